Background: an optimization exercise with open tools, aiming at small area. Do not read the settings as production practice.
Function was checked by simulation only, so behaviour that the tests miss may differ from the original.
The runs stand in the order in which they began. Some may have run side by side, so a run need not build on the results above it, and the first need not be the original design.
The series may have gaps, and a smaller design here may also do less where the tests do not look.
The clock port is modelled as an ideal driver; clocking choices that lean on that would not hold on a real chip.
Power and IR drop assume default switching activity.

`flow/run.sh`:
```
#!/bin/bash
# synth_recipe.tcl (not shown) runs the flow's synth.tcl, then flattens the netlist and writes it again
# the make line also repeats each setting of config.mk as NAME=value (left out here)
make -C /OpenROAD-flow-scripts/flow DESIGN_CONFIG=/design/flow/config.mk WORK_HOME=/design/flow/orfs CLKGATE_MAP_FILE= SYNTH_SCRIPT=/design/flow/synth_recipe.tcl finish
```
`flow/config.mk`:
```
export PLATFORM = sky130hd
export DESIGN_NAME = UM6845R
export DESIGN_NICKNAME = UM6845R
export VERILOG_FILES = /design/flow/design.v
export SDC_FILE = /design/flow/constraint.sdc
export NUM_CORES = 4
export LEC_CHECK = 0
export CAP_MARGIN = 20
export CORE_MARGIN = 2
export CORE_UTILIZATION = 40
export PLACE_DENSITY = 0.6
export SLEW_MARGIN = 20
```
`flow/constraint.sdc`:
```
create_clock -name core_clock -period 8.0 [get_ports {CLOCK}]
set_input_delay 1.6000 -clock core_clock [delete_from_list [all_inputs] [get_ports {CLOCK}]]
set_output_delay 1.6000 -clock core_clock [all_outputs]
set_load 0.01 [all_outputs]
```
`flow/design.v`:
```
module UM6845R
(
  	input            CLOCK,
	input            CLKEN,
	input            nRESET,
	input            TYPE,
	input            ENABLE,
	input            nCS,
	input            R_nW,
	input            RS,
	input      [7:0] DI,
	output reg [7:0] DO,
	output reg       VSYNC,
	output reg       HSYNC,
	output           DE,
	output           hBlank,
	output           vBlank,
	output           FIELD,
	output           CURSOR,
	output    [13:0] MA,
	output     [4:0] RA
);
/*verilator lint_off WIDTH*/
assign FIELD = ~field & interlace[0];
assign MA = row_addr + hcc;
assign RA = line | (field & interlace[0]);
assign DE = de[R8_skew & ~{2{TYPE}}];
assign hBlank = ~hde;
assign vBlank = ~vde;
reg [7:0] R0_h_total;
reg [7:0] R1_h_displayed;
reg [7:0] R2_h_sync_pos;
reg [3:0] R3_v_sync_width;
reg [3:0] R3_h_sync_width;
reg [6:0] R4_v_total;
reg [4:0] R5_v_total_adj;
reg [6:0] R6_v_displayed;
reg [6:0] R7_v_sync_pos;
reg [1:0] R8_skew;
reg [1:0] R8_interlace;
reg [4:0] R9_v_max_line;
reg [1:0] R10_cursor_mode;
reg [4:0] R10_cursor_start;
reg [4:0] R11_cursor_end;
reg [5:0] R12_start_addr_h;
reg [7:0] R13_start_addr_l;
reg [5:0] R14_cursor_h;
reg [7:0] R15_cursor_l;
reg [4:0] addr;
always @(*) begin
	DO = 8'hFF;
	if (ENABLE & ~nCS) begin
		if (RS) begin
			case (addr)
				10: DO = {R10_cursor_mode, R10_cursor_start};
				11: DO = R11_cursor_end;
				12: DO = TYPE ? 8'h00 : R12_start_addr_h;
				13: DO = TYPE ? 8'h00 : R13_start_addr_l;
				14: DO = R14_cursor_h;
				15: DO = R15_cursor_l;
				31: DO = TYPE ? 8'hFF : 8'h00;
			 default: DO = 0;
			endcase
		end
		else if(TYPE) begin
			DO = vde ? 8'h00 : 8'h20;  
		end
	end
end
always @(posedge CLOCK) begin
	if (~nRESET) begin
		addr <= 0;
		R0_h_total <= 0;
		R1_h_displayed <= 0;
		R2_h_sync_pos <= 0;
		{R3_v_sync_width,R3_h_sync_width} <= 0;
		R4_v_total <= 0;
		R5_v_total_adj <= 0;
		R6_v_displayed <= 0;
		R7_v_sync_pos <= 0;
		{R8_skew, R8_interlace} <= 0;
		R9_v_max_line <= 0;
		{R10_cursor_mode,R10_cursor_start} <= 0;
		R11_cursor_end <= 0;
		R12_start_addr_h <= 0;
		R13_start_addr_l <= 0;
		R14_cursor_h <= 0;
		R15_cursor_l <= 0;
	end
	else if (ENABLE & ~nCS & ~R_nW) begin
		if (~RS) addr <= DI[4:0];
		else begin
			case (addr)
				00: R0_h_total <= DI;
				01: R1_h_displayed <= DI;
				02: R2_h_sync_pos <= DI;
				03: {R3_v_sync_width,R3_h_sync_width} <= DI;
				04: R4_v_total <= DI[6:0];
				05: R5_v_total_adj <= DI[4:0];
				06: R6_v_displayed <= DI[6:0];
				07: R7_v_sync_pos <= DI[6:0];
				08: {R8_skew, R8_interlace} <= {DI[5:4],DI[1:0]};
				09: R9_v_max_line <= DI[4:0];
				10: {R10_cursor_mode,R10_cursor_start} <= DI[6:0];
				11: R11_cursor_end <= DI[4:0];
				12: R12_start_addr_h <= DI[5:0];
				13: R13_start_addr_l <= DI[7:0];
				14: R14_cursor_h <= DI[5:0];
				15: R15_cursor_l <= DI[7:0];
			endcase
		end
	end
end
wire [4:0] interlace = &R8_interlace[1:0];
reg        in_adj;
reg  [7:0] hcc;
wire       hcc_last  = (hcc == R0_h_total) && (TYPE || R0_h_total);  
wire [7:0] hcc_next  = hcc_last ? 8'h00 : hcc + 1'd1;
reg  [4:0] line;
wire [4:0] line_max  = (in_adj ? R5_v_total_adj-1'd1 : R9_v_max_line) & ~interlace;
wire       line_last = (line == line_max) || !line_max;
wire [4:0] line_next = (line_last ? 5'd0 : line + 1'd1 + interlace) & ~interlace;
wire       line_new  = hcc_last;
reg  [6:0] row;
wire       row_last  = (row == R4_v_total) || !R4_v_total;
wire [6:0] row_next  = (row_last & ~frame_adj) ? 7'd0 : row + 1'd1;
wire       row_new   = line_new & line_last;
wire       frame_adj = row_last && ~in_adj && R5_v_total_adj;
wire       frame_new = row_new & (row_last | in_adj) & ~frame_adj;
reg  field;
always @(posedge CLOCK) begin
	if(~nRESET) begin
		hcc    <= 0;
		line   <= 0;
		row    <= 0;
		in_adj <= 0;
		field  <= 0;
	end
	else if(CLKEN) begin
		hcc <= hcc_next;
		if(line_new) line <= line_next;
		if(row_new) begin
			if(frame_adj) in_adj <= 1;
			else if(frame_new) begin
				in_adj <= 0;
				row <= 0;
				field <= ~field & R8_interlace[0];
			end
			else row <= row_next;
		end
	end
end
wire CRTC1_reload =  TYPE & ~line_last & !row & !hcc_next;  
wire CRTC0_reload = ~TYPE & line_new & !R4_v_total & !R9_v_max_line;
reg  [13:0] row_addr;
always @(posedge CLOCK) begin
	if(~nRESET) row_addr <= 0;
	else if(CLKEN) begin
		if(hcc_next == R1_h_displayed && line_last) row_addr <= row_addr + R1_h_displayed;
		if(frame_new | CRTC0_reload | CRTC1_reload) row_addr <= {R12_start_addr_h, R13_start_addr_l};
	end
end
reg hde;
reg [3:0] hsc;
always @(posedge CLOCK) begin
	if(~nRESET) begin
		hsc    <= 0;
		hde    <= 0;
		HSYNC  <= 0;
	end
	else if (CLKEN) begin
		if(line_new)                   hde <= 1;
		if(hcc_next == R1_h_displayed) hde <= 0;
		if(hsc) hsc <= hsc - 1'd1;
		else if (hcc_next == R2_h_sync_pos) begin
			if(R3_h_sync_width) begin
				HSYNC <= 1;
				hsc <= R3_h_sync_width - 1'd1;
			end
		end
		else HSYNC <= 0;
	end
end
reg vde;
reg old_hs;
reg [3:0] vsc;
always @(posedge CLOCK) begin
	if(~nRESET) begin
		vsc    <= 0;
		vde    <= 0;
		VSYNC  <= 0;
		old_hs <= 0;
	end
	else if (CLKEN) begin
		if(row_new) begin
			if(frame_new)                  vde <= 1;
			if(row_next == R6_v_displayed) vde <= 0;
		end
		old_hs <= HSYNC;
		if(old_hs && ~HSYNC && !vsc) VSYNC <= 0;
		if(field ? (hcc_next == {1'b0, R0_h_total[7:1]}) : line_new) begin
			if(vsc) vsc <= vsc - 1'd1;
			else if (field ? (row == R7_v_sync_pos && !line) : (row_next == R7_v_sync_pos && line_last)) begin
				VSYNC <= 1;
				vsc <= (TYPE ? 4'd0 : R3_v_sync_width) - 1'd1;
			end
			else VSYNC <= 0;
		end
	end
end
wire [3:0] de = {1'b0, dde[1:0], hde & vde & |R6_v_displayed};
reg  [1:0] dde;
always @(posedge CLOCK) if (~nRESET) dde <= 0; else if (CLKEN) dde <= {dde[0],de[0]};
reg cursor_line;
assign CURSOR = hde & vde & MA == {R14_cursor_h, R15_cursor_l} & cursor_line;
always @(posedge CLOCK) begin
	if(~nRESET) begin
		cursor_line <= 0;
	end
	else if (CLKEN) begin
		if (line == R10_cursor_start)
			cursor_line <= 1;
		else if (line == R11_cursor_end)
			cursor_line <= 0;
		end
	end
endmodule
```
==> results_dict.tcl, run 1 <==
set metrics [dict create \
    final_area_um2 11860 \
    grt_antenna_before_repair 0 \
    slew_headroom 0.2333 \
    r2r-start "hcc[4]$_SDFFE_PN0P_" \
    slew_viol_final 0 \
    crit_path_end "CURSOR" \
    grt_max_degree 115 \
    area_delta_synth_final_pct 10.54 \
    comb_power_share 0.157 \
    dr.pass1.iters 8 \
    cp_data_required_time_ps 6400 \
    worstPathArrival_ps 4280 \
    design.core.area_um2 26210 \
    worstMarginPinSlew_ps 1146 \
    grtUsageTotal 0.2178 \
    hold_viol 0 \
    grt_pass1_wl_um 49130 \
    intPower_mw 1.361 \
    portBuffers 49 \
    die_w_um 167.8 \
    syn_area_um2 10730 \
    cap_violations 0 \
    swShare 0.2949 \
    clkPwrFrac 0.401 \
    syn_area_per_cell_um2 8.235 \
    rrSetupSlack_ps 3990 \
    ys_ff_latch 164 \
    hp-start "R8_skew[0]$_SDFFE_PN0P_" \
    power.switching_mw 0.5694 \
    clock.fmax_mhz 170.0 \
    setup_tns_ps 0 \
    r2r_end "row_addr[0]$_SDFFE_PN0P_" \
    synth_edf_count 0 \
    status "complete, no violations" \
    syn-num-nets 1345 \
    grt_setup_unrepaired "no" \
    peakVddDrop_mv 0.1479 \
    clk_pin_slew_ps 70 \
    dieArea_um2 28150 \
    ys_types 92 \
    numCtsBuffers 17 \
    grt_overflow 0 \
    period_minus_slack_ps 5881 \
    final_common_cell "dfxtp_1" \
    cts_resized 0 \
    drc 0 \
    cts_tree "done" \
    via_per_inst 5.788 \
    placed_area_um2 11310 \
    grt_pass1_vias 8852 \
    syn_inst 1303 \
    dr_total_vias 9486 \
    first_iter_violations 747 \
    critical_path.startpoint_type "flop" \
    r2r_cells 9 \
    ys_async_sr_fraction 0 \
    nets 1333 \
    post_cts_buffers 0 \
    synth_area_leader_cell "dfxtp_1" \
    clock-sinks 164 \
    power_frac_seq 0.442 \
    critPathMaxFanout 19 \
    endpoint_kind "output pin" \
    ant_nets 0 \
    skew_ps 11.86 \
    drive_gt1_frac 0.05982 \
    synth-main-ff-cell "dfxtp_1" \
    startpoint "hcc[0]$_SDFFE_PN0P_" \
    cts_root_buf "clkbuf_16" \
    pin_count 50 \
    min_period_over_period 0.7352 \
    fin_util 0.4526 \
    ys_warn_count 1 \
    layout.cells.non_filler 1639 \
    drt_wl_total_um 31160 \
    leakagePower_nw 4.508 \
    clk_path_buf_depth 2 \
    crit_type "reg2out" \
    htree_num_levels 4 \
    layout_common_cells "dfxtp_1 (164), nand2_1 (142), nor2b_1 (97)" \
    setup_viol 0 \
    die_h_um 167.8 \
    powerDensity_nw_per_um2 162.8 \
    rows 59 \
    initial_core_util 0.4095 \
    yosysSeqAreaShare 0.3060 \
    min_path_type "reg2reg" \
    place.gp.congestion 0.8808 \
    dp_hpwl_um 21910 \
    clk_latency_ps 430 \
    synthTopCellsByArea "dfxtp_1 (31%), mux2i_1 (7.5%), nor2b_1 (5.7%), nand2_1 (5.0%), nand3_1 (4.0%)" \
    num_antenna_cells 0 \
    place_inst 1607 \
    synth_top_area_frac 0.3060 \
    wl_per_cell_um 19.01 \
    cts_hold_buf 0 \
    finalPower_mw 1.931 \
]
==> worst min path at each step <==
| stage | endpoint | slack [ps] | depth (start not counted) |
|---|---|---|---|
| floorplan | R8_skew[0]$_SDFFE_PN0P_ | 450 | 2 |
| finish | R8_skew[0]$_SDFFE_PN0P_ | 480 | 2 |
| CTS | R8_skew[0]$_SDFFE_PN0P_ | 480 | 2 |
| global route | R8_interlace[1]$_SDFFE_PN0P_ | 520 | 2 |
| global placement | R8_skew[0]$_SDFFE_PN0P_ | 470 | 2 |
| detailed placement | R8_skew[0]$_SDFFE_PN0P_ | 480 | 2 |
==> cells in the mapped netlist, types with 5 or more instances <==
cell type  instances
dfxtp_1          164
nand2_1          142
nor2b_1           97
nand3_1           85
mux2i_1           80
nor2_1            67
clkbuf_1          61
a21boi_0          55
xor2_1            45
xnor2_1           42
a21oi_1           41
o21ai_0           41
inv_1             28
nor3_1            25
ha_1              24
nand2b_1          15
buf_2             14
nor4_1            14
nand4_1           13
nor3b_1           13
a22oi_1           12
a31oi_1           12
and3_1            12
and2_1            11
o32ai_1           10
a211oi_1           9
a32oi_1            8
buf_4              8
mux2_2             8
nand3b_1           8
a211o_1            7
a222oi_1           5
a2bb2oi_1          5
and4_1             5
or2_2              5
or3_1              5
==> through the flow <==
step	setup slack, ps	hold slack, ps
4_1_cts	2089	484.9
5_1_grt	1760	520.3
3_3_place_gp	2334	470.2
6_report	2119	483.8
3_5_place_dp	2201	475.6
2_1_floorplan	3531	453.7
==> flip-flops by register name, indices dropped and copies added, names as in the netlist, 7 cells and up, named ones only <==
register	cells
R0_h_total	8
R13_start_addr_l	8
R15_cursor_l	8
R1_h_displayed	8
R2_h_sync_pos	8
R4_v_total	7
R6_v_displayed	7
R7_v_sync_pos	7
hcc	8
row	7
row_addr	14
==> per-layer routing <==
| layer | up-vias | routed length (um) | GRT usage |
|---|---|---|---|
| met4 | 0 | 632 | 0.06692 |
| met5 | - | 0 | 0 |
| met1 | 4518 | 14890 | 0.3067 |
| met2 | 289 | 13990 | 0.3419 |
| li1 | 4632 | - | - |
| met3 | 47 | 1642 | 0.03573 |
==> area by class of cell <==
type                       count  area (um^2)
fill                        2574        14350
multi-input combinational   1020         6942
sequential                   164         3283
timing repair buffer          59        563.0
clock buffer                  20        446.7
tap                          335        419.2
inverter                      29        108.9
clock inverter                12        98.84
==> cells by family (layout without fill, tap and decap cells) <==
family	after synthesis	after routing	synth area share
DFF	164	164	0.3060
adders and majority gates	26	26	0.03172
AOI/OAI and AO/OA	272	272	0.1852
muxes	89	89	0.08442
and+or+nand+nor	542	542	0.2662
xor gates and xnor gates	91	91	0.07824
buffers and inverters	119	120	0.04827
==> power by group through the flow <==
stage | Clock (mW) | Combinational, mW | Sequential (mW)
after global routing | 0.821 | 0.327 | 0.856
after global placement | 0 | 0.300 | 0.872
after CTS | 0.783 | 0.301 | 0.853
after detailed placement | 0 | 0.300 | 0.872
final | 0.774 | 0.303 | 0.854
after floorplan | 0 | 0.229 | 0.857
==> worst max-delay path, stage by stage (launching register included) <==
cell and delay, ps:
dfxtp_1 760, ha_1 280, inv_1 50, fa_1 400, nor2b_1 120, o21ai_0 100, a21boi_0 230, o21ai_0 140
nor2b_1 210, or4_1 480, o31ai_1 80, nand4_1 140, nor4_1 290, clkdlybuf4s50_1 580
==> run 2: changes to the inputs <==
==> flow/design.v (replaced) <==
module UM6845R
(
  	input            CLOCK,
	input            CLKEN,
	input            nRESET,
	input            TYPE,
	input            ENABLE,
	input            nCS,
	input            R_nW,
	input            RS,
	input      [7:0] DI,
	output reg [7:0] DO,
	output reg       VSYNC,
	output reg       HSYNC,
	output           DE,
	output           hBlank,
	output           vBlank,
	output           FIELD,
	output           CURSOR,
	output    [13:0] MA,
	output     [4:0] RA
);
reg [7:0] R0_h_total;
reg [7:0] R1_h_displayed;
reg [7:0] R2_h_sync_pos;
reg [3:0] R3_v_sync_width;
reg [3:0] R3_h_sync_width;
reg [6:0] R4_v_total;
reg [4:0] R5_v_total_adj;
reg [6:0] R6_v_displayed;
reg [6:0] R7_v_sync_pos;
reg [1:0] R8_skew;
reg [1:0] R8_interlace;
reg [4:0] R9_v_max_line;
reg [1:0] R10_cursor_mode;
reg [4:0] R10_cursor_start;
reg [4:0] R11_cursor_end;
reg [5:0] R12_start_addr_h;
reg [7:0] R13_start_addr_l;
reg [5:0] R14_cursor_h;
reg [7:0] R15_cursor_l;
reg [4:0] addr;
reg  [7:0] hcc;
reg  [4:0] line;
reg  [6:0] row;
reg        in_adj;
reg        field;
reg [13:0] row_addr;
reg        hde;
reg  [3:0] hsc;
reg        vde;
reg        old_hs;
reg  [3:0] vsc;
reg  [1:0] dde;
reg        cursor_line;
wire il = R8_interlace[1] & R8_interlace[0];
assign FIELD  = ~field & il;
assign MA     = row_addr + hcc;
assign RA     = {line[4:1], line[0] | (field & il)};
assign hBlank = ~hde;
assign vBlank = ~vde;
wire de0 = hde & vde & |R6_v_displayed;
assign DE = TYPE ? de0 :
            R8_skew[1] ? (~R8_skew[0] & dde[1]) :
            (R8_skew[0] ? dde[0] : de0);
wire sel = ENABLE & ~nCS;
always @(*) begin
	DO = 8'hFF;
	if (sel) begin
		if (RS) begin
			case (addr)
				10: DO = {1'b0, R10_cursor_mode, R10_cursor_start};
				11: DO = {3'b0, R11_cursor_end};
				12: DO = TYPE ? 8'h00 : {2'b0, R12_start_addr_h};
				13: DO = TYPE ? 8'h00 : R13_start_addr_l;
				14: DO = {2'b0, R14_cursor_h};
				15: DO = R15_cursor_l;
				31: DO = {8{TYPE}};
			 default: DO = 0;
			endcase
		end
		else if (TYPE) DO = {2'b0, ~vde, 5'b0};
	end
end
wire       wr  = sel & ~R_nW;
wire       rst = ~nRESET;
wire [7:0] dr  = DI & {8{nRESET}};
wire       wd  = wr & RS;
wire [15:0] we;
genvar gi;
generate for (gi = 0; gi < 16; gi = gi + 1) begin : g_we
	assign we[gi] = rst | (wd & (addr == gi));
end endgenerate
wire       wa  = rst | (wr & ~RS);
always @(posedge CLOCK) begin
	if (wa)     addr <= dr[4:0];
	if (we[0])  R0_h_total <= dr;
	if (we[1])  R1_h_displayed <= dr;
	if (we[2])  R2_h_sync_pos <= dr;
	if (we[3])  {R3_v_sync_width,R3_h_sync_width} <= dr;
	if (we[4])  R4_v_total <= dr[6:0];
	if (we[5])  R5_v_total_adj <= dr[4:0];
	if (we[6])  R6_v_displayed <= dr[6:0];
	if (we[7])  R7_v_sync_pos <= dr[6:0];
	if (we[8])  {R8_skew, R8_interlace} <= {dr[5:4],dr[1:0]};
	if (we[9])  R9_v_max_line <= dr[4:0];
	if (we[10]) {R10_cursor_mode,R10_cursor_start} <= dr[6:0];
	if (we[11]) R11_cursor_end <= dr[4:0];
	if (we[12]) R12_start_addr_h <= dr[5:0];
	if (we[13]) R13_start_addr_l <= dr;
	if (we[14]) R14_cursor_h <= dr[5:0];
	if (we[15]) R15_cursor_l <= dr;
end
wire       hcc_last = (hcc == R0_h_total) & (TYPE | (|R0_h_total));
wire [7:0] hcc_inc  = hcc + 1'd1;
wire [7:0] hcc_next = hcc_last ? 8'h00 : hcc_inc;
wire [4:0] line_max  = {in_adj ? R5_v_total_adj[4:1] - {3'b0, ~|R5_v_total_adj[0]} : R9_v_max_line[4:1],
                        ~il & (in_adj ? ~R5_v_total_adj[0] : R9_v_max_line[0])};
wire       line_last = (line == line_max) | ~|line_max;
wire [4:0] line_inc  = line + {il, ~il};
wire [4:0] line_next = line_last ? 5'd0 : {line_inc[4:1], line_inc[0] & ~il};
wire       row_last  = (row == R4_v_total) | ~|R4_v_total;
wire [6:0] row_inc   = row + 1'd1;
wire       frame_adj = row_last & ~in_adj & (|R5_v_total_adj);
wire       row_wrap  = row_last & ~frame_adj;
wire [6:0] row_next  = row_wrap ? 7'd0 : row_inc;
wire       row_new   = hcc_last & line_last;
wire       frame_new = row_new & (row_last | in_adj) & ~frame_adj;
always @(posedge CLOCK) begin
	if (~nRESET) begin
		hcc    <= 0;
		line   <= 0;
		row    <= 0;
		in_adj <= 0;
		field  <= 0;
	end
	else if (CLKEN) begin
		hcc <= hcc_next;
		if (hcc_last) line <= line_next;
		if (row_new) begin
			if (frame_adj) in_adj <= 1;
			else if (frame_new) begin
				in_adj <= 0;
				row <= 0;
				field <= ~field & R8_interlace[0];
			end
			else row <= row_inc;
		end
	end
end
wire hd_match   = (hcc_next == R1_h_displayed);
wire reload     = frame_new |
                  (~TYPE & hcc_last & ~|R4_v_total & ~|R9_v_max_line) |
                  (TYPE & ~line_last & ~|row & ~|hcc_next);
always @(posedge CLOCK) begin
	if (~nRESET) row_addr <= 0;
	else if (CLKEN) begin
		if (reload) row_addr <= {R12_start_addr_h, R13_start_addr_l};
		else if (hd_match & line_last & (|R1_h_displayed)) row_addr <= MA + 1'd1;
	end
end
always @(posedge CLOCK) begin
	if (~nRESET) begin
		hsc   <= 0;
		hde   <= 0;
		HSYNC <= 0;
	end
	else if (CLKEN) begin
		if (hd_match) hde <= 0;
		else if (hcc_last) hde <= 1;
		if (|hsc) hsc <= hsc - 1'd1;
		else if (hcc_next == R2_h_sync_pos) begin
			if (|R3_h_sync_width) begin
				HSYNC <= 1;
				hsc <= R3_h_sync_width - 1'd1;
			end
		end
		else HSYNC <= 0;
	end
end
always @(posedge CLOCK) begin
	if (~nRESET) begin
		vsc    <= 0;
		vde    <= 0;
		VSYNC  <= 0;
		old_hs <= 0;
	end
	else if (CLKEN) begin
		if (row_new) begin
			if (row_next == R6_v_displayed) vde <= 0;
			else if (frame_new) vde <= 1;
		end
		old_hs <= HSYNC;
		if (field ? (hcc_next == {1'b0, R0_h_total[7:1]}) : hcc_last) begin
			if (|vsc) vsc <= vsc - 1'd1;
			else if (field ? (row == R7_v_sync_pos && ~|line) : (row_next == R7_v_sync_pos && line_last)) begin
				VSYNC <= 1;
				vsc <= TYPE ? 4'hF : R3_v_sync_width - 1'd1;
			end
			else VSYNC <= 0;
		end
		else if (old_hs & ~HSYNC & ~|vsc) VSYNC <= 0;
	end
end
always @(posedge CLOCK) begin
	if (~nRESET) dde <= 0;
	else if (CLKEN) dde <= {dde[0], de0};
end
assign CURSOR = hde & vde & cursor_line & (MA == {R14_cursor_h, R15_cursor_l});
always @(posedge CLOCK) begin
	if (~nRESET) cursor_line <= 0;
	else if (CLKEN) begin
		if (line == R10_cursor_start) cursor_line <= 1;
		else if (line == R11_cursor_end) cursor_line <= 0;
	end
end
endmodule
==> flow/flow/run.sh (new file) <==
#!/bin/bash
# Layout flow: the standard ORFS flow (standard.sh) with an area-oriented
# ABC mapping script in synthesis and a lighter clock tree. Each tool's
# output goes to ORFS's own logs under orfs/logs; make's output to flow.log.
set -euo pipefail
HERE=$(pwd)
CTS="-sink_clustering_enable -repair_clock_nets -dont_use_dummy_load -buf_list {sky130_fd_sc_hd__clkbuf_2 sky130_fd_sc_hd__clkbuf_4 sky130_fd_sc_hd__clkbuf_8}"
bash standard.sh \
  SYNTH_SCRIPT=$HERE/flow/my_synth.tcl \
  "CTS_ARGS=$CTS" \
  "BUFFER_PORTS_ARGS=-buffer_cell sky130_fd_sc_hd__buf_1" \
  finish > flow.log 2>&1
==> flow/flow/abc.script (new file) <==
strash
dch -f
amap
topo
==> flow/flow/my_synth.tcl (new file) <==
set my_abc_script [file join [file dirname [file normalize [info script]]] abc.script]
proc synth {args} { yosys synth -nofsm -noshare {*}$args }
proc abc {args} {
  set i [lsearch -exact $args -script]
  if {$i >= 0} {
    set args [lreplace $args $i [expr {$i+1}] -script $::my_abc_script]
  }
  yosys abc {*}$args
}
source $::env(SCRIPTS_DIR)/synth.tcl
# left out here: clear keep_hierarchy, flatten, clean up, hide names made inside functions, write 1_2_yosys.v
==> flow/standard.sh (new file) <==
#!/bin/bash
# synth_recipe.tcl (not shown) runs the flow's synth.tcl, then flattens the netlist and writes it again
# the make line also repeats each setting of config.mk as NAME=value (left out here)
make -C /OpenROAD-flow-scripts/flow DESIGN_CONFIG=/design/flow/config.mk WORK_HOME=/design/flow/orfs CLKGATE_MAP_FILE= SYNTH_SCRIPT=/design/flow/synth_recipe.tcl "${@:-finish}"
--- a/flow/config.mk
+++ b/flow/config.mk
@@ -5,8 +5,9 @@
 export SDC_FILE = /design/flow/constraint.sdc
 export NUM_CORES = 4
 export LEC_CHECK = 0
+export ABC_AREA = 1
 export CAP_MARGIN = 20
 export CORE_MARGIN = 2
-export CORE_UTILIZATION = 40
-export PLACE_DENSITY = 0.6
+export CORE_UTILIZATION = 65
+export PLACE_DENSITY = 0.75
 export SLEW_MARGIN = 20
removed: flow/run.sh
==> run 2 against run 1 <==
Net effect: still clean; sequential share of layout area rose by 21 points; clock-buffer cell count fell by 3; first-iteration DRC count rose by 48%; setup slack got worse by 320 ps; non-clock buffer count rose by 1; register-to-register slack got worse by 1200 ps; power fell by 13%; critical path depth rose by 3; die area fell by 51%; maximum frequency fell by 5.2%; synthesized cell count fell by 32%; critical path type is now in2reg; critical endpoint is now row_addr[3]$_SDFFE_PN0P_.
==> results_dict.tcl, run 2 <==
set metrics [dict create \
    status "complete, no violations" \
    fin_util 0.7216 \
    pin_count 50 \
    largest_reg_flops 14 \
    crit_top_cell "clkinv_1" \
    critPathMaxFanout 15 \
    syn_inst 887 \
    critPathMaxStageDelay_ps 670 \
    drive_gt1_frac 0.03333 \
    slew_headroom 0.2946 \
    grtUsageTotal 0.3408 \
    synthTopCellsByArea "edfxtp_1 (40%), dfxtp_1 (12%), clkinv_1 (6.6%), nor2_1 (4.2%), o22ai_1 (4.1%)" \
    setup_tns_ps 0 \
    critPathSlowestCell "a211oi_1" \
    peakVddDrop_mv 0.1690 \
    comb_power_share 0.145 \
    synth_edf_count 112 \
    setup_viol 0 \
    power.switching_mw 0.4638 \
    drc 0 \
    cts_root_buf "clkbuf_8" \
    syn_area_um2 8411 \
    first_iter_violations 1108 \
    cap_violations 0 \
    layout_common_cells "clkinv_1 (147), edfxtp_1 (112), nor2_1 (94)" \
    grt_pass1_wl_um 36560 \
    clock.fmax_mhz 161.2 \
    num_antenna_cells 0 \
    fill_cells 953 \
    post_cts_buffers 0 \
    dieArea_um2 13870 \
    syn-num-nets 924 \
    swShare 0.2748 \
    hold_depth 2 \
    r2r_cells 14 \
    period_minus_slack_ps 6202 \
    portBuffers 49 \
    slew_viol_final 0 \
    wl_per_cell_um 20.82 \
    area_delta_synth_final_pct 8.271 \
    crit_cells 16 \
    nets 999 \
    clock-sinks 164 \
    ys_ff_latch 164 \
    grt_max_degree 37 \
    skew_ps 28.95 \
    rows 41 \
    crit_buf_inv 6 \
    ys_async_sr_fraction 0 \
    crit_type "in2reg" \
    yosysSeqAreaShare 0.5237 \
    via_per_inst 6.761 \
    cp_data_required_time_ps 8330 \
    critical_path.top_delay_family "compound AO/OA/AOI/OAI gates" \
    design.core.area_um2 12620 \
    drt_wl_total_um 23570 \
    powerDensity_nw_per_um2 185.3 \
    ant_nets 0 \
    dp_hpwl_um 17190 \
    finalPower_mw 1.688 \
    min_period_over_period 0.7752 \
    final_common_cell "clkinv_1" \
    power_frac_seq 0.592 \
    worstPathArrival_ps 6530 \
    yosysMostFrequentCell "clkinv_1" \
    numCtsBuffers 17 \
    ys_warn_count 1 \
    synthTopCellsByCount "clkinv_1 (147), edfxtp_1 (112), nor2_1 (94), nand2_1 (62), a21oi_1 (57)" \
    min_path_type "reg2reg" \
    critical_path.startpoint_type "primary input" \
    grt_antenna_before_repair 0 \
    place.gp.congestion 1.006 \
    endpoint_kind "flop" \
    grt_overflow 0 \
    cts_tree "done" \
    cts_hold_buf 0 \
    cts_resized 0 \
    clkPwrFrac 0.263 \
    ys_types 47 \
    synth-main-ff-cell "edfxtp_1" \
    initial_core_util 0.6665 \
    hold_viol 0 \
    htree_num_levels 4 \
    synth_top_area_frac 0.3999 \
    synth_area_leader_cell "edfxtp_1" \
    leakagePower_nw 2.961 \
    grt_setup_unrepaired "no" \
    dr_total_vias 7653 \
    dr.pass1.iters 6 \
    intPower_mw 1.224 \
    path_cells "buf_1 > buf_4 > nor4_1 > a21oi_1 > o211ai_1 > clkinv_1 > a211oi_1 > clkinv_1 > nand2_1 > o2111ai_1 > a2111oi_0 > o311ai_0 > o21ai_0 > buf_4 > clkinv_1 > o221a_1" \
    grt_pass1_vias 7141 \
    die_w_um 117.8 \
    clk_latency_ps 460 \
    clk_pin_slew_ps 80 \
    worstMarginPinSlew_ps 1056 \
    clk_path_buf_depth 2 \
    largest-register "row_addr" \
    die_h_um 117.8 \
    syn_area_per_cell_um2 9.482 \
]
## run 2: changes by cell type after synthesis, sizes merged, moves of 60 or more
cell / previous run / this run
clkinv: 1 / 147
dfxtp: 164 / 52
edfxtp: 0 / 112
nor2b: 97 / 11
mux2i: 80 / 0
nand2: 142 / 62
clkbuf: 62 / 0
a21boi: 60 / 0
## run 2: worst min-delay path, delay by kind of cell (launching register included)
kind            cells  cell delay, ps
flops               1             310
buf+inv             1              70
compound gates      1              60
## run 2: layout make-up
cell class | instances | area, um^2 | area share
inverter | 147 | 551.8 | 0.06059
tap | 172 | 215.2 | 0.02363
sequential | 164 | 4404 | 0.4836
timing repair buffer | 60 | 266.5 | 0.02927
clock buffer | 17 | 234.0 | 0.02569
multi-input combinational | 572 | 3435 | 0.3772
## run 2: worst paths after layout
path	startpoint	end	slack, ps
worst max-delay path	TYPE	row_addr[3]$_SDFFE_PN0P_	1800
worst min-delay path	vsc[2]$_SDFFE_PN0P_	vsc[2]$_SDFFE_PN0P_	480
worst max register to register	R0_h_total[7]$_DFFE_PP_	row_addr[3]$_SDFFE_PN0P_	2750
worst min register to register	vsc[2]$_SDFFE_PN0P_	vsc[2]$_SDFFE_PN0P_	480
## run 2: per-layer routing
layer | global-route usage | vias to the layer above | routed length, um
li1 | - | 3481 | -
met1 | 0.4384 | 3556 | 9007
met2 | 0.5607 | 533 | 11200
met3 | 0.07025 | 83 | 2596
met4 | 0.1506 | 0 | 765
met5 | 0 | - | 0
## run 2: power groups by stage
stage	Clock, mW	Combinational (mW)	Sequential, mW
finish	0.444	0.245	0.998
global route	0.469	0.268	1.00
CTS	0.441	0.239	0.997
detailed placement	0	0.237	1.02
global placement	0	0.225	1.01
floorplan	0	0.164	1.00
## run 2: kinds of logic (layout without fill, tap and decap cells)
kind of cell / count (synthesis) / after routing / share of synthesized area
AO/OA/AOI/OAI: 295 / 295 / 0.2358
XOR/XNOR: 2 / 2 / 0.002083
adder cells (fa/ha/maj): 21 / 21 / 0.03303
buffers and inverters: 151 / 224 / 0.06918
flip-flops: 164 / 164 / 0.5237
AND/OR/NAND/NOR: 254 / 254 / 0.1363
## run 2: per-stage QoR
stage / instance area [um^2] / hold WS (ps) / setup WS, ps / cells
floorplan: 8411 / 441.8 / 2360 / 887
global placement: 8872 / 462.3 / 1734 / 1115
detailed placement: 8872 / 466.2 / 1523 / 1115
CTS: 9106 / 479.5 / 1959 / 1132
global route: 9106 / 507.9 / 1301 / 1132
finish: 9106 / 481.5 / 1798 / 1132
==> run 3: changes to the inputs <==
--- a/flow/flow/run.sh
+++ b/flow/flow/run.sh
@@ -4,7 +4,7 @@
 # output goes to ORFS's own logs under orfs/logs; make's output to flow.log.
 set -euo pipefail
 HERE=$(pwd)
-CTS="-sink_clustering_enable -repair_clock_nets -dont_use_dummy_load -buf_list {sky130_fd_sc_hd__clkbuf_2 sky130_fd_sc_hd__clkbuf_4 sky130_fd_sc_hd__clkbuf_8}"
+CTS="-sink_clustering_enable -repair_clock_nets -dont_use_dummy_load -sink_clustering_size 40 -sink_clustering_max_diameter 120 -buf_list {sky130_fd_sc_hd__clkbuf_2 sky130_fd_sc_hd__clkbuf_4 sky130_fd_sc_hd__clkbuf_8}"
 bash standard.sh \
   SYNTH_SCRIPT=$HERE/flow/my_synth.tcl \
   "CTS_ARGS=$CTS" \
--- a/flow/config.mk
+++ b/flow/config.mk
@@ -6,8 +6,8 @@
 export NUM_CORES = 4
 export LEC_CHECK = 0
 export ABC_AREA = 1
-export CAP_MARGIN = 20
+export CAP_MARGIN = 0
 export CORE_MARGIN = 2
-export CORE_UTILIZATION = 65
-export PLACE_DENSITY = 0.75
-export SLEW_MARGIN = 20
+export CORE_UTILIZATION = 80
+export PLACE_DENSITY = 0.88
+export SLEW_MARGIN = 0
==> run 3 against run 2 <==
Net effect: clock skew up 1.6 ps; routed wire length up 9.5%; critical path type unchanged; worst hold slack improved by 32 ps; first-iteration DRC count up 73%; sequential share of layout area up 0.36 points; flip-flop and latch count unchanged; design area decreased by 0.74%; register-to-register slack improved by 80 ps; maximum frequency fell by 0.80%; still clean on timing, DRC and antenna; largest power group unchanged; sequential power about the same; combinational power up 6%; critical endpoint is now hsc[3]$_SDFFE_PN0P_; area after synthesis did not move.
==> results_dict.tcl, run 3 <==
set metrics [dict create \
    status "complete, no violations" \
    final_common_cell "clkinv_1" \
    slew_viol_final 0 \
    die_w_um 106.5 \
    cts_root_buf "clkbuf_8" \
    die_h_um 106.5 \
    synthTopCellsByArea "edfxtp_1 (40%), dfxtp_1 (12%), clkinv_1 (6.6%), nor2_1 (4.2%), o22ai_1 (4.1%)" \
    cp_data_required_time_ps 8390 \
    ys_async_sr_fraction 0 \
    syn_area_per_cell_um2 9.482 \
    placed_area_um2 8800 \
    skew_ps 30.52 \
    initial_core_util 0.8184 \
    clkPwrFrac 0.264 \
    endpoint_kind "flop" \
    synth_top_family_by_area "compound AO/OA/AOI/OAI gates" \
    cts_hold_buf 0 \
    r2r-start "R5_v_total_adj[0]$_DFFE_PP_" \
    setup_tns_ps 0 \
    design.core.area_um2 10280 \
    setup_viol 0 \
    r2r_end "row_addr[8]$_SDFFE_PN0P_" \
    grt_max_degree 37 \
    place.gp.congestion 1.083 \
    peakVddDrop_mv 0.2576 \
    cap_violations 0 \
    syn_inst 887 \
    drt_wl_total_um 25820 \
    grt_antenna_before_repair 1 \
    period_minus_slack_ps 6252 \
    area_delta_synth_final_pct 7.468 \
    min_path_type "reg2reg" \
    ys_warn_count 1 \
    drive_gt1_frac 0.03033 \
    leakagePower_nw 2.942 \
    power.switching_mw 0.4902 \
    path_cells "buf_1 > nor4_1 > a21oi_1 > o211ai_1 > clkinv_1 > a211oi_1 > a21oi_1 > a2111oi_0 > o2111ai_1 > a2111oi_0 > clkinv_1 > nor2_1 > o21ai_0 > clkinv_1 > a31oi_1 > nor3_1" \
    clock.fmax_mhz 160.0 \
    ys_types 47 \
    place_inst 1075 \
    r2r_cells 19 \
    hp-start "row_addr[13]$_SDFFE_PN0P_" \
    dr.pass1.iters 10 \
    cts_tree "done" \
    drc 0 \
    cts_resized 0 \
    post_cts_buffers 0 \
    first_iter_violations 1916 \
    final_area_um2 9039 \
    powerDensity_nw_per_um2 189.7 \
    grtUsageTotal 0.4711 \
    ant_nets 0 \
    clk_path_buf_depth 2 \
    synthSimpleGateAreaFrac 0.1363 \
    synth-compound-area-share 0.2358 \
    yosysMostFrequentCell "clkinv_1" \
    grt_setup_unrepaired "no" \
    swShare 0.2859 \
    layout_common_cells "clkinv_1 (147), edfxtp_1 (112), nor2_1 (94)" \
    layout.cells.non_filler 1094 \
    synthMuxAreaShare 0 \
    worstPathArrival_ps 6640 \
    multiInputGateArea_um2 3437 \
    rows 37 \
    clk_latency_ps 470 \
    critPathMaxStageDelay_ps 970 \
    nets 995 \
    hold_viol 0 \
    slew_headroom 0.07223 \
    clock-sinks 164 \
    synth-adder-area-share 0.03303 \
    yosysSeqAreaShare 0.5237 \
    portBuffers 49 \
    ys_ff_latch 164 \
    pin_count 50 \
    synth-xor-area-share 0.002083 \
    min_period_over_period 0.7815 \
    comb_power_share 0.152 \
    wl_per_cell_um 23.60 \
    largest-register "row_addr" \
    crit_top_cell "clkinv_1" \
    fill_cells 521 \
    syn_area_um2 8411 \
    numCtsBuffers 17 \
    seqCellArea_um2 4404 \
    largest_reg_flops 14 \
    grt_overflow 0 \
    synthTopCellsByCount "clkinv_1 (147), edfxtp_1 (112), nor2_1 (94), nand2_1 (62), a21oi_1 (57)" \
    grt_pass1_wl_um 40280 \
    synth_top_area_frac 0.3999 \
    critPathSlowestCell "a2111oi_0" \
    syn-num-nets 924 \
    critPathMaxFanout 9 \
    worstMarginPinSlew_ps 1389 \
    synth_edf_count 112 \
    dr_total_vias 8334 \
    dp_hpwl_um 18260 \
    synth-main-ff-cell "edfxtp_1" \
    synth_area_leader_cell "edfxtp_1" \
    power_frac_seq 0.585 \
    htree_num_levels 4 \
    rrSetupSlack_ps 2830 \
    via_per_inst 7.618 \
    dieArea_um2 11350 \
    hold_depth 2 \
    crit_type "in2reg" \
    hold_end "row_addr[13]$_SDFFE_PN0P_" \
    intPower_mw 1.224 \
    grt_pass1_vias 7852 \
    clk_pin_slew_ps 90 \
    critical_path.startpoint_type "primary input" \
]
-- run 3: cell counts after synthesis --
Identical to the previous run, type by type.
-- run 3: area by class of cell --
class | instances | area share
multi-input cells | 572 | 0.3803
clock buffers | 17 | 0.02589
well taps | 136 | 0.01883
flip-flops and latches | 164 | 0.4873
repair buffers | 56 | 0.02616
diodes | 2 | 0.0005537
inverters | 147 | 0.06105
-- run 3: per-stage QoR --
step	utilization	hold slack, ps	total power [mW]	setup WS [ps]
3_3_place_gp	0.8562	456.5	1.232	1979
6_report	0.8795	513.7	1.714	1748
4_1_cts	0.8790	506.2	1.684	2122
3_5_place_dp	0.8562	491.3	1.260	1681
5_1_grt	0.8792	527.4	1.751	1502
2_1_floorplan	-	441.8	1.166	2360
-- run 3: kinds of logic after synthesis --
group                    Yosys count
flip-flops                       164
adder cells (fa/ha/maj)           21
buffers and inverters            151
XOR/XNOR                           2
AO/OA/AOI/OAI                    295
AND/OR/NAND/NOR                  254
-- run 3: worst max-delay path, delay by kind of cell --
kind / cells / cell delay (ps)
AOI/OAI and AO/OA: 9 / 3130
buffers and inverters: 4 / 1180
and+or+nand+nor: 3 / 740
-- run 3: layer usage --
| layer | part of all wire | track usage |
|---|---|---|
| met1 | 0.33 | 0.6077 |
| met2 | 0.44 | 0.7262 |
| met3 | 0.16 | 0.1471 |
| met4 | 0.066 | 0.2347 |
| met5 | 0 | 0 |
-- run 3: power groups by stage --
stage | clock network (mW) | registers, mW | logic [mW]
after floorplan | 0 | 1.00 | 0.164
after global placement | 0 | 1.01 | 0.220
after detailed placement | 0 | 1.02 | 0.243
after CTS | 0.439 | 0.999 | 0.246
after global routing | 0.469 | 1.01 | 0.277
final | 0.452 | 1.00 | 0.260
-- run 3: worst max-delay path by stage --
stage / start / endpoint / slack [ps] / depth (start not counted)
final: TYPE / hsc[3]$_SDFFE_PN0P_ / 1750 / 16
after global routing: TYPE / hsc[3]$_SDFFE_PN0P_ / 1500 / 16
after CTS: TYPE / hsc[3]$_SDFFE_PN0P_ / 2120 / 16
after detailed placement: TYPE / hsc[3]$_SDFFE_PN0P_ / 1680 / 16
after global placement: TYPE / hsc[3]$_SDFFE_PN0P_ / 1980 / 16
after floorplan: TYPE / row_addr[3]$_SDFFE_PN0P_ / 2360 / 13
==> run 4: changes to the inputs <==
--- a/flow/config.mk
+++ b/flow/config.mk
@@ -8,6 +8,6 @@
 export ABC_AREA = 1
 export CAP_MARGIN = 0
 export CORE_MARGIN = 2
-export CORE_UTILIZATION = 80
-export PLACE_DENSITY = 0.88
+export CORE_UTILIZATION = 65
+export PLACE_DENSITY = 0.75
 export SLEW_MARGIN = 0
==> run 4 against run 3 <==
Net effect: still clean on timing, DRC and antenna; routed wire length fell by 8.7%; sequential power about the same; combinational power fell by 6%; design area increased by 0.75%; synthesized cell count unchanged; clock-buffer cell count stayed put; highest routed layer unchanged.
==> results_dict.tcl, run 4 <==
set metrics [dict create \
    status "complete, no violations" \
    dr_total_vias 7653 \
    finalPower_mw 1.688 \
    clk_latency_ps 460 \
    dp_hpwl_um 17190 \
    dr.pass1.iters 6 \
    leakagePower_nw 2.961 \
    powerDensity_nw_per_um2 185.3 \
    synth_area_leader_cell "edfxtp_1" \
    rrSetupSlack_ps 2750 \
    wl_per_cell_um 20.82 \
    synth-main-ff-cell "edfxtp_1" \
    peakVddDrop_mv 0.1690 \
    hold_depth 2 \
    cts_tree "done" \
    setup_viol 0 \
    grt_pass1_wl_um 36560 \
    initial_core_util 0.6665 \
    clock.fmax_mhz 161.2 \
    endpoint_kind "flop" \
    worstPathArrival_ps 6530 \
    largest-register "row_addr" \
    min_path_type "reg2reg" \
    post_cts_buffers 0 \
    ant_nets 0 \
    hp-start "vsc[2]$_SDFFE_PN0P_" \
    grt_antenna_before_repair 0 \
    largest_reg_flops 14 \
    slew_headroom 0.2946 \
    syn_area_per_cell_um2 9.482 \
    syn_area_um2 8411 \
    grt_setup_unrepaired "no" \
    cp_data_required_time_ps 8330 \
    area_delta_synth_final_pct 8.271 \
    slew_viol_final 0 \
    synth_edf_count 112 \
    r2r_cells 14 \
    pin_count 50 \
    via_per_inst 6.761 \
    portBuffers 49 \
    final_common_cell "clkinv_1" \
    syn_inst 887 \
    critPathMaxFanout 15 \
    synth_top_area_frac 0.3999 \
    crit_type "in2reg" \
    clock-sinks 164 \
    setup_tns_ps 0 \
    clk_pin_slew_ps 80 \
    ys_types 47 \
    place.gp.congestion 1.006 \
    yosysSeqAreaShare 0.5237 \
    synthTopCellsByArea "edfxtp_1 (40%), dfxtp_1 (12%), clkinv_1 (6.6%), nor2_1 (4.2%), o22ai_1 (4.1%)" \
    drive_gt1_frac 0.03333 \
    hold_viol 0 \
    syn-num-nets 924 \
    drc 0 \
    placed_area_um2 8872 \
    grt_max_degree 37 \
    worstMarginPinSlew_ps 1056 \
    grt_pass1_vias 7141 \
    cts_root_buf "clkbuf_8" \
    cap_violations 0 \
    r2r_end "row_addr[3]$_SDFFE_PN0P_" \
    rows 41 \
    nets 999 \
    clk_path_buf_depth 2 \
    dieArea_um2 13870 \
    htree_num_levels 4 \
    die_h_um 117.8 \
    num_antenna_cells 0 \
    cts_hold_buf 0 \
    grtUsageTotal 0.3408 \
    min_period_over_period 0.7752 \
    final_area_um2 9106 \
    critical_path.startpoint_type "primary input" \
    die_w_um 117.8 \
    ys_ff_latch 164 \
    hold_end "vsc[2]$_SDFFE_PN0P_" \
    period_minus_slack_ps 6202 \
    layout_common_cells "clkinv_1 (147), edfxtp_1 (112), nor2_1 (94)" \
    ys_async_sr_fraction 0 \
    drt_wl_total_um 23570 \
    skew_ps 28.95 \
    numCtsBuffers 17 \
    design.core.area_um2 12620 \
    synthTopCellsByCount "clkinv_1 (147), edfxtp_1 (112), nor2_1 (94), nand2_1 (62), a21oi_1 (57)" \
    cts_resized 0 \
    r2r-start "R0_h_total[7]$_DFFE_PP_" \
    yosysMostFrequentCell "clkinv_1" \
    ys_warn_count 1 \
    first_iter_violations 1108 \
    grt_overflow 0 \
]
## run 4: cell types whose count changed in the layout (fill, tap and decap cells not counted)
| cell | change |
|---|---|
| buf_4 | +4 |
| diode_2 | -2 |
| nor2b_1 | +1 |
| nor2b_2 | -1 |
## run 4: final cells by class
cell class,instances,area (um^2)
Sequential cell,164,4404
Inverter,147,551.8
Fill cell,953,3513
Tap cell,172,215.2
Clock buffer,17,234.0
Timing Repair Buffer,60,266.5
Multi-Input combinational cell,572,3435
## run 4: cell families after synthesis
logic type      synth area share
xor+xnor                0.002083
flops                     0.5237
simple gates              0.1363
buf+inv                  0.06918
fa+ha+maj                0.03303
compound gates            0.2358
## run 4: power breakdown
group / leakage [nW] / internal (mW) / switching [mW]
combinational: 1.27 / 0.0780 / 0.167
sequential: 1.57 / 0.959 / 0.0397
clock: 0.122 / 0.187 / 0.257
total: 2.96 / 1.22 / 0.464
## run 4: how the worst max path moves through the flow
stage,from,depth (start not counted),endpoint,slack [ps]
finish,TYPE,16,row_addr[3]$_SDFFE_PN0P_,1800
global route,TYPE,17,row_addr[8]$_SDFFE_PN0P_,1300
global placement,TYPE,16,row_addr[5]$_SDFFE_PN0P_,1730
CTS,TYPE,16,row_addr[3]$_SDFFE_PN0P_,1960
floorplan,TYPE,13,row_addr[3]$_SDFFE_PN0P_,2360
detailed placement,TYPE,16,row_addr[3]$_SDFFE_PN0P_,1520
## run 4: metrics by stage
stage	std cells	hold slack [ps]	utilization	worst slack (ps)
after global placement	1115	462.3	0.7031	1734
after global routing	1132	507.9	0.7216	1301
after floorplan	887	441.8	-	2360
after detailed placement	1115	466.2	0.7031	1523
after CTS	1132	479.5	0.7216	1959
final	1132	481.5	0.7216	1798
## run 4: layer usage
metal  GRT usage  wire length [um]  part of all wire  up-vias
met3     0.07025              2596              0.11       83
met1      0.4384              9007              0.38     3556
li1            -                 -                 -     3481
met4      0.1506               765             0.032        0
met5           0                 0                 0        -
met2      0.5607             11200              0.48      533
## run 4: worst max-delay path, stage by stage
cell       delay, ps
buf_1             70
buf_4            180
nor4_1           290
a21oi_1          100
o211ai_1         610
clkinv_1         420
a211oi_1         670
clkinv_1         280
nand2_1          130
o2111ai_1        130
a2111oi_0        590
o311ai_0         280
o21ai_0          170
buf_4            250
clkinv_1         360
o221a_1          390
==> run 5: changes to the inputs <==
--- a/flow/flow/run.sh
+++ b/flow/flow/run.sh
@@ -8,5 +8,6 @@
 bash standard.sh \
   SYNTH_SCRIPT=$HERE/flow/my_synth.tcl \
   "CTS_ARGS=$CTS" \
+  ADDER_MAP_FILE= \
   "BUFFER_PORTS_ARGS=-buffer_cell sky130_fd_sc_hd__buf_1" \
   finish > flow.log 2>&1
--- a/flow/config.mk
+++ b/flow/config.mk
@@ -8,6 +8,6 @@
 export ABC_AREA = 1
 export CAP_MARGIN = 0
 export CORE_MARGIN = 2
-export CORE_UTILIZATION = 65
-export PLACE_DENSITY = 0.75
+export CORE_UTILIZATION = 70
+export PLACE_DENSITY = 0.8
 export SLEW_MARGIN = 0
==> run 5 against run 4 <==
Net effect: maximum frequency increased by 0.28%; largest power group unchanged; sequential power decreased by 0.9%; sequential share of layout area increased by 2.0 points; register-to-register slack got worse by 410 ps; final cell count decreased by 3.6%; global-route usage increased by 5.4 points; clock-buffer cell count unchanged; routed wire length increased by 3.4%; first-iteration DRC count increased by 6.9%; clock skew decreased by 11 ps; non-clock buffer count unchanged.
==> results_dict.tcl, run 5 <==
set metrics [dict create \
    grt_pass1_wl_um 37490 \
    die_h_um 111.4 \
    powerDensity_nw_per_um2 187.8 \
    critPathMaxFanout 8 \
    syn_area_per_cell_um2 9.227 \
    grt_overflow 0 \
    rows 39 \
    grt_antenna_before_repair 0 \
    clock.fmax_mhz 161.7 \
    slew_headroom 0.2351 \
    dieArea_um2 12410 \
    min_period_over_period 0.7730 \
    use_met3 0.07567 \
    nets 966 \
    yosysMostFrequentCell "clkinv_1" \
    leakagePower_nw 2.882 \
    portBuffers 49 \
    cts_hold_buf 0 \
    worst_slack_ps 1816 \
    syn_area_um2 8074 \
    synth-main-ff-cell "edfxtp_1" \
    synth_edf_count 112 \
    use_met2 0.6589 \
    final_area_um2 8743 \
    setup_tns_ps 0 \
    grt_pass1_vias 7260 \
    synth_top_area_frac 0.4166 \
    setup_viol 0 \
    largest-register "row_addr" \
    largest_reg_flops 14 \
    first_iter_violations 1185 \
    num_antenna_cells 0 \
    clock-sinks 164 \
    status "complete, no violations" \
    critPathSlowestCell "dfxtp_1" \
    ys_types 44 \
    critical_path.top_delay_family "compound AO/OA/AOI/OAI gates" \
    ant_nets 0 \
    path_cells "nand2_1 > o21ai_0 > nand2_1 > nand3_1 > o21ai_0 > o221ai_1 > clkinv_1 > o22ai_1 > clkinv_1 > o22ai_1 > o221ai_1 > or4_1 > a2111oi_0 > o211ai_1 > a2111oi_0 > buf_1" \
    via_per_inst 7.072 \
    peakVddDrop_mv 0.1669 \
    syn-num-nets 891 \
    cts_resized 0 \
    post_cts_buffers 0 \
    place.gp.congestion 0.9997 \
    crit_type "reg2out" \
    layout_common_cells "clkinv_1 (123), nor2_1 (115), edfxtp_1 (112)" \
    drt_wl_total_um 24360 \
    ys_warn_count 1 \
    grt_max_degree 34 \
    fin_util 0.7723 \
    synth_area_leader_cell "edfxtp_1" \
    dr.pass1.iters 8 \
    ys_ff_latch 164 \
    synthTopCellsByCount "clkinv_1 (123), nor2_1 (115), edfxtp_1 (112), nand2_1 (88), o21ai_0 (84)" \
    top_usage_layer "met2" \
    area_delta_synth_final_pct 8.291 \
    syn_inst 875 \
    hp-start "old_hs$_SDFFE_PN0P_" \
    rrSetupSlack_ps 2340 \
    skew_ps 18.41 \
    clk_latency_ps 450 \
    drc 0 \
    grt_setup_unrepaired "no" \
    die_w_um 111.4 \
    cts_tree "done" \
    grtUsageTotal 0.3947 \
    design.core.area_um2 11320 \
    numCtsBuffers 17 \
    hold_depth 2 \
    hold_viol 0 \
    worstMarginPinSlew_ps 1135 \
    place_ws_ps 1798 \
    htree_num_levels 4 \
    critical_path.startpoint_type "flop" \
    crit_buf_inv 3 \
    synthTopCellsByArea "edfxtp_1 (42%), dfxtp_1 (13%), clkinv_1 (5.7%), nor2_1 (5.3%), o21ai_0 (5.2%)" \
    drive_gt1_frac 0.03586 \
    cts_root_buf "clkbuf_8" \
    startpoint "hcc[0]$_SDFFE_PN0P_" \
    period_minus_slack_ps 6184 \
    fill_cells 757 \
    endpoint_kind "output pin" \
    hold_end "old_hs$_SDFFE_PN0P_" \
    r2r-start "hcc[6]$_SDFFE_PN0P_" \
    worstPathArrival_ps 4580 \
    clk_path_buf_depth 2 \
    wl_per_cell_um 22.33 \
    clk_pin_slew_ps 70 \
    ys_async_sr_fraction 0 \
    r2r_cells 15 \
    use_met1 0.4938 \
    initial_core_util 0.7132 \
    placed_area_um2 8509 \
    min_path_type "reg2reg" \
    cp_data_required_time_ps 6400 \
    pin_count 50 \
    yosysSeqAreaShare 0.5455 \
    dr_total_vias 7716 \
    critPathMaxStageDelay_ps 490 \
    slew_viol_final 0 \
    dp_hpwl_um 17610 \
    r2r_end "row_addr[6]$_SDFFE_PN0P_" \
    cap_violations 0 \
    final_common_cell "clkinv_1" \
]
-- run 5: power by group --
| group | internal (mW) | switching (mW) |
|---|---|---|
| Sequential | 0.954 | 0.0348 |
| Clock | 0.187 | 0.257 |
| Combinational | 0.0628 | 0.145 |
-- run 5: through the flow --
stage	hold WS, ps	power (mW)	instances
6_report	457.6	1.642	1091
5_1_grt	481.9	1.688	1091
4_1_cts	454.4	1.628	1091
3_5_place_dp	445.2	1.206	1074
3_3_place_gp	435.6	1.193	1074
2_1_floorplan	423.2	1.128	875
-- run 5: layout make-up --
type	count	area [um^2]	area share
Timing Repair Buffer	60	266.5	0.03048
Multi-Input combinational cell	584	3198	0.3658
Tap cell	143	178.9	0.02046
Sequential cell	164	4404	0.5037
Inverter	123	461.7	0.05280
Clock buffer	17	234.0	0.02676
-- run 5: worst reg2reg max path, stage by stage (launching register included) --
cell and delay (ps):
dfxtp_1 460, clkinv_1 200, a2111oi_0 570, o211ai_1 430, o211ai_1 430, clkinv_1 200, or3_1 350, nor3_1 140
nand3_1 100, o221ai_1 850, clkinv_1 690, o32ai_2 230, buf_4 260, clkinv_1 280, a22oi_1 300, nor2_1 60
-- run 5: how the worst max path moves through the flow --
stage | end | slack, ps | cells after the start
after global routing | CURSOR | 1450 | 16
after detailed placement | row_addr[0]$_SDFFE_PN0P_ | 1800 | 17
after floorplan | row_addr[0]$_SDFFE_PN0P_ | 1820 | 12
final | CURSOR | 1820 | 16
after global placement | row_addr[3]$_SDFFE_PN0P_ | 1990 | 17
after CTS | CURSOR | 1920 | 16
-- run 5: kinds of logic (layout without fill, tap and decap cells) --
logic type / count (synthesis) / count (layout) / share of synthesized area
flops: 164 / 164 / 0.5455
simple gates: 288 / 288 / 0.1573
buf+inv: 127 / 200 / 0.06090
compound gates: 295 / 295 / 0.2352
xor+xnor: 1 / 1 / 0.001085
-- run 5: per-layer routing --
metal | part of all wire | vias up
met2 | 0.48 | 661
met1 | 0.34 | 3505
met3 | 0.12 | 140
li1 | - | 3410
met4 | 0.053 | 0
met5 | 0 | -
==> run 6: changes to the inputs <==
==> flow/flow/abc.script (replaced) <==
strash
&get -n
&deepsyn -T 30
&put
dch -f
amap
topo
==> run 6 against run 5 <==
Net effect: still clean; area after synthesis is 3.8% lower; register-to-register slack better by 350 ps; sequential share of layout area is 2.2 points higher; flip-flop and latch count stayed put; design area is 4.1% lower; synthesized cell count is 8.0% lower; critical path depth is 8 higher; global-route usage is 0.31 points lower; clock power hardly changed; largest cell class unchanged.
==> results_dict.tcl, run 6 <==
set metrics [dict create \
    syn-num-nets 821 \
    critPathMaxFanout 8 \
    setup_tns_ps 0 \
    cts_hold_buf 0 \
    num_antenna_cells 0 \
    grt_overflow 0 \
    slew_headroom 0.1284 \
    syn_inst 805 \
    place.gp.congestion 0.9774 \
    dieArea_um2 11960 \
    cp_data_required_time_ps 6400 \
    ys_warn_count 1 \
    startpoint "hcc[1]$_SDFFE_PN0P_" \
    worstMarginPinSlew_ps 1294 \
    hold_end "old_hs$_SDFFE_PN0P_" \
    clk_pin_slew_ps 70 \
    peakVddDrop_mv 0.1688 \
    crit_buf_inv 2 \
    synth_edf_count 112 \
    critical_path.startpoint_type "flop" \
    post_cts_buffers 0 \
    hp-start "old_hs$_SDFFE_PN0P_" \
    cts_root_buf "clkbuf_8" \
    clock-sinks 164 \
    cap_violations 0 \
    dr.pass1.iters 10 \
    yosysMostFrequentCell "clkinv_1" \
    initial_core_util 0.7166 \
    place_ws_ps 1683 \
    seqCellArea_um2 4404 \
    r2r-start "hcc[2]$_SDFFE_PN0P_" \
    synth_area_leader_cell "edfxtp_1" \
    clk_path_buf_depth 2 \
    synth-main-ff-cell "edfxtp_1" \
    endpoint_kind "output pin" \
    leakagePower_nw 2.768 \
    grt_max_degree 28 \
    skew_ps 24.52 \
    worstPathArrival_ps 4960 \
    grtUsageTotal 0.3917 \
    ys_types 47 \
    grt_pass1_vias 6645 \
    slew_viol_final 0 \
    pin_count 50 \
    grt_setup_unrepaired "no" \
    path_cells "clkinv_1 > o22ai_1 > nor2_1 > a21oi_1 > nand2_1 > o21ai_0 > a22oi_1 > nand2_1 > o21ai_0 > o21ai_0 > o21ai_0 > a21oi_1 > a21boi_0 > o21ai_0 > a21oi_1 > o21ai_0 > a21oi_1 > o21ai_0 > a211o_1 > a211o_1 > a221oi_1 > nor2b_1 > o211a_1 > buf_1" \
    worst_slack_ps 1439 \
    hold_depth 2 \
    design.core.area_um2 10840 \
    wl_per_cell_um 22.23 \
    crit_type "reg2out" \
    rows 38 \
    nets 890 \
    layout_common_cells "clkinv_1 (125), edfxtp_1 (112), nor2_1 (108)" \
    dr_total_vias 7109 \
    crit_top_cell "o21ai_0" \
    synth_top_area_frac 0.4329 \
    status "complete, no violations" \
    area_delta_synth_final_pct 7.892 \
    drc 0 \
    grt_antenna_before_repair 0 \
    synthTopCellsByCount "clkinv_1 (125), edfxtp_1 (112), nor2_1 (108), nand2_1 (67), o21ai_0 (62)" \
    drt_wl_total_um 22500 \
    ys_async_sr_fraction 0 \
    clock.fmax_mhz 152.4 \
    min_path_type "reg2reg" \
    portBuffers 49 \
    cts_resized 0 \
    rrSetupSlack_ps 2690 \
    die_h_um 109.3 \
    first_iter_violations 1136 \
    r2r_end "vsc[3]$_SDFFE_PN0P_" \
    critPathMaxStageDelay_ps 490 \
    ant_nets 0 \
    drive_gt1_frac 0.03096 \
    fill_cells 730 \
    cts_tree "done" \
    period_minus_slack_ps 6561 \
    synthTopCellsByArea "edfxtp_1 (43%), dfxtp_1 (13%), clkinv_1 (6.0%), nor2_1 (5.2%), o21ai_0 (4.0%)" \
    ys_ff_latch 164 \
    largest-register "row_addr" \
    syn_area_per_cell_um2 9.651 \
    min_period_over_period 0.8201 \
    die_w_um 109.3 \
    setup_viol 0 \
    critical_path.top_delay_family "compound AO/OA/AOI/OAI gates" \
    powerDensity_nw_per_um2 187.1 \
    r2r_cells 20 \
    hold_viol 0 \
    yosysSeqAreaShare 0.5669 \
    multiInputGateArea_um2 2878 \
    dp_hpwl_um 16290 \
    final_common_cell "clkinv_1" \
    whs_ps 478.4 \
    htree_num_levels 4 \
    critPathSlowestCell "o21ai_0" \
    syn_area_um2 7769 \
    largest_reg_flops 14 \
    via_per_inst 7.025 \
    numCtsBuffers 17 \
    grt_pass1_wl_um 34530 \
    clk_latency_ps 470 \
]
## run 6: logic make-up (layout without fill, tap and decap cells)
group | after synthesis | after routing | share of synthesized area
xor+xnor | 2 | 2 | 0.002255
flops | 164 | 164 | 0.5669
simple gates | 249 | 249 | 0.1419
buf+inv | 129 | 196 | 0.06426
compound gates | 261 | 261 | 0.2247
## run 6: area by class of cell
type	instances	share of cell area
clock buffers	17	0.02791
inverters	125	0.05598
multi-input cells	512	0.3433
flip-flops and latches	164	0.5255
well taps	140	0.02090
repair buffers	54	0.02642
## run 6: where the power goes
| group | internal, mW | switching [mW] |
|---|---|---|
| logic | 0.0404 | 0.105 |
| registers | 0.950 | 0.0257 |
| clock network | 0.187 | 0.260 |
| total | 1.18 | 0.391 |
## run 6: metrics by stage
| stage | instances | power [mW] | area (um^2) | util |
|---|---|---|---|---|
| floorplan | 805 | 1.073 | 7769 | - |
| global placement | 995 | 1.122 | 8148 | 0.7516 |
| detailed placement | 995 | 1.132 | 8148 | 0.7516 |
| CTS | 1012 | 1.557 | 8382 | 0.7732 |
| global route | 1012 | 1.605 | 8382 | 0.7732 |
| finish | 1012 | 1.569 | 8382 | 0.7732 |
## run 6: worst max path at each step
stage,end,slack [ps],cells after the start
floorplan,CURSOR,2590,23
global placement,vsc[3]$_SDFFE_PN0P_,2020,23
detailed placement,vsc[3]$_SDFFE_PN0P_,1680,23
CTS,CURSOR,1560,24
global route,CURSOR,950,26
finish,CURSOR,1440,24
## run 6: worst register-to-register path: stages (launching register included)
cell,delay (ps)
dfxtp_1,430
clkinv_1,250
o22ai_1,270
nor4_1,90
o21ai_0,70
a2111oi_0,90
o21ai_0,270
clkinv_1,310
a211oi_1,540
clkinv_1,370
a221oi_1,380
o2111ai_1,170
a2111oi_0,570
a21oi_1,200
nor2_1,170
o311ai_0,290
nor2_1,240
clkinv_1,110
nor2_1,180
o21ai_0,100
a21oi_1,140
## run 6: metal layers
metal	share of wire	vias up	GRT usage
met5	0	-	0
met4	0.050	0	0.1971
met3	0.11	120	0.09247
met2	0.47	551	0.6270
met1	0.37	3306	0.5018
li1	-	3132	-
==> run 7: changes to the inputs <==
--- a/flow/design.v
+++ b/flow/design.v
@@ -63,53 +63,71 @@
 assign DE = TYPE ? de0 :
             R8_skew[1] ? (~R8_skew[0] & dde[1]) :
             (R8_skew[0] ? dde[0] : de0);
-wire sel = ENABLE & ~nCS;
+wire       sel  = ENABLE & ~nCS;
+wire       rd   = sel & RS;
+wire       a1x  = rd & (addr[4:2] == 3'b011);       
+wire       t10  = rd & (addr == 5'd10);
+wire       t11  = rd & (addr == 5'd11);
+wire       t12  = a1x & ~TYPE & (addr[1:0] == 2'd0);
+wire       t13  = a1x & ~TYPE & (addr[1:0] == 2'd1);
+wire       t14  = a1x & (addr[1:0] == 2'd2);
+wire       t15  = a1x & (addr[1:0] == 2'd3);
+wire       hall = ~sel | (~RS & ~TYPE) | (rd & TYPE & (&addr));
+wire       st5  = sel & ~RS & TYPE & ~vde;
+wire [7:0] r10  = {1'b0, R10_cursor_mode, R10_cursor_start};
+wire [7:0] r11  = {3'b0, R11_cursor_end};
+wire [7:0] r12  = {2'b0, R12_start_addr_h};
+wire [7:0] r14  = {2'b0, R14_cursor_h};
 always @(*) begin
-	DO = 8'hFF;
-	if (sel) begin
-		if (RS) begin
+	DO = {8{hall}} | ({8{t10}} & r10) | ({8{t11}} & r11) | ({8{t12}} & r12) |
+	     ({8{t13}} & R13_start_addr_l) | ({8{t14}} & r14) | ({8{t15}} & R15_cursor_l) |
+	     {2'b0, st5, 5'b0};
+end
+wire wr = sel & ~R_nW;
+always @(posedge CLOCK) begin
+	if (~nRESET) begin
+		addr <= 0;
+		R0_h_total <= 0;
+		R1_h_displayed <= 0;
+		R2_h_sync_pos <= 0;
+		{R3_v_sync_width,R3_h_sync_width} <= 0;
+		R4_v_total <= 0;
+		R5_v_total_adj <= 0;
+		R6_v_displayed <= 0;
+		R7_v_sync_pos <= 0;
+		{R8_skew, R8_interlace} <= 0;
+		R9_v_max_line <= 0;
+		{R10_cursor_mode,R10_cursor_start} <= 0;
+		R11_cursor_end <= 0;
+		R12_start_addr_h <= 0;
+		R13_start_addr_l <= 0;
+		R14_cursor_h <= 0;
+		R15_cursor_l <= 0;
+	end
+	else if (wr) begin
+		if (~RS) addr <= DI[4:0];
+		else begin
 			case (addr)
-				10: DO = {1'b0, R10_cursor_mode, R10_cursor_start};
-				11: DO = {3'b0, R11_cursor_end};
-				12: DO = TYPE ? 8'h00 : {2'b0, R12_start_addr_h};
-				13: DO = TYPE ? 8'h00 : R13_start_addr_l;
-				14: DO = {2'b0, R14_cursor_h};
-				15: DO = R15_cursor_l;
-				31: DO = {8{TYPE}};
-			 default: DO = 0;
+				00: R0_h_total <= DI;
+				01: R1_h_displayed <= DI;
+				02: R2_h_sync_pos <= DI;
+				03: {R3_v_sync_width,R3_h_sync_width} <= DI;
+				04: R4_v_total <= DI[6:0];
+				05: R5_v_total_adj <= DI[4:0];
+				06: R6_v_displayed <= DI[6:0];
+				07: R7_v_sync_pos <= DI[6:0];
+				08: {R8_skew, R8_interlace} <= {DI[5:4],DI[1:0]};
+				09: R9_v_max_line <= DI[4:0];
+				10: {R10_cursor_mode,R10_cursor_start} <= DI[6:0];
+				11: R11_cursor_end <= DI[4:0];
+				12: R12_start_addr_h <= DI[5:0];
+				13: R13_start_addr_l <= DI[7:0];
+				14: R14_cursor_h <= DI[5:0];
+				15: R15_cursor_l <= DI[7:0];
+				default: ;
 			endcase
 		end
-		else if (TYPE) DO = {2'b0, ~vde, 5'b0};
-	end
-end
-wire       wr  = sel & ~R_nW;
-wire       rst = ~nRESET;
-wire [7:0] dr  = DI & {8{nRESET}};
-wire       wd  = wr & RS;
-wire [15:0] we;
-genvar gi;
-generate for (gi = 0; gi < 16; gi = gi + 1) begin : g_we
-	assign we[gi] = rst | (wd & (addr == gi));
-end endgenerate
-wire       wa  = rst | (wr & ~RS);
-always @(posedge CLOCK) begin
-	if (wa)     addr <= dr[4:0];
-	if (we[0])  R0_h_total <= dr;
-	if (we[1])  R1_h_displayed <= dr;
-	if (we[2])  R2_h_sync_pos <= dr;
-	if (we[3])  {R3_v_sync_width,R3_h_sync_width} <= dr;
-	if (we[4])  R4_v_total <= dr[6:0];
-	if (we[5])  R5_v_total_adj <= dr[4:0];
-	if (we[6])  R6_v_displayed <= dr[6:0];
-	if (we[7])  R7_v_sync_pos <= dr[6:0];
-	if (we[8])  {R8_skew, R8_interlace} <= {dr[5:4],dr[1:0]};
-	if (we[9])  R9_v_max_line <= dr[4:0];
-	if (we[10]) {R10_cursor_mode,R10_cursor_start} <= dr[6:0];
-	if (we[11]) R11_cursor_end <= dr[4:0];
-	if (we[12]) R12_start_addr_h <= dr[5:0];
-	if (we[13]) R13_start_addr_l <= dr;
-	if (we[14]) R14_cursor_h <= dr[5:0];
-	if (we[15]) R15_cursor_l <= dr;
+	end
 end
 wire       hcc_last = (hcc == R0_h_total) & (TYPE | (|R0_h_total));
 wire [7:0] hcc_inc  = hcc + 1'd1;
--- a/flow/flow/run.sh
+++ b/flow/flow/run.sh
@@ -1,6 +1,7 @@
 #!/bin/bash
 # Layout flow: the standard ORFS flow (standard.sh) with an area-oriented
-# ABC mapping script in synthesis and a lighter clock tree. Each tool's
+# ABC mapping script in synthesis (flow/my_synth.tcl, flow/abc.script), no
+# adder cell mapping, and a clock tree without dummy loads. Each tool's
 # output goes to ORFS's own logs under orfs/logs; make's output to flow.log.
 set -euo pipefail
 HERE=$(pwd)
==> flow/flow/abc.script (replaced) <==
strash
&get -n
&deepsyn -T 30
&put
dch -f
amap -A 16 -F 4 -C 1000
topo
==> run 7 against run 6 <==
Net effect: still clean on timing, DRC and antenna; sequential share of layout area decreased by 12 points; worst hold slack got worse by 8.1 ps; maximum frequency increased by 3.7%; power increased by 4.3%; critical path depth decreased by 1; final cell count increased by 16%; first-iteration DRC count decreased by 1.3%; clock skew decreased by 5.1 ps.
==> results_dict.tcl, run 7 <==
set metrics [dict create \
    clock-sinks 164 \
    synthTopCellsByCount "clkinv_1 (205), o22ai_1 (175), dfxtp_1 (164), nor2_1 (92), nand2_1 (56)" \
    use_met3 0.1169 \
    dr.pass1.iters 6 \
    grt_pass1_vias 7238 \
    setup_tns_ps 0 \
    place_ws_ps 2020 \
    die_w_um 108.2 \
    skew_ps 19.41 \
    dieArea_um2 11710 \
    rows 38 \
    wl_per_cell_um 20.51 \
    cts_tree "done" \
    peakVddDrop_mv 0.1689 \
    setup_viol 0 \
    min_period_over_period 0.7908 \
    grt_pass1_wl_um 37230 \
    largest_reg_flops 14 \
    endpoint_kind "output pin" \
    min_path_type "reg2reg" \
    syn_area_um2 7605 \
    syn_inst 970 \
    top_usage_layer "met2" \
    period_minus_slack_ps 6326 \
    cts_root_buf "clkbuf_8" \
    crit_type "reg2out" \
    path_cells "nand2_1 > o21ai_0 > clkinv_1 > a2111oi_0 > o221ai_1 > a221oi_1 > o221ai_1 > a221oi_1 > o21ai_0 > a21oi_1 > o21ai_0 > a21oi_1 > o21ai_0 > a21oi_1 > o21ai_0 > a21oi_1 > o21ai_0 > a221o_1 > a211o_1 > a221oi_1 > o221a_1 > o221a_1 > buf_1" \
    drive_gt1_frac 0.02027 \
    placed_area_um2 7964 \
    design.core.area_um2 10700 \
    hold_viol 0 \
    fill_cells 829 \
    place.gp.congestion 0.9715 \
    yosysMostFrequentCell "clkinv_1" \
    status "complete, no violations" \
    via_per_inst 6.952 \
    post_cts_buffers 0 \
    largest-register "row_addr" \
    grt_setup_unrepaired "no" \
    synth_area_leader_cell "dfxtp_1" \
    area_delta_synth_final_pct 7.799 \
    clock.fmax_mhz 158.1 \
    finalPower_mw 1.636 \
    final_common_cell "clkinv_1" \
    ys_ff_latch 164 \
    cp_data_required_time_ps 6400 \
    crit_top_cell "o21ai_0" \
    num_antenna_cells 0 \
    syn-num-nets 986 \
    slew_headroom 0.2282 \
    die_h_um 108.2 \
    cts_hold_buf 0 \
    dp_hpwl_um 17400 \
    ys_types 46 \
    fin_util 0.7663 \
    worstMarginPinSlew_ps 1155 \
    grt_overflow 0 \
    numCtsBuffers 17 \
    first_iter_violations 1121 \
    synth_edf_count 0 \
    portBuffers 49 \
    critPathSlowestCell "a2111oi_0" \
    grt_antenna_before_repair 0 \
    nets 1054 \
    ant_nets 0 \
    critPathMaxStageDelay_ps 440 \
    leakagePower_nw 2.615 \
    initial_core_util 0.7109 \
    critPathMaxFanout 5 \
    pin_count 50 \
    clk_latency_ps 470 \
    synth_top_area_frac 0.4317 \
    synthTopCellsByArea "dfxtp_1 (43%), o22ai_1 (14%), clkinv_1 (10%), nor2_1 (4.5%), o221ai_1 (3.2%)" \
    ys_warn_count 1 \
    htree_num_levels 4 \
    dr_total_vias 8176 \
    synth-main-ff-cell "dfxtp_1" \
    grtUsageTotal 0.4191 \
    use_met2 0.6204 \
    grt_max_degree 36 \
    worst_slack_ps 1674 \
    ys_async_sr_fraction 0 \
    layout_common_cells "clkinv_1 (205), o22ai_1 (175), dfxtp_1 (164)" \
    yosysSeqAreaShare 0.4317 \
    cap_violations 0 \
    worstPathArrival_ps 4730 \
    drt_wl_total_um 24120 \
    clk_pin_slew_ps 80 \
    clk_path_buf_depth 2 \
    slew_viol_final 0 \
    syn_area_per_cell_um2 7.840 \
    powerDensity_nw_per_um2 199.5 \
    cts_resized 0 \
    final_area_um2 8198 \
    use_met1 0.5655 \
    critical_path.startpoint_type "flop" \
    drc 0 \
]
## run 7: worst paths after layout
check | start | end | slack (ps) | cells after the start
min | R8_interlace[1]$_SDFFE_PN0P_ | R8_interlace[1]$_SDFFE_PN0P_ | 470 | 2
min reg2reg | R8_interlace[1]$_SDFFE_PN0P_ | R8_interlace[1]$_SDFFE_PN0P_ | 470 | 2
max | hcc[0]$_SDFFE_PN0P_ | CURSOR | 1670 | 23
max reg2reg | R0_h_total[3]$_SDFFE_PN0P_ | row_addr[8]$_SDFFE_PN0P_ | 3260 | 16
## run 7: critical path: cells and delay by family (launching register included)
kind                   cells  cell delay (ps)
and+or+nand+nor            1              100
DFF                        1              400
buffers and inverters      2              370
AOI/OAI and AO/OA         20             3420
## run 7: logic make-up (layout without fill, tap and decap cells)
group / after synthesis / in the layout / synth area share
AO/OA/AOI/OAI: 375 / 375 / 0.3315
buffers and inverters: 209 / 275 / 0.1051
flip-flops: 164 / 164 / 0.4317
AND/OR/NAND/NOR: 222 / 222 / 0.1316
## run 7: layer usage
| layer | wire, um | vias up |
|---|---|---|
| met1 | 9357 | 3700 |
| met2 | 10410 | 597 |
| met5 | 0 | - |
| li1 | - | 3763 |
| met3 | 3249 | 116 |
| met4 | 1100 | 0 |
## run 7: layout make-up
cell class | count | area (um^2) | area share
Clock buffer | 17 | 234.0 | 0.02854
Inverter | 205 | 769.5 | 0.09386
Multi-Input combinational cell | 597 | 3522 | 0.4296
Sequential cell | 164 | 3283 | 0.4005
Tap cell | 140 | 175.2 | 0.02137
Timing Repair Buffer | 53 | 214.0 | 0.02610
## run 7: stage by stage
| stage | hold slack (ps) | std cells |
|---|---|---|
| final | 470.2 | 1176 |
| after global routing | 496.9 | 1176 |
| after CTS | 467.3 | 1176 |
| after detailed placement | 456.2 | 1159 |
| after global placement | 447.2 | 1159 |
| after floorplan | 434.5 | 970 |
## run 7: report_power, final
part           internal (mW)  switching (mW)  total, mW
Combinational         0.0967           0.217      0.314
Sequential             0.841          0.0301      0.871
Clock                  0.187           0.263      0.451
Total                   1.12           0.511       1.64
==> run 8: changes to the inputs <==
==> flow/flow/run.sh (replaced) <==
#!/bin/bash
# Layout flow: the standard ORFS flow (standard.sh) with an area-oriented
# ABC mapping script in synthesis (flow/my_synth.tcl, flow/abc.script), no
# adder cell mapping, and a clock tree without dummy loads
# whose clkbuf_4 leaves are upsized only where slew needs it (flow/pre_cts.tcl). Each tool's
# output goes to ORFS's own logs under orfs/logs; make's output to flow.log.
set -euo pipefail
HERE=$(pwd)
CTS="-sink_clustering_enable -repair_clock_nets -dont_use_dummy_load -sink_clustering_size 40 -sink_clustering_max_diameter 120 -root_buf sky130_fd_sc_hd__clkbuf_8 -buf_list {sky130_fd_sc_hd__clkbuf_4}"
bash standard.sh \
  SYNTH_SCRIPT=$HERE/flow/my_synth.tcl \
  "CTS_ARGS=$CTS" \
  PRE_CTS_TCL=$HERE/flow/pre_cts.tcl \
  ADDER_MAP_FILE= \
  "BUFFER_PORTS_ARGS=-buffer_cell sky130_fd_sc_hd__buf_1" \
  finish > flow.log 2>&1
==> flow/flow/pre_cts.tcl (new file) <==
# Clock tree: TritonCTS with small leaf buffers, then each leaf buffer whose
# estimated clock-pin slew is above a margin is upsized to clkbuf_8.
rename clock_tree_synthesis __tritoncts_clock_tree_synthesis
proc clock_tree_synthesis {args} {
  __tritoncts_clock_tree_synthesis {*}$args
  estimate_parasitics -placement
  set_propagated_clock [all_clocks]
  set block [ord::get_db_block]
  set n 0
  foreach inst [$block getInsts] {
    set m [[$inst getMaster] getName]
    if {![string match "clkbuf_*" [$inst getName]]} { continue }
    set net [[$inst findITerm X] getNet]
    set worst 0
    foreach it [$net getITerms] {
      if {[[$it getMTerm] getName] ne "CLK"} { continue }
      set p [get_pins [$it getName /]]
      foreach e {rise fall} { set s [get_property $p slew_max_$e]; if {$s > $worst} { set worst $s } }
    }
    if {$worst > 0.105 && $m ne "sky130_fd_sc_hd__clkbuf_8"} {
      replace_cell [get_cells [$inst getName]] sky130_fd_sc_hd__clkbuf_8
      incr n
    }
    puts "clock buffer [$inst getName] $m worst clock-pin slew $worst"
  }
  unset_propagated_clock [all_clocks]
  puts "upsized $n clock buffers"
}
==> run 8 against run 7 <==
Net effect: first-iteration DRC count is 9.8% lower; largest power group unchanged; sequential share of layout area unchanged; clock power down 12%; largest cell class unchanged; still clean on timing, DRC and antenna; setup slack improved by 18 ps; synthesized cell count increased by 2.1%; clock-buffer cell count did not move; final cell count increased by 1.4%.
==> results_dict.tcl, run 8 <==
set metrics [dict create \
    status "complete, no violations" \
    grtUsageTotal 0.4057 \
    die_h_um 108.8 \
    dr_total_vias 8059 \
    clk_pin_slew_ps 100 \
    grt_overflow 0 \
    dieArea_um2 11830 \
    dr.pass1.iters 10 \
    cts_tree "done" \
    drc 0 \
    min_path_type "reg2reg" \
    ys_async_sr_fraction 0 \
    worst_slack_ps 1692 \
    place.gp.congestion 0.9521 \
    area_delta_synth_final_pct 6.710 \
    yosysMostFrequentCell "clkinv_1" \
    syn-num-nets 1006 \
    grt_pass1_wl_um 36540 \
    final_common_cell "clkinv_1" \
    synthTopCellsByCount "clkinv_1 (214), o22ai_1 (180), dfxtp_1 (164), nor2_1 (80), nand2_1 (61)" \
    fill_cells 882 \
    largest-register "row_addr" \
    design.core.area_um2 10790 \
    ys_types 42 \
    wl_per_cell_um 19.74 \
    slew_headroom 0.2980 \
    ant_nets 0 \
    die_w_um 108.8 \
    crit_type "reg2out" \
    synth-main-ff-cell "dfxtp_1" \
    grt_setup_unrepaired "no" \
    rows 38 \
    dp_hpwl_um 16980 \
    critPathMaxFanout 5 \
    largest_reg_flops 14 \
    syn_inst 990 \
    initial_core_util 0.7118 \
    powerDensity_nw_per_um2 185.2 \
    synth_edf_count 0 \
    hold_viol 0 \
    synthTopCellsByArea "dfxtp_1 (43%), o22ai_1 (15%), clkinv_1 (10%), nor2_1 (3.9%), o21ai_0 (3.5%)" \
    clk_latency_ps 470 \
    grt_antenna_before_repair 0 \
    worstMarginPinSlew_ps 1050 \
    drive_gt1_frac 0.01804 \
    leakagePower_nw 2.568 \
    cts_hold_buf 0 \
    peakVddDrop_mv 0.1578 \
    critPathSlowestCell "dfxtp_1" \
    cts_resized 0 \
    syn_area_per_cell_um2 7.760 \
    setup_tns_ps 0 \
    path_cells "clkinv_1 > o22ai_1 > clkinv_1 > nand2_1 > o21ai_0 > nand2_1 > o21ai_0 > a22oi_1 > nor2_1 > a21oi_1 > nor2_1 > a21oi_1 > clkinv_1 > a221oi_1 > o221a_1 > o21ai_0 > o21bai_1 > a211oi_1 > o221a_1 > o221a_1 > o221a_1 > o221a_1 > buf_1" \
    drt_wl_total_um 23550 \
    portBuffers 49 \
    layout_common_cells "clkinv_1 (214), o22ai_1 (180), dfxtp_1 (164)" \
    pin_count 50 \
    skew_ps 30.96 \
    setup_viol 0 \
    min_period_over_period 0.7885 \
    cp_data_required_time_ps 6400 \
    grt_pass1_vias 7290 \
    clock.fmax_mhz 158.5 \
    slew_viol_final 0 \
    synth_area_leader_cell "dfxtp_1" \
    post_cts_buffers 0 \
    num_antenna_cells 0 \
    worstPathArrival_ps 4710 \
    endpoint_kind "output pin" \
    critical_path.startpoint_type "flop" \
    yosysSeqAreaShare 0.4274 \
    grt_max_degree 37 \
    synth_top_area_frac 0.4274 \
    ys_ff_latch 164 \
    place_ws_ps 2233 \
    crit_top_cell "o221a_1" \
    syn_area_um2 7682 \
    via_per_inst 6.755 \
    numCtsBuffers 17 \
    first_iter_violations 1011 \
    nets 1071 \
    critPathMaxStageDelay_ps 410 \
    clock-sinks 164 \
    ys_warn_count 1 \
    period_minus_slack_ps 6308 \
    cap_violations 0 \
]
==> run 8: cell types whose count changed in the layout (fill, tap and decap cells not counted), sizes merged, moves of 7 or more <==
cell,change
o221ai,-16
a22oi,+13
o21ai,+11
clkinv,+9
o221a,+7
nor2,-12
nor3,+8
==> run 8: where the power goes <==
group	switching, mW	internal [mW]	total, mW
clock network	0.258	0.141	0.398
registers	0.0204	0.837	0.857
logic	0.186	0.0762	0.262
total	0.464	1.05	1.52
==> run 8: kinds of logic after synthesis <==
kind of cell,Yosys count,synth area share
simple gates,223,0.1324
flops,164,0.4274
buf+inv,218,0.1085
compound gates,385,0.3318
==> run 8: final cells by class <==
class	count	area, um^2	area share
Timing Repair Buffer	50	192.7	0.02350
Multi-Input combinational cell	608	3566	0.4350
Inverter	214	803.3	0.09799
Tap cell	140	175.2	0.02137
Sequential cell	164	3283	0.4005
Clock buffer	17	177.7	0.02167
==> run 8: path summary, 6_finish.rpt <==
kind	cells past startpoint	to	from	slack, ps
worst max-delay path	23	CURSOR	hcc[2]$_SDFFE_PN0P_	1690
worst min-delay path	2	R10_cursor_mode[0]$_SDFFE_PN0P_	R10_cursor_mode[0]$_SDFFE_PN0P_	470
worst max register to register	25	row_addr[2]$_SDFFE_PN0P_	hcc[0]$_SDFFE_PN0P_	2910
worst min register to register	2	R10_cursor_mode[0]$_SDFFE_PN0P_	R10_cursor_mode[0]$_SDFFE_PN0P_	470
==> run 8: metal layers <==
metal	global-route usage	part of all wire	wire length (um)	vias to the layer above
li1	-	-	-	3835
met1	0.5258	0.41	9672	3643
met2	0.6357	0.44	10370	470
met3	0.1076	0.11	2515	111
met4	0.1822	0.042	993	0
met5	0	0	0	-
==> run 8: per-stage QoR <==
stage,hold WS (ps),utilization,area (um^2),cells,power [mW]
after floorplan,437.1,-,7682,990,1.041
after global placement,446.9,0.7431,8020,1176,1.123
after detailed placement,458.7,0.7431,8020,1176,1.127
after CTS,459.6,0.7596,8198,1193,1.417
after global routing,486.2,0.7596,8198,1193,1.571
final,474.6,0.7596,8198,1193,1.518
==> run 8: worst max-delay path, delay by kind of cell, from the launching register on <==
family,cells,cell delay [ps]
AO/OA/AOI/OAI,15,2900
buffers and inverters,4,600
flip-flops,1,410
AND/OR/NAND/NOR,4,330
==> run 9: changes to the inputs <==
==> flow/flow/abc.script (replaced) <==
strash
&get -n
&deepsyn -T 90
&put
dch -f
amap -A 16 -F 4 -C 1000
topo
==> run 9 against run 8 <==
Net effect: design area shrank 0.50%; core utilization is essentially flat; highest routed layer unchanged; die area shrank 0.62%; largest cell class unchanged; largest power group unchanged; routed wire length grew 0.63%; still clean on timing, DRC and antenna; first-iteration DRC count grew 19%; register-to-register slack lost 40 ps; power shrank 0.33%.
==> results_dict.tcl, run 9 <==
set metrics [dict create \
    status "complete, no violations" \
    synth-adder-area-share 0 \
    largest_reg_flops 14 \
    critPathMaxFanout 6 \
    cts_tree "done" \
    dp_hpwl_um 17270 \
    synthTopCellsByArea "dfxtp_1 (43%), o22ai_1 (15%), clkinv_1 (10%), o21ai_0 (4.3%), nor2_1 (3.9%)" \
    multiInputGateArea_um2 3528 \
    initial_core_util 0.7103 \
    drive_gt1_frac 0.01903 \
    rrSetupSlack_ps 2870 \
    yosysMostFrequentCell "clkinv_1" \
    use_met3 0.1127 \
    cap_violations 0 \
    ant_nets 0 \
    hold_end "dde[1]$_SDFFE_PN0P_" \
    slew_headroom 0.3086 \
    swShare 0.3036 \
    design.core.area_um2 10750 \
    synthTopCellsByCount "clkinv_1 (211), o22ai_1 (182), dfxtp_1 (164), nor2_1 (79)" \
    skew_ps 38.21 \
    synth_edf_count 0 \
    peakVddDrop_mv 0.1496 \
    powerDensity_nw_per_um2 185.5 \
    syn_area_um2 7632 \
    nets 1069 \
    synth-xor-area-share 0 \
    min_period_over_period 0.8014 \
    fill_cells 884 \
    worstPathArrival_ps 4810 \
    yosysSeqAreaShare 0.4302 \
    wl_per_cell_um 19.90 \
    ys_warn_count 1 \
    seqCellArea_um2 3283 \
    die_w_um 108.4 \
    r2r-start "hcc[0]$_SDFFE_PN0P_" \
    endpoint_kind "output pin" \
    r2r_cells 26 \
    dr_total_vias 8119 \
    grt_pass1_wl_um 36560 \
    intPower_mw 1.054 \
    grt_overflow 0 \
    hold_depth 2 \
    worstMarginPinSlew_ps 1035 \
    place.gp.congestion 0.9819 \
    leakagePower_nw 2.597 \
    r2r_end "hsc[2]$_SDFFE_PN0P_" \
    ys_types 41 \
    critical_path.startpoint_type "flop" \
    synth-compound-area-share 0.3308 \
    critPathMaxStageDelay_ps 400 \
    critPathSlowestCell "dfxtp_1" \
    ys_async_sr_fraction 0 \
    drt_wl_total_um 23700 \
    synthSimpleGateAreaFrac 0.1313 \
    grt_setup_unrepaired "no" \
    rows 38 \
    num_antenna_cells 0 \
    hp-start "dde[0]$_SDFFE_PN0P_" \
    via_per_inst 6.817 \
    grt_antenna_before_repair 0 \
    clk_latency_ps 470 \
    min_path_type "reg2reg" \
    hold_viol 0 \
    syn-num-nets 1003 \
    slew_viol_final 0 \
    synth_area_leader_cell "dfxtp_1" \
    top_usage_layer "met2" \
    layout_common_cells "clkinv_1 (211), o22ai_1 (182), dfxtp_1 (164)" \
    synthMuxAreaShare 0 \
    critical_path.top_delay_family "compound AO/OA/AOI/OAI gates" \
    syn_area_per_cell_um2 7.733 \
    clk_pin_slew_ps 110 \
    die_h_um 108.4 \
    setup_viol 0 \
    drc 0 \
    use_met1 0.5199 \
    synth_top_area_frac 0.4302 \
    crit_buf_inv 4 \
    whs_ps 459.5 \
    largest-register "row_addr" \
    pin_count 50 \
    numCtsBuffers 17 \
    clock-sinks 164 \
    setup_tns_ps 0 \
    synth-main-ff-cell "dfxtp_1" \
    crit_top_cell "o21ai_0" \
    comb_power_share 0.170 \
    cts_resized 0 \
    first_iter_violations 1207 \
    final_common_cell "clkinv_1" \
    syn_inst 987 \
    grt_max_degree 37 \
    cp_data_required_time_ps 6400 \
    clock.fmax_mhz 156.0 \
    post_cts_buffers 0 \
    grtUsageTotal 0.4088 \
    grt_pass1_vias 7286 \
    dieArea_um2 11750 \
    area_delta_synth_final_pct 6.869 \
    ys_ff_latch 164 \
    cts_hold_buf 0 \
    dr.pass1.iters 7 \
    synth_top_family_by_area "compound AO/OA/AOI/OAI gates" \
    portBuffers 49 \
    clkPwrFrac 0.262 \
    crit_type "reg2out" \
    period_minus_slack_ps 6411 \
    use_met2 0.6455 \
    power_frac_seq 0.568 \
    power.switching_mw 0.4593 \
]
==> run 9: worst reg2reg max path, delay by kind of cell (launching register included) <==
| kind | cells | cell delay [ps] |
|---|---|---|
| compound gates | 6 | 1430 |
| buf+inv | 10 | 1360 |
| simple gates | 10 | 1790 |
| flops | 1 | 450 |
==> run 9: power by group through the flow <==
stage / Clock (mW) / Sequential, mW / Combinational [mW]
CTS: 0.288 / 0.877 / 0.248
global route: 0.417 / 0.861 / 0.280
detailed placement: 0 / 0.877 / 0.247
floorplan: 0 / 0.871 / 0.169
global placement: 0 / 0.876 / 0.244
finish: 0.397 / 0.859 / 0.257
==> run 9: how the worst max path moves through the flow <==
stage	start	end	slack, ps	depth (start not counted)
2_1_floorplan	hcc[1]$_SDFFE_PN0P_	CURSOR	2740	24
3_3_place_gp	hcc[2]$_SDFFE_PN0P_	CURSOR	2350	23
3_5_place_dp	TYPE	hsc[2]$_SDFFE_PN0P_	2100	21
4_1_cts	TYPE	hsc[2]$_SDFFE_PN0P_	2100	21
5_1_grt	hcc[1]$_SDFFE_PN0P_	CURSOR	970	25
6_report	hcc[1]$_SDFFE_PN0P_	CURSOR	1590	25
==> run 9: area by class of cell <==
| class | count | area share |
|---|---|---|
| multi-input cells | 608 | 0.4326 |
| flip-flops and latches | 164 | 0.4025 |
| inverters | 211 | 0.09710 |
| repair buffers | 51 | 0.02454 |
| clock buffers | 17 | 0.02178 |
| well taps | 140 | 0.02148 |
==> run 9: logic make-up after synthesis <==
family | count (synthesis)
DFF | 164
AOI/OAI and AO/OA | 386
buffers and inverters | 215
and+or+nand+nor | 222
==> run 9: metrics by stage <==
stage / setup WS (ps) / power (mW) / instance area (um^2) / instances / util
finish: 1589 / 1.513 / 8157 / 1191 / 0.7591
global route: 971.9 / 1.558 / 8157 / 1191 / 0.7591
CTS: 2105 / 1.414 / 8157 / 1191 / 0.7591
detailed placement: 2103 / 1.124 / 7979 / 1174 / 0.7425
global placement: 2351 / 1.120 / 7979 / 1174 / 0.7425
floorplan: 2742 / 1.040 / 7632 / 987 / -
==> run 9: layer usage <==
layer / up-vias / share of wire
li1: 3813 / -
met3: 81 / 0.12
met4: 0 / 0.034
met1: 3727 / 0.40
met2: 498 / 0.45
met5: - / 0
==> run 10: changes to the inputs <==
==> flow/flow/abc.script (replaced) <==
strash
&get -n
&deepsyn -T 40
&deepsyn -T 40 -S 11
&deepsyn -T 40 -S 23
&put
dch -f
amap -A 16 -F 4 -C 1000
topo
==> run 10 against run 9 <==
Net effect: maximum frequency is 0.84% higher; synthesized cell count up 0.20%; still clean on timing, DRC and antenna; clock skew up 2.2 ps; core utilization about the same; final cell count up 0.17%; design area is essentially flat; largest cell class unchanged.
==> results_dict.tcl, run 10 <==
set metrics [dict create \
    status "complete, no violations" \
    clock-sinks 164 \
    syn_inst 989 \
    post_cts_buffers 0 \
    ys_async_sr_fraction 0 \
    slew_viol_final 0 \
    setup_tns_ps 0 \
    path_cells "o21ai_0 > clkinv_1 > a22oi_1 > nand2_1 > o21ai_0 > clkinv_1 > a22oi_1 > nor2_1 > a21oi_1 > nor2_1 > a21oi_1 > o22ai_1 > nand2_1 > o21ai_0 > a21oi_1 > o21ai_0 > a211o_1 > a221o_1 > a221oi_1 > o221a_1 > nor2b_1 > buf_1" \
    die_w_um 108.3 \
    area_delta_synth_final_pct 7.113 \
    cp_data_required_time_ps 6400 \
    dr_total_vias 8073 \
    pin_count 50 \
    endpoint_kind "output pin" \
    drive_gt1_frac 0.01899 \
    cts_hold_buf 0 \
    first_iter_violations 1358 \
    syn_area_um2 7616 \
    final_common_cell "clkinv_1" \
    r2r_cells 25 \
    syn_area_per_cell_um2 7.701 \
    seqCellArea_um2 3283 \
    grtUsageTotal 0.4060 \
    largest-register "row_addr" \
    synth_edf_count 0 \
    nets 1071 \
    rows 38 \
    slew_headroom 0.1924 \
    yosysSeqAreaShare 0.4311 \
    powerDensity_nw_per_um2 193.1 \
    grt_antenna_before_repair 0 \
    hold_depth 2 \
    grt_overflow 0 \
    numCtsBuffers 17 \
    hold_end "dde[1]$_SDFFE_PN0P_" \
    design.core.area_um2 10750 \
    multiInputGateArea_um2 3530 \
    place.gp.congestion 1.003 \
    cts_resized 0 \
    peakVddDrop_mv 0.1672 \
    grt_pass1_vias 7130 \
    critPathSlowestCell "dfxtp_1" \
    synth_area_leader_cell "dfxtp_1" \
    layout_common_cells "clkinv_1 (206), o22ai_1 (174), dfxtp_1 (164)" \
    critPathMaxFanout 7 \
    critical_path.startpoint_type "flop" \
    hp-start "dde[1]$_SDFFE_PN0P_" \
    worstMarginPinSlew_ps 1200 \
    crit_type "reg2out" \
    portBuffers 49 \
    synthTopCellsByCount "clkinv_1 (206), o22ai_1 (174), dfxtp_1 (164), nor2_1 (92), nand2_1 (63)" \
    dp_hpwl_um 16800 \
    rrSetupSlack_ps 2870 \
    ant_nets 0 \
    via_per_inst 6.767 \
    wl_per_cell_um 19.69 \
    die_h_um 108.3 \
    final_area_um2 8158 \
    synth_top_area_frac 0.4311 \
    fill_cells 863 \
    min_path_type "reg2reg" \
    whs_ps 466.5 \
    period_minus_slack_ps 6357 \
    worstPathArrival_ps 4760 \
    syn-num-nets 1005 \
    leakagePower_nw 2.583 \
    largest_reg_flops 14 \
    grt_pass1_wl_um 36740 \
    synthTopCellsByArea "dfxtp_1 (43%), o22ai_1 (14%), clkinv_1 (10%), nor2_1 (4.5%), o21ai_0 (3.7%)" \
    critPathMaxStageDelay_ps 390 \
    drt_wl_total_um 23490 \
    min_period_over_period 0.7947 \
    cap_violations 0 \
    cts_tree "done" \
    ys_types 38 \
    clock.fmax_mhz 157.3 \
    clk_pin_slew_ps 90 \
    initial_core_util 0.7088 \
    synth-main-ff-cell "dfxtp_1" \
    skew_ps 40.41 \
    grt_max_degree 39 \
    grt_setup_unrepaired "no" \
    placed_area_um2 7961 \
    num_antenna_cells 0 \
    r2r-start "hcc[0]$_SDFFE_PN0P_" \
    clk_latency_ps 480 \
    yosysMostFrequentCell "clkinv_1" \
    ys_ff_latch 164 \
    crit_top_cell "o21ai_0" \
    dieArea_um2 11730 \
    setup_viol 0 \
    hold_viol 0 \
    r2r_end "hsc[2]$_SDFFE_PN0P_" \
    dr.pass1.iters 8 \
    drc 0 \
    ys_warn_count 1 \
]
## run 10: changes by cell type in the layout (fill, tap and decap cells not counted), moves of 5 or more
| cell | change |
|---|---|
| a221oi_1 | +6 |
| a21oi_1 | +11 |
| nand3_1 | +5 |
| o21ai_0 | -10 |
| nor2_1 | +13 |
| a2111oi_0 | +5 |
| o22ai_1 | -8 |
| clkinv_1 | -5 |
## run 10: power by group
group	internal, mW	switching [mW]	total [mW]
combinational	0.0848	0.205	0.290
sequential	0.841	0.0244	0.865
clock	0.157	0.264	0.421
## run 10: how the worst max path moves through the flow
stage                        start                   to  slack (ps)  cells past startpoint
6_report       hcc[2]$_SDFFE_PN0P_               CURSOR        1640                     22
5_1_grt        hcc[2]$_SDFFE_PN0P_               CURSOR        1010                     24
4_1_cts        hcc[2]$_SDFFE_PN0P_               CURSOR        2130                     20
3_5_place_dp                  TYPE  vsc[3]$_SDFFE_PN0P_        2170                     20
3_3_place_gp   hcc[2]$_SDFFE_PN0P_               CURSOR        2260                     24
2_1_floorplan  hcc[2]$_SDFFE_PN0P_               CURSOR        2530                     23
## run 10: kinds of logic (layout without fill, tap and decap cells)
| family | count (synthesis) | in the layout | share of synthesized area |
|---|---|---|---|
| xor gates and xnor gates | 1 | 1 | 0.001150 |
| and+or+nand+nor | 235 | 235 | 0.1385 |
| DFF | 164 | 164 | 0.4311 |
| AOI/OAI and AO/OA | 379 | 379 | 0.3238 |
| buffers and inverters | 210 | 274 | 0.1055 |
## run 10: worst max-delay path, delay by kind of cell (launching register included)
kind | cells | cell delay, ps
compound gates | 14 | 2910
buf+inv | 3 | 510
flops | 1 | 390
simple gates | 5 | 490
## run 10: through the flow
stage                     instances    util  setup slack, ps  power [mW]
after floorplan                 989       -             2531       1.068
after global placement         1176  0.7409             2263       1.154
after detailed placement       1176  0.7409             2174       1.159
after CTS                      1193  0.7592             2132       1.469
after global routing           1193  0.7592             1006       1.624
final                          1193  0.7592             1643       1.576
## run 10: layout make-up
type                    count  area share
repair buffers             51     0.02454
flip-flops and latches    164      0.4025
clock buffers              17     0.02408
well taps                 140     0.02147
multi-input cells         615      0.4327
inverters                 206     0.09479
## run 10: metal layers
metal	GRT usage	up-vias	part of all wire
li1	-	3797	-
met1	0.5706	3643	0.41
met2	0.6128	528	0.43
met3	0.08318	105	0.12
met4	0.1621	0	0.041
met5	0	-	0
==> run 11: changes to the inputs <==
==> flow/flow/abc.script (replaced) <==
strash
&get -n
&deepsyn -T 90
&put
dch -f
amap -A 16 -F 4 -C 1000
topo
--- a/flow/config.mk
+++ b/flow/config.mk
@@ -8,6 +8,6 @@
 export ABC_AREA = 1
 export CAP_MARGIN = 0
 export CORE_MARGIN = 2
-export CORE_UTILIZATION = 70
-export PLACE_DENSITY = 0.8
+export CORE_UTILIZATION = 76
+export PLACE_DENSITY = 0.86
 export SLEW_MARGIN = 0
==> run 11 against run 10 <==
Net effect: still clean on timing, DRC and antenna; power shrank 3.5%; first-iteration DRC count shrank 7.2%; setup slack lost 110 ps; sequential power shrank 0.8%; die area shrank 7.4%; design area is essentially flat; area after synthesis grew 0.21%; largest cell class unchanged.
==> results_dict.tcl, run 11 <==
set metrics [dict create \
    yosysSeqAreaShare 0.4302 \
    dr.pass1.iters 9 \
    pin_count 50 \
    drc 0 \
    synth_top_area_frac 0.4302 \
    hold_viol 0 \
    period_minus_slack_ps 6471 \
    final_common_cell "clkinv_1" \
    nets 1069 \
    slew_viol_final 0 \
    status "complete, no violations" \
    synth-main-ff-cell "dfxtp_1" \
    rows 36 \
    ys_ff_latch 164 \
    syn_inst 987 \
    clock.fmax_mhz 154.5 \
    ys_warn_count 1 \
    ant_nets 0 \
    drive_gt1_frac 0.01903 \
    layout_common_cells "clkinv_1 (211), o22ai_1 (182), dfxtp_1 (164)" \
    grt_antenna_before_repair 0 \
    place.gp.congestion 1.010 \
    drt_wl_total_um 23540 \
    critPathSlowestCell "dfxtp_1" \
    powerDensity_nw_per_um2 186.5 \
    yosysMostFrequentCell "clkinv_1" \
    skew_ps 34.42 \
    die_w_um 104.2 \
    crit_top_cell "o21ai_0" \
    critical_path.startpoint_type "flop" \
    ys_types 41 \
    initial_core_util 0.7809 \
    design.core.area_um2 9774 \
    setup_viol 0 \
    grt_pass1_wl_um 37490 \
    cts_tree "done" \
    area_delta_synth_final_pct 6.836 \
    die_h_um 104.2 \
    syn-num-nets 1003 \
    wl_per_cell_um 19.88 \
    synth_area_leader_cell "dfxtp_1" \
    clk_latency_ps 480 \
    largest-register "row_addr" \
    post_cts_buffers 0 \
    cap_violations 0 \
    critPathMaxStageDelay_ps 390 \
    min_period_over_period 0.8089 \
    dieArea_um2 10860 \
    dp_hpwl_um 16910 \
    grt_max_degree 37 \
    synthTopCellsByArea "dfxtp_1 (43%), o22ai_1 (15%), clkinv_1 (10%), o21ai_0 (4.3%), nor2_1 (3.9%)" \
    startpoint "hcc[1]$_SDFFE_PN0P_" \
    slew_headroom 0.3279 \
    critPathMaxFanout 6 \
    clock-sinks 164 \
    hp-start "R10_cursor_mode[0]$_SDFFE_PN0P_" \
    worstMarginPinSlew_ps 1006 \
    synthTopCellsByCount "clkinv_1 (211), o22ai_1 (182), dfxtp_1 (164), nor2_1 (79)" \
    dr_total_vias 8289 \
    min_path_type "reg2reg" \
    num_antenna_cells 0 \
    ys_async_sr_fraction 0 \
    clk_pin_slew_ps 90 \
    portBuffers 49 \
    crit_type "reg2out" \
    grt_pass1_vias 7502 \
    grt_setup_unrepaired "no" \
    largest_reg_flops 14 \
    leakagePower_nw 2.600 \
    grtUsageTotal 0.4372 \
    setup_tns_ps 0 \
    first_iter_violations 1260 \
    cp_data_required_time_ps 6400 \
    worstPathArrival_ps 4870 \
    syn_area_um2 7632 \
    cts_hold_buf 0 \
    cts_resized 0 \
    numCtsBuffers 17 \
    fill_cells 654 \
    synth_edf_count 0 \
    syn_area_per_cell_um2 7.733 \
    via_per_inst 7.001 \
    r2r-start "hcc[0]$_SDFFE_PN0P_" \
    endpoint_kind "output pin" \
    fin_util 0.8342 \
    peakVddDrop_mv 0.1682 \
    grt_overflow 0 \
]
run 11: path summary, 6_finish.rpt:
check / to / slack (ps) / cells past startpoint
max: CURSOR / 1530 / 25
min: R10_cursor_mode[0]$_SDFFE_PN0P_ / 480 / 2
max reg2reg: hsc[2]$_SDFFE_PN0P_ / 2970 / 26
min reg2reg: R10_cursor_mode[0]$_SDFFE_PN0P_ / 480 / 2
run 11: power by group:
part	leakage (nW)	internal [mW]	total [mW]	switching (mW)
clock	0.102	0.146	0.405	0.259
sequential	1.32	0.838	0.858	0.0207
combinational	1.17	0.0752	0.258	0.182
run 11: through the flow:
| step | total power, mW | hold slack (ps) | cell area, um^2 | setup WS, ps | cells |
|---|---|---|---|---|---|
| global placement | 1.117 | 449.4 | 7970 | 2415 | 1167 |
| CTS | 1.419 | 465.9 | 8154 | 2105 | 1184 |
| global route | 1.567 | 497.3 | 8154 | 959.6 | 1184 |
| floorplan | 1.040 | 437.1 | 7632 | 2742 | 987 |
| detailed placement | 1.122 | 459.3 | 7970 | 2128 | 1167 |
| finish | 1.521 | 482.0 | 8154 | 1529 | 1184 |
run 11: layout make-up:
cell class                      instances  area, um^2  area share
Inverter                              211       792.0     0.09713
Sequential cell                       164        3283      0.4026
Tap cell                              133       166.4     0.02041
Timing Repair Buffer                   51       200.2     0.02455
Multi-Input combinational cell        608        3528      0.4327
Clock buffer                           17       183.9     0.02256
run 11: cells by family after synthesis:
group / Yosys count / synth area share
AND/OR/NAND/NOR: 222 / 0.1313
AO/OA/AOI/OAI: 386 / 0.3308
buffers and inverters: 215 / 0.1077
flip-flops: 164 / 0.4302
run 11: critical path: cells and delay by family, from the launching register on:
kind	cells	cell delay, ps
compound gates	18	3100
buf+inv	3	480
simple gates	4	420
flops	1	390
run 11: layer usage:
layer  GRT usage  wire, um  vias up
met3      0.1266      3147      152
met2      0.6720     10170      641
met1      0.5626      8976     3677
li1            -         -     3819
met4      0.2210      1239        0
met5           0         0        -

## afterwards: timing with drivers on the ports
How much do the figures lean on ideal ports? The routed layouts below were timed once more, with nothing changed but the port constraints. Step 1: set_driving_cell puts a clkbuf_16 on CLOCK and a buf_2 on each other input, an assumption about the parent block. Step 2 also shifts input and output timing later by t, the mid clock arrival at the registers, as if the neighbouring blocks saw the same clock. a / b / c = ideal / step 1 / step 2; a / b = the first two.
| run | shift t [ns] | slack for setup (ns) | hold WS [ns] |
|---|---|---|---|
| run 1 | 0.472 | 2.119 / 2.071 / 2.384 | 0.484 / 0.484 / 0.484 |
| run 2 | 0.485 | 1.798 / 1.815 / 1.330 | 0.482 / 0.482 / 0.482 |
| run 3 | 0.489 | 1.748 / 1.751 / 1.261 | 0.514 / 0.514 / 0.514 |
| run 4 | 0.485 | 1.798 / 1.815 / 1.330 | 0.482 / 0.482 / 0.482 |
| run 5 | 0.481 | 1.816 / 1.780 / 1.568 | 0.458 / 0.458 / 0.458 |
| run 6 | 0.495 | 1.439 / 1.402 / 1.251 | 0.478 / 0.478 / 0.478 |
| run 7 | 0.502 | 1.674 / 1.636 / 1.854 | 0.470 / 0.470 / 0.470 |
| run 8 | 0.491 | 1.692 / 1.654 / 2.145 | 0.475 / 0.475 / 0.475 |
| run 9 | 0.486 | 1.589 / 1.554 / 1.867 | 0.460 / 0.460 / 0.460 |
| run 10 | 0.491 | 1.643 / 1.607 / 1.886 | 0.466 / 0.466 / 0.466 |
| run 11 | 0.495 | 1.529 / 1.492 / 1.946 | 0.482 / 0.482 / 0.482 |
After both steps setup and hold are still met in every run listed. For run 3, which loses most, drivers alone change the setup slack by +0.003 ns; drivers and shift together by -0.487 ns.
